Background: an optimization exercise with open tools, aiming at a short achievable clock period and few clock cycles. Do not read the settings as production practice.
Where RTL was checked, it was by simulation tests only, not by an equivalence proof against the original.
The runs stand in the order in which they began. Some may have run side by side, so a run need not build on the results above it, and the first need not be the original design.
The series may have gaps, and a smaller design here may also do less where the tests do not look.
Function not checked in run 2: the RTL went through the layout flow alone.
Power and IR drop assume default switching activity.

### design/flow/run.sh
#!/bin/bash
# synth_recipe.tcl (not shown) runs the flow's synth.tcl, then flattens the netlist and writes it again
# the make line also repeats each setting of config.mk as NAME=value (left out here)
make -C /OpenROAD-flow-scripts/flow DESIGN_CONFIG=/design/flow/config.mk WORK_HOME=/design/flow/orfs CLKGATE_MAP_FILE= SYNTH_SCRIPT=/design/flow/synth_recipe.tcl finish
### design/flow/config.mk
export PLATFORM = sky130hd
export DESIGN_NAME = t21_node
export DESIGN_NICKNAME = t21_node
export VERILOG_FILES = /design/flow/design.v
export SDC_FILE = /design/flow/constraint.sdc
export NUM_CORES = 4
export LEC_CHECK = 0
export CAP_MARGIN = 20
export CORE_MARGIN = 2
export CORE_UTILIZATION = 40
export SLEW_MARGIN = 20
### design/flow/constraint.sdc
create_clock -name core_clock -period 11.0 [get_ports {clk}]
set_input_delay 2.2000 -clock core_clock [delete_from_list [all_inputs] [get_ports {clk}]]
set_output_delay 2.2000 -clock core_clock [all_outputs]
set_load 0.01 [all_outputs]
### design/flow/design.v
localparam OP_NOP = 4'd0;
localparam OP_MOV = 4'd1;
localparam OP_SWP = 4'd2;
localparam OP_SAV = 4'd3;
localparam OP_ADD = 4'd4;
localparam OP_SUB = 4'd5;
localparam OP_NEG = 4'd6;
localparam OP_JMP = 4'd7;
localparam OP_JEZ = 4'd8;
localparam OP_JNZ = 4'd9;
localparam OP_JGZ = 4'd10;
localparam OP_JLZ = 4'd11;
localparam OP_JRO = 4'd12;
localparam TARGET_NIL = 3'd0;
localparam TARGET_ACC = 3'd1;
localparam TARGET_UP = 3'd2;
localparam TARGET_DOWN = 3'd3;
localparam TARGET_LEFT = 3'd4;
localparam TARGET_RIGHT = 3'd5;
localparam TARGET_ANY = 3'd6;
localparam TARGET_LAST = 3'd7;
localparam IN_MUX_SEL_CONST = 2'd0;
localparam IN_MUX_SEL_ACC = 2'd1;
localparam IN_MUX_SEL_DIR = 2'd2;
localparam OUT_MUX_SEL_IN = 1'd0;
localparam OUT_MUX_SEL_ALU = 1'd1;
localparam INSTR_ALU_ADD = 2'b00;
localparam INSTR_ALU_SUB = 2'b01;
localparam INSTR_ALU_NEG = 2'b10;
localparam INSTR_REG_READ = 2'b00;
localparam INSTR_REG_WRITE = 2'b01;
localparam INSTR_REG_SWP = 2'b10;
localparam INSTR_REG_SAV = 2'b11;
`timescale 1ns / 1ps
module alu(
        input [1:0] instr,
        input signed [10:0] acc,
        input signed [10:0] src,
        output signed [10:0] out
    );
     localparam OP_NOP = 4'd0;
localparam OP_MOV = 4'd1;
localparam OP_SWP = 4'd2;
localparam OP_SAV = 4'd3;
localparam OP_ADD = 4'd4;
localparam OP_SUB = 4'd5;
localparam OP_NEG = 4'd6;
localparam OP_JMP = 4'd7;
localparam OP_JEZ = 4'd8;
localparam OP_JNZ = 4'd9;
localparam OP_JGZ = 4'd10;
localparam OP_JLZ = 4'd11;
localparam OP_JRO = 4'd12;
localparam TARGET_NIL = 3'd0;
localparam TARGET_ACC = 3'd1;
localparam TARGET_UP = 3'd2;
localparam TARGET_DOWN = 3'd3;
localparam TARGET_LEFT = 3'd4;
localparam TARGET_RIGHT = 3'd5;
localparam TARGET_ANY = 3'd6;
localparam TARGET_LAST = 3'd7;
localparam IN_MUX_SEL_CONST = 2'd0;
localparam IN_MUX_SEL_ACC = 2'd1;
localparam IN_MUX_SEL_DIR = 2'd2;
localparam OUT_MUX_SEL_IN = 1'd0;
localparam OUT_MUX_SEL_ALU = 1'd1;
localparam INSTR_ALU_ADD = 2'b00;
localparam INSTR_ALU_SUB = 2'b01;
localparam INSTR_ALU_NEG = 2'b10;
localparam INSTR_REG_READ = 2'b00;
localparam INSTR_REG_WRITE = 2'b01;
localparam INSTR_REG_SWP = 2'b10;
localparam INSTR_REG_SAV = 2'b11;
    function [10:0] saturate;
        input signed [11:0] in;
        localparam MIN_VAL = -11'sd999;
        localparam MAX_VAL = 11'sd999;
        begin
            saturate = (in < MIN_VAL) ? MIN_VAL :
                       (in > MAX_VAL) ? MAX_VAL :
                       in;  
        end
    endfunction
    wire signed [10:0] neg_out;
    wire signed [11:0] add_tmp;
    wire signed [11:0] sub_tmp;
    wire signed [10:0] add_out;
    wire signed [10:0] sub_out;
    assign neg_out = -acc;
    assign add_tmp = acc + src;
    assign sub_tmp =  acc - src;
    assign add_out = saturate(add_tmp);
    assign sub_out = saturate(sub_tmp);
     assign out = (instr == INSTR_ALU_ADD) ? add_out :
          (instr == INSTR_ALU_SUB) ? sub_out :
          neg_out;
endmodule
`timescale 1ns / 1ps
module op_decode(
        input [20:0] op_code,
        output [2:0] src,
        output signed [10:0] const_val,
        output [2:0] dst,
        output [3:0] pc_instr,
        output [1:0] alu_instr,
        output [1:0] registers_instr,
        output [1:0] in_mux_sel,
        output out_mux_sel
    );
     localparam OP_NOP = 4'd0;
localparam OP_MOV = 4'd1;
localparam OP_SWP = 4'd2;
localparam OP_SAV = 4'd3;
localparam OP_ADD = 4'd4;
localparam OP_SUB = 4'd5;
localparam OP_NEG = 4'd6;
localparam OP_JMP = 4'd7;
localparam OP_JEZ = 4'd8;
localparam OP_JNZ = 4'd9;
localparam OP_JGZ = 4'd10;
localparam OP_JLZ = 4'd11;
localparam OP_JRO = 4'd12;
localparam TARGET_NIL = 3'd0;
localparam TARGET_ACC = 3'd1;
localparam TARGET_UP = 3'd2;
localparam TARGET_DOWN = 3'd3;
localparam TARGET_LEFT = 3'd4;
localparam TARGET_RIGHT = 3'd5;
localparam TARGET_ANY = 3'd6;
localparam TARGET_LAST = 3'd7;
localparam IN_MUX_SEL_CONST = 2'd0;
localparam IN_MUX_SEL_ACC = 2'd1;
localparam IN_MUX_SEL_DIR = 2'd2;
localparam OUT_MUX_SEL_IN = 1'd0;
localparam OUT_MUX_SEL_ALU = 1'd1;
localparam INSTR_ALU_ADD = 2'b00;
localparam INSTR_ALU_SUB = 2'b01;
localparam INSTR_ALU_NEG = 2'b10;
localparam INSTR_REG_READ = 2'b00;
localparam INSTR_REG_WRITE = 2'b01;
localparam INSTR_REG_SWP = 2'b10;
localparam INSTR_REG_SAV = 2'b11;
    wire [3:0] op;
    assign op = op_code[20:17];
    assign src = op_code[16:14];
    assign const_val = op_code[13:3];
    assign dst = op_code[2:0];
    assign pc_instr = op;
    assign alu_instr = (op == OP_ADD) ? INSTR_ALU_ADD :
                       (op == OP_SUB) ? INSTR_ALU_SUB :
                       (op == OP_NEG) ? INSTR_ALU_NEG :
                       2'b11;
    assign registers_instr = ((op == OP_MOV && dst == TARGET_ACC)
                              || op == OP_ADD
                              || op == OP_SUB
                              || op == OP_NEG) ? INSTR_REG_WRITE :
                             (op == OP_SWP) ? INSTR_REG_SWP :
                             (op == OP_SAV) ? INSTR_REG_SAV :
                             INSTR_REG_READ;
    assign in_mux_sel = (src == TARGET_NIL) ? IN_MUX_SEL_CONST :
                        (src == TARGET_ACC) ? IN_MUX_SEL_ACC :
                        IN_MUX_SEL_DIR;
    assign out_mux_sel = (op == OP_MOV) ? OUT_MUX_SEL_IN : OUT_MUX_SEL_ALU;
endmodule
`timescale 1ns / 1ps
module registers(
        input clk,
        input clk_en,
        input reset,
        input [1:0] instr,
        input signed [10:0] val_in,
        output reg signed [10:0] acc
    );
     localparam OP_NOP = 4'd0;
localparam OP_MOV = 4'd1;
localparam OP_SWP = 4'd2;
localparam OP_SAV = 4'd3;
localparam OP_ADD = 4'd4;
localparam OP_SUB = 4'd5;
localparam OP_NEG = 4'd6;
localparam OP_JMP = 4'd7;
localparam OP_JEZ = 4'd8;
localparam OP_JNZ = 4'd9;
localparam OP_JGZ = 4'd10;
localparam OP_JLZ = 4'd11;
localparam OP_JRO = 4'd12;
localparam TARGET_NIL = 3'd0;
localparam TARGET_ACC = 3'd1;
localparam TARGET_UP = 3'd2;
localparam TARGET_DOWN = 3'd3;
localparam TARGET_LEFT = 3'd4;
localparam TARGET_RIGHT = 3'd5;
localparam TARGET_ANY = 3'd6;
localparam TARGET_LAST = 3'd7;
localparam IN_MUX_SEL_CONST = 2'd0;
localparam IN_MUX_SEL_ACC = 2'd1;
localparam IN_MUX_SEL_DIR = 2'd2;
localparam OUT_MUX_SEL_IN = 1'd0;
localparam OUT_MUX_SEL_ALU = 1'd1;
localparam INSTR_ALU_ADD = 2'b00;
localparam INSTR_ALU_SUB = 2'b01;
localparam INSTR_ALU_NEG = 2'b10;
localparam INSTR_REG_READ = 2'b00;
localparam INSTR_REG_WRITE = 2'b01;
localparam INSTR_REG_SWP = 2'b10;
localparam INSTR_REG_SAV = 2'b11;
    reg signed [10:0] bak;
    always @ (posedge clk)
    begin
        if (reset)
        begin
            acc <= 0;
            bak <= 0;
        end
        else if(clk_en)
        begin
            if (instr == INSTR_REG_SWP || instr == INSTR_REG_SAV)
            begin
                bak <= acc;
                if (instr == INSTR_REG_SWP)
                begin
                    acc <= bak;
                end
            end
            else if (instr == INSTR_REG_WRITE)
            begin
                acc <= val_in;
            end
        end
    end
endmodule
`timescale 1ns / 1ps
module instr_ram(
        input clk,
        input clk_en,
        input reset,
        input [3:0] instr,
        input signed [10:0] acc,
        input signed [10:0] jmp_off,
        input write_en,
        input [4:0] write_addr,
        input [20:0] write_data,
        output [20:0] opcode
    );
     localparam OP_NOP = 4'd0;
localparam OP_MOV = 4'd1;
localparam OP_SWP = 4'd2;
localparam OP_SAV = 4'd3;
localparam OP_ADD = 4'd4;
localparam OP_SUB = 4'd5;
localparam OP_NEG = 4'd6;
localparam OP_JMP = 4'd7;
localparam OP_JEZ = 4'd8;
localparam OP_JNZ = 4'd9;
localparam OP_JGZ = 4'd10;
localparam OP_JLZ = 4'd11;
localparam OP_JRO = 4'd12;
localparam TARGET_NIL = 3'd0;
localparam TARGET_ACC = 3'd1;
localparam TARGET_UP = 3'd2;
localparam TARGET_DOWN = 3'd3;
localparam TARGET_LEFT = 3'd4;
localparam TARGET_RIGHT = 3'd5;
localparam TARGET_ANY = 3'd6;
localparam TARGET_LAST = 3'd7;
localparam IN_MUX_SEL_CONST = 2'd0;
localparam IN_MUX_SEL_ACC = 2'd1;
localparam IN_MUX_SEL_DIR = 2'd2;
localparam OUT_MUX_SEL_IN = 1'd0;
localparam OUT_MUX_SEL_ALU = 1'd1;
localparam INSTR_ALU_ADD = 2'b00;
localparam INSTR_ALU_SUB = 2'b01;
localparam INSTR_ALU_NEG = 2'b10;
localparam INSTR_REG_READ = 2'b00;
localparam INSTR_REG_WRITE = 2'b01;
localparam INSTR_REG_SWP = 2'b10;
localparam INSTR_REG_SAV = 2'b11;
    reg [20:0] ram[31:0];
    reg [5:0] num_entries;
    reg [4:0] pc;
    wire jmp_en;
    wire signed [11:0] pc_jmp;
    wire signed [5:0] pc_ext;
    assign jmp_en = (instr == OP_JMP) ||
                    (instr == OP_JRO) ||
                    (instr == OP_JEZ && acc == 0) ||
                    (instr == OP_JNZ && acc != 0) ||
                    (instr == OP_JGZ && acc > 0) ||
                    (instr == OP_JLZ && acc < 0);
    assign pc_ext = {1'b0, pc};
    assign pc_jmp = pc_ext + jmp_off;
    assign opcode = ram[pc];
    always @ (posedge clk)
    begin
        if (reset)
        begin
            pc <= 0;
        end
        else if(clk_en)
        begin
            if (jmp_en)
            begin
                if (pc_jmp < 0)
                begin
                    pc <= 0;
                end
                else if (pc_jmp >= num_entries)
                begin
                    pc <= num_entries - 1;
                end
                else
                begin
                    pc <= pc_jmp;
                end
            end
            else
            begin
                if (pc == num_entries - 1)
                begin
                    pc <= 0;
                end
                else
                begin
                    pc <= pc + 1;
                end
            end
        end
        if (write_en)
        begin
            ram[write_addr] <= write_data;
            num_entries <= {1'b0, write_addr} + 6'd1;
        end
    end
endmodule
`timescale 1ns / 1ps
module dir_manager(
        input clk,
        input reset,
        input [2:0] src,
        input [2:0] dst,
        input signed [10:0] left_in_data,
        input left_in_valid,
        output left_in_ready,
        input signed [10:0] right_in_data,
        input right_in_valid,
        output right_in_ready,
        input signed [10:0] up_in_data,
        input up_in_valid,
        output up_in_ready,
        input signed [10:0] down_in_data,
        input down_in_valid,
        output down_in_ready,
        output signed [10:0] left_out_data,
        output left_out_valid,
        input left_out_ready,
        output signed [10:0] right_out_data,
        output right_out_valid,
        input right_out_ready,
        output signed [10:0] up_out_data,
        output up_out_valid,
        input up_out_ready,
        output signed [10:0] down_out_data,
        output down_out_valid,
        input down_out_ready,
        output clk_en,
        output signed [10:0] dir_src_data,
        input signed [10:0] dir_dst_data
    );
     localparam OP_NOP = 4'd0;
localparam OP_MOV = 4'd1;
localparam OP_SWP = 4'd2;
localparam OP_SAV = 4'd3;
localparam OP_ADD = 4'd4;
localparam OP_SUB = 4'd5;
localparam OP_NEG = 4'd6;
localparam OP_JMP = 4'd7;
localparam OP_JEZ = 4'd8;
localparam OP_JNZ = 4'd9;
localparam OP_JGZ = 4'd10;
localparam OP_JLZ = 4'd11;
localparam OP_JRO = 4'd12;
localparam TARGET_NIL = 3'd0;
localparam TARGET_ACC = 3'd1;
localparam TARGET_UP = 3'd2;
localparam TARGET_DOWN = 3'd3;
localparam TARGET_LEFT = 3'd4;
localparam TARGET_RIGHT = 3'd5;
localparam TARGET_ANY = 3'd6;
localparam TARGET_LAST = 3'd7;
localparam IN_MUX_SEL_CONST = 2'd0;
localparam IN_MUX_SEL_ACC = 2'd1;
localparam IN_MUX_SEL_DIR = 2'd2;
localparam OUT_MUX_SEL_IN = 1'd0;
localparam OUT_MUX_SEL_ALU = 1'd1;
localparam INSTR_ALU_ADD = 2'b00;
localparam INSTR_ALU_SUB = 2'b01;
localparam INSTR_ALU_NEG = 2'b10;
localparam INSTR_REG_READ = 2'b00;
localparam INSTR_REG_WRITE = 2'b01;
localparam INSTR_REG_SWP = 2'b10;
localparam INSTR_REG_SAV = 2'b11;
    localparam STATE_SRC = 1'd0;
    localparam STATE_DST = 1'd1;
    function is_dir_target;
    input [2:0] target;
    begin
        is_dir_target = target >= TARGET_UP;
    end
    endfunction
    reg state;
    wire perform_in;
    wire perform_out;
    reg signed [10:0] dir_src_data_reg;
    wire signed [10:0] dir_dst_data_internal;
    wire signed [10:0] dir_src_data_internal;
    wire [2:0] src_sel;
    wire src_waiting;
    wire stall_read;
    wire dst_available;
    assign clk_en = (!stall_read && state == STATE_SRC && !perform_out) || (state == STATE_DST && dst_available);
    assign perform_in = is_dir_target(src);
    assign src_waiting = state == STATE_SRC && perform_in;
    assign left_in_ready = src_waiting && src == TARGET_LEFT;
    assign right_in_ready = src_waiting && src == TARGET_RIGHT;
    assign up_in_ready = src_waiting && src == TARGET_UP;
    assign down_in_ready = src_waiting && src == TARGET_DOWN;
    assign src_sel = (src == TARGET_LEFT && left_in_valid) ? 3'b100 :
                     (src == TARGET_RIGHT && right_in_valid) ? 3'b101 :
                     (src == TARGET_UP && up_in_valid) ? 3'b110 :
                     (src == TARGET_DOWN && down_in_valid) ? 3'b111 :
                     3'b0;
    assign dir_src_data_internal = (src_sel[1:0] == 2'b00) ? left_in_data :
                                   (src_sel[1:0] == 2'b01) ? right_in_data :
                                   (src_sel[1:0] == 2'b10) ? up_in_data :
                                   down_in_data;
    assign stall_read = src_waiting && !src_sel[2];
    assign dir_src_data = (state == STATE_SRC) ? dir_src_data_internal : dir_src_data_reg;
    assign dir_dst_data_internal = (!perform_in) ? dir_dst_data : dir_src_data_reg;
    assign perform_out = is_dir_target(dst);
    assign left_out_data = dir_dst_data_internal;
    assign left_out_valid = state == STATE_DST && dst == TARGET_LEFT;
    assign right_out_data = dir_dst_data_internal;
    assign right_out_valid = state == STATE_DST && dst == TARGET_RIGHT;
    assign up_out_data = dir_dst_data_internal;
    assign up_out_valid = state == STATE_DST && dst == TARGET_UP;
    assign down_out_data = dir_dst_data_internal;
    assign down_out_valid = state == STATE_DST && dst == TARGET_DOWN;
    assign dst_available = (dst == TARGET_LEFT && left_out_ready) ||
                           (dst == TARGET_RIGHT && right_out_ready) ||
                           (dst == TARGET_UP && up_out_ready) ||
                           (dst == TARGET_DOWN && down_out_ready);
    always @ (posedge clk)
    begin
        if (reset)
        begin
            state <= STATE_SRC;
            dir_src_data_reg <= 'd0;
        end
        else
        begin
            if (state == STATE_SRC && perform_out && !stall_read)
            begin
                state <= STATE_DST;
                dir_src_data_reg <= dir_src_data_internal;
            end
            else if (state == STATE_DST && dst_available)
            begin
                state <= STATE_SRC;
            end
        end
    end
endmodule
`timescale 1ns / 1ps
module t21_node(
        input clk,
        input reset,
        input signed [10:0] left_in_data,
        input left_in_valid,
        output signed left_in_ready,
        input signed [10:0] right_in_data,
        input right_in_valid,
        output signed right_in_ready,
        input signed [10:0] up_in_data,
        input up_in_valid,
        output signed up_in_ready,
        input signed [10:0] down_in_data,
        input down_in_valid,
        output signed down_in_ready,
        output signed [10:0] left_out_data,
        output left_out_valid,
        input signed left_out_ready,
        output signed [10:0] right_out_data,
        output right_out_valid,
        input signed right_out_ready,
        output signed [10:0] up_out_data,
        output up_out_valid,
        input signed up_out_ready,
        output signed [10:0] down_out_data,
        output down_out_valid,
        input signed down_out_ready,
        input write_en,
        input [4:0] write_addr,
        input [20:0] write_data
    );
     localparam OP_NOP = 4'd0;
localparam OP_MOV = 4'd1;
localparam OP_SWP = 4'd2;
localparam OP_SAV = 4'd3;
localparam OP_ADD = 4'd4;
localparam OP_SUB = 4'd5;
localparam OP_NEG = 4'd6;
localparam OP_JMP = 4'd7;
localparam OP_JEZ = 4'd8;
localparam OP_JNZ = 4'd9;
localparam OP_JGZ = 4'd10;
localparam OP_JLZ = 4'd11;
localparam OP_JRO = 4'd12;
localparam TARGET_NIL = 3'd0;
localparam TARGET_ACC = 3'd1;
localparam TARGET_UP = 3'd2;
localparam TARGET_DOWN = 3'd3;
localparam TARGET_LEFT = 3'd4;
localparam TARGET_RIGHT = 3'd5;
localparam TARGET_ANY = 3'd6;
localparam TARGET_LAST = 3'd7;
localparam IN_MUX_SEL_CONST = 2'd0;
localparam IN_MUX_SEL_ACC = 2'd1;
localparam IN_MUX_SEL_DIR = 2'd2;
localparam OUT_MUX_SEL_IN = 1'd0;
localparam OUT_MUX_SEL_ALU = 1'd1;
localparam INSTR_ALU_ADD = 2'b00;
localparam INSTR_ALU_SUB = 2'b01;
localparam INSTR_ALU_NEG = 2'b10;
localparam INSTR_REG_READ = 2'b00;
localparam INSTR_REG_WRITE = 2'b01;
localparam INSTR_REG_SWP = 2'b10;
localparam INSTR_REG_SAV = 2'b11;
    wire clk_en;
    wire [20:0] op_code;
    wire [3:0] pc_instr;
    wire [2:0] src, dst;
    wire [1:0] alu_instr;
    wire [1:0] registers_instr;
    wire [1:0] in_mux_sel;
    wire out_mux_sel;
    wire signed [10:0] const_val;
    wire signed [10:0] acc_reg, alu_output;
    wire signed [10:0] src_input;
    wire signed [10:0] dst_output;
    wire signed [10:0] dir_output;
    dir_manager dir_manager_0(
        clk, reset,
        src, dst,
        left_in_data, left_in_valid, left_in_ready,
        right_in_data, right_in_valid, right_in_ready,
        up_in_data, up_in_valid, up_in_ready,
        down_in_data, down_in_valid, down_in_ready,
        left_out_data, left_out_valid, left_out_ready,
        right_out_data, right_out_valid, right_out_ready,
        up_out_data, up_out_valid, up_out_ready,
        down_out_data, down_out_valid, down_out_ready,
        clk_en,
        dir_output, dst_output
    );
    op_decode op_decode_0(op_code, src, const_val, dst, pc_instr, alu_instr, registers_instr, in_mux_sel, out_mux_sel);
    alu alu_0(alu_instr, acc_reg, src_input, alu_output);
    instr_ram instr_ram_0(clk, clk_en, reset, pc_instr, acc_reg, src_input, write_en, write_addr, write_data, op_code);
    registers registers_0(clk, clk_en, reset, registers_instr, dst_output, acc_reg);
    assign src_input = (in_mux_sel == IN_MUX_SEL_CONST) ? const_val :
                        (in_mux_sel == IN_MUX_SEL_ACC) ? acc_reg :
                        dir_output;
    assign dst_output = (out_mux_sel == OUT_MUX_SEL_IN) ? src_input :
                        alu_output;
endmodule
==> results of run 1 <==
tightest hold or removal path, stage by stage, from the launching register on:
cell and delay [ns]:
dfxtp_1 0.33, a21oi_1 0.06, nor2_1 0.07
per-layer routing:
| layer | GRT usage | vias to the layer above |
|---|---|---|
| li1 | - | 7651 |
| met1 | 0.286 | 9347 |
| met2 | 0.364 | 659 |
| met3 | 0.0321 | 118 |
| met4 | 0.0722 | 2 |
| met5 | 0 | - |
cells by family after synthesis:
family	count (synthesis)	synth area share
flops	722	0.673
simple gates	323	0.0489
mux	268	0.165
fa+ha+maj	49	0.0201
compound gates	257	0.0558
xor+xnor	38	0.0105
buf+inv	166	0.0260
what timing repair did:
item / in CTS / in global routing
buffers inserted: 0 / 7
gates resized for setup: 1 / 7
endpoints found under the hold margin: 0 / 0
pin swaps: 0 / 1
setup endpoints to repair: 4 / 40
cells in the final DEF, fill, tap and decap left out, types with 12 or more instances in the layout:
master / instances
a211oi_1: 15
nor2_1: 105
xnor2_1: 27
buf_12: 13
clkinv_2: 19
a31oi_1: 15
nand2_1: 58
inv_1: 40
clkbuf_16: 79
mux4_2: 196
o21ai_0: 46
mux2i_1: 57
nand3_1: 21
dfxtp_1: 40
o211ai_1: 12
ha_1: 45
edfxtp_1: 678
nor3_1: 17
buf_4: 63
clkdlybuf4s50_1: 132
a21oi_1: 61
nand2b_1: 18
nor2_4: 32
layout make-up:
type,count,share of cell area
Clock buffer,91,0.0548
Antenna cell,1,0.0000674
Inverter,43,0.00438
Multi-Input combinational cell,935,0.263
Timing Repair Buffer,210,0.0569
Clock inverter,41,0.0128
Tap cell,1040,0.0351
Sequential cell,722,0.573
per-stage QoR:
stage / std cells / total power [mW] / hold WS (ns) / area [µm²] / setup WS (ns)
5_1_grt: 3082 / 11.5 / 0.511 / 37100 / 0.0106
6_report: 3083 / 11.0 / 0.486 / 37100 / 0.498
3_5_place_dp: 2942 / 8.37 / 0.479 / 34500 / 0.159
4_1_cts: 3074 / 11.0 / 0.489 / 37000 / 0.0556
2_1_floorplan: 1823 / 6.62 / 0.448 / 31600 / 1.04
3_3_place_gp: 2932 / 8.41 / 0.466 / 34200 / 0.188
power by group through the flow:
stage	combinational [mW]	sequential, mW	clock, mW
2_1_floorplan	3.44	3.19	0
3_3_place_gp	5.09	3.32	0
3_5_place_dp	5.05	3.32	0
4_1_cts	5.09	3.26	2.64
5_1_grt	5.54	3.26	2.73
6_report	5.14	3.25	2.60
how the worst max path moves through the flow:
| stage | startpoint | end | slack, ns | cells after the start |
|---|---|---|---|---|
| finish | right_in_valid | up_out_data[1] | 0.50 | 28 |
| global route | flip-flop | down_out_data[3] | 0.01 | 26 |
| CTS | flip-flop | up_out_data[1] | 0.06 | 28 |
| detailed placement | up_in_valid | up_out_data[1] | 0.16 | 25 |
| global placement | right_in_valid | down_out_data[4] | 0.19 | 24 |
| floorplan | flip-flop | left_out_data[3] | 1.04 | 29 |
==> impl_metrics.csv, run 1 <==
group,metric,value,unit
status,status,"finished clean",
pwr,clkPwrFrac,0.236,
cts,cts_buffer_depth,3,
global_routing,grt-ovfl-total,0,
cts,cts_made_buffers,75,
cells_and_area,regMostFlops,"instr_ram_0.ram",
sta,skew,0.0260,ns
routing,dr_wl_met2,43500,µm
worst_hold_path,hold_end,"registers_0.bak[1]",
cells_and_area,fillers,6492,
sta,period_share,0.955,
synth,yosys-top-cells-count,"678 x edfxtp_1, 196 x mux4_2, 137 x nor2_1",
cts,clk_latency,0.61,ns
cells_and_area,largest_register_ffs,672,
critical_path,cp_common_cell,"a21oi_1",
critical_path,critPathBufInv,5,
routing,vias,17800,
sta,final.setup.tns,0,ns
synth,ys.warnings.count,4,
critical_path,worstSetupPathType,"in2out",
synth,synth.distinct_cells,84,
pwr,p_int,6.86,mW
sta,worstMarginPinSlew,1.17,ns
floorplanning,placeableCoreArea,77700,µm²
global_routing,antenna_found_initial,2,
synth,yosysTopAreaCell,"edfxtp_1",
synth,synth-seq-cells,722,
critical_path,arrival,8.30,ns
cells_and_area,post-route-util,0.477,
floorplanning,chipWidth,285,µm
sta,hold_viol,0,
synth,synth-edff-count,678,
floorplanning,die-area,81100,µm²
cts,clock-sinks,722,
critical_path,max_stage_delay,0.53,ns
critical_path,critPathTopFamily,"compound AO/OA/AOI/OAI gates",
critical_path,crit_path_top_delay_cell,"clkdlybuf4s50_1",
sta,layout_min_cycle_time,10.50,ns
cells_and_area,seqCellArea,21300,µm²
critical_path,reg2reg_to,"registers_0.acc[1]",
critical_path,cp-start-kind,"primary input",
cells_and_area,area_growth,17.6,%
critical_path,worst-path-max-fanout,9,
worst_hold_path,hold_path_depth,2,
synth,synth.avg_cell_area,17.3,µm²
synth,synth_area,31600,µm²
critical_path,rr_worst_depth,25,
floorplanning,initial_core_util,0.406,
critical_path,critical_path_required,8.80,ns
synth,yosysSeqAreaShare,0.673,
routing,wl_per_cell,28.4,µm
cts,cts_tree,"yes",
synth,synth_top_area_share,0.645,
routing,met3WireLength,5260,µm
routing,drt_wl_total,87700,µm
sta,max_freq,95.2,MHz
pwr,seqPwrFrac,0.296,
routing,drc,0,
synth,yosys-top-cells-area,"edfxtp_1 65%, mux4_2 14%, dfxtp_1 2.8%, mux2i_1 1.8%, ha_1 1.8%",
global_routing,grtUsageTotal,0.215,
sta,relSlewSlack,0.218,
pwr,leakage,12.0,nW
routing,postRouteAntennaNets,0,
routing,top_layer,"met5",
routing,drt_iter0_drc,1694,
cts,ctsRootBufferMaster,"clkbuf_16",
synth,ys.flop_type,"edfxtp_1",
cells_and_area,multiInputGateArea,9770,µm²
routing,vias_per_cell,5.77,
synth,syn_inst,1823,
synth,async_flop_share,0,
sta,slew_viol_final,0,
global_routing,grt_pass1_vias,18100,
synth,synth.most_common_cell,"edfxtp_1",
cts,ctsHtreeMaxLevel,3,
global_routing,grt_start_max_net_pins,90,
routing,drt-pass1-iter-count,5,
cts,cts-hold-fix-buffers,0,
placement,place_congestion,0.877,
critical_path,r2r_slack,3.65,ns
synth,synth_fp_nets,1952,
placement,dp_hpwl,53700,µm
cts,clk_pin_slew,0.06,ns
cells_and_area,fin_nets,2116,
floorplanning,ios,133,
sta,setup_viol,0,
floorplanning,num_rows,102,
routing,wl_met1,36300,µm
pwr,vdd_drop_max,0.000152,V
pwr,power.switching,4.12,mW
pwr,switching_share,0.375,
flow_run,max_cap_viol_count,0,
floorplanning,die_h,285,µm
placement,io_buffer_count,132,
sta,rsz0062_at_grt,"false",
pwr,combinationalPowerShare,0.468,
critical_path,worstSetupEndpointType,"primary output",
global_routing,grt_pass1_wl,127000,µm
cells_and_area,drive_gt1_frac,0.227,
worst_hold_path,hold_path_class,"reg2reg",
worst_hold_path,min-delay-start,"registers_0.bak[1]",
pwr,p_per_area,296,nW/µm²
Testbench counts, summed over its fixed seeds: cycles 46,013.
==> run 2: changes to the inputs <==
==> design/flow/design.v (replaced) <==
localparam OP_NOP = 4'd0;
localparam OP_MOV = 4'd1;
localparam OP_SWP = 4'd2;
localparam OP_SAV = 4'd3;
localparam OP_ADD = 4'd4;
localparam OP_SUB = 4'd5;
localparam OP_NEG = 4'd6;
localparam OP_JMP = 4'd7;
localparam OP_JEZ = 4'd8;
localparam OP_JNZ = 4'd9;
localparam OP_JGZ = 4'd10;
localparam OP_JLZ = 4'd11;
localparam OP_JRO = 4'd12;
localparam TARGET_NIL = 3'd0;
localparam TARGET_ACC = 3'd1;
localparam TARGET_UP = 3'd2;
localparam TARGET_DOWN = 3'd3;
localparam TARGET_LEFT = 3'd4;
localparam TARGET_RIGHT = 3'd5;
localparam TARGET_ANY = 3'd6;
localparam TARGET_LAST = 3'd7;
localparam IN_MUX_SEL_CONST = 2'd0;
localparam IN_MUX_SEL_ACC = 2'd1;
localparam IN_MUX_SEL_DIR = 2'd2;
localparam OUT_MUX_SEL_IN = 1'd0;
localparam OUT_MUX_SEL_ALU = 1'd1;
localparam INSTR_ALU_ADD = 2'b00;
localparam INSTR_ALU_SUB = 2'b01;
localparam INSTR_ALU_NEG = 2'b10;
localparam INSTR_REG_READ = 2'b00;
localparam INSTR_REG_WRITE = 2'b01;
localparam INSTR_REG_SWP = 2'b10;
localparam INSTR_REG_SAV = 2'b11;
`timescale 1ns / 1ps
module t21_node(
        input clk,
        input reset,
        input signed [10:0] left_in_data,
        input left_in_valid,
        output signed left_in_ready,
        input signed [10:0] right_in_data,
        input right_in_valid,
        output signed right_in_ready,
        input signed [10:0] up_in_data,
        input up_in_valid,
        output signed up_in_ready,
        input signed [10:0] down_in_data,
        input down_in_valid,
        output signed down_in_ready,
        output signed [10:0] left_out_data,
        output left_out_valid,
        input signed left_out_ready,
        output signed [10:0] right_out_data,
        output right_out_valid,
        input signed right_out_ready,
        output signed [10:0] up_out_data,
        output up_out_valid,
        input signed up_out_ready,
        output signed [10:0] down_out_data,
        output down_out_valid,
        input signed down_out_ready,
        input write_en,
        input [4:0] write_addr,
        input [20:0] write_data
    );
     localparam OP_NOP = 4'd0;
localparam OP_MOV = 4'd1;
localparam OP_SWP = 4'd2;
localparam OP_SAV = 4'd3;
localparam OP_ADD = 4'd4;
localparam OP_SUB = 4'd5;
localparam OP_NEG = 4'd6;
localparam OP_JMP = 4'd7;
localparam OP_JEZ = 4'd8;
localparam OP_JNZ = 4'd9;
localparam OP_JGZ = 4'd10;
localparam OP_JLZ = 4'd11;
localparam OP_JRO = 4'd12;
localparam TARGET_NIL = 3'd0;
localparam TARGET_ACC = 3'd1;
localparam TARGET_UP = 3'd2;
localparam TARGET_DOWN = 3'd3;
localparam TARGET_LEFT = 3'd4;
localparam TARGET_RIGHT = 3'd5;
localparam TARGET_ANY = 3'd6;
localparam TARGET_LAST = 3'd7;
localparam IN_MUX_SEL_CONST = 2'd0;
localparam IN_MUX_SEL_ACC = 2'd1;
localparam IN_MUX_SEL_DIR = 2'd2;
localparam OUT_MUX_SEL_IN = 1'd0;
localparam OUT_MUX_SEL_ALU = 1'd1;
localparam INSTR_ALU_ADD = 2'b00;
localparam INSTR_ALU_SUB = 2'b01;
localparam INSTR_ALU_NEG = 2'b10;
localparam INSTR_REG_READ = 2'b00;
localparam INSTR_REG_WRITE = 2'b01;
localparam INSTR_REG_SWP = 2'b10;
localparam INSTR_REG_SAV = 2'b11;
    function is_port;
        input [2:0] t;
        is_port = (t[2:1] == 2'b01) || (t[2:1] == 2'b10);
    endfunction
    function is_hang;
        input [2:0] t;
        is_hang = (t[2:1] == 2'b11);
    endfunction
    function [3:0] port_oh;
        input [2:0] t;
        port_oh = {t == TARGET_RIGHT, t == TARGET_LEFT, t == TARGET_DOWN, t == TARGET_UP};
    endfunction
    function is_jmp;
        input [3:0] o;
        is_jmp = (o >= OP_JMP) && (o <= OP_JRO);
    endfunction
    function [10:0] sat;
        input signed [11:0] x;
        sat = (x > 12'sd999) ? 11'sd999 : (x < -12'sd999) ? -11'sd999 : x[10:0];
    endfunction
    function cond;
        input [3:0] o;
        input zf;
        input nf;
        cond = (o == OP_JMP) || (o == OP_JRO) ||
               (o == OP_JEZ && zf) || (o == OP_JNZ && !zf) ||
               (o == OP_JGZ && !zf && !nf) || (o == OP_JLZ && nf);
    endfunction
    reg [20:0] ram_i [0:31];
    reg [2:0]  ram_n [0:31];
    reg [4:0]  ram_t [0:31];
    reg [4:0]  nm1;             
    wire signed [11:0] wsum = $signed({7'd0, write_addr}) + $signed({write_data[13], write_data[13:3]});
    wire [4:0] wtraw = wsum[11] ? 5'd0 : (|wsum[10:5]) ? 5'd31 : wsum[4:0];
    always @(posedge clk) begin
        if (write_en) begin
            ram_i[write_addr] <= write_data;
            ram_t[write_addr] <= wtraw;
            nm1 <= write_addr;
        end
    end
    integer k;
    always @(posedge clk) begin
        for (k = 0; k < 32; k = k + 1) begin
            if (write_en && write_addr == k)
                ram_n[k] <= (write_addr == 5'd0) ? write_data[16:14] : ram_i[0][16:14];
            else if (write_en && write_addr == k + 1)
                ram_n[k] <= write_data[16:14];
        end
    end
    function [4:0] seqa;
        input [4:0] a;
        input [4:0] last;
        seqa = (a == last) ? 5'd0 : a + 5'd1;
    endfunction
    function [4:0] clampt;
        input [4:0] t;
        input [4:0] last;
        clampt = (t > last) ? last : t;
    endfunction
    reg [4:0]  pc;
    reg [20:0] cur;
    reg [2:0]  cur_n;
    reg [4:0]  cur_c;
    reg [20:0] ns, nt;
    reg [2:0]  ns_n, nt_n;
    reg [4:0]  ns_c, nt_c;      
    reg [4:0]  ns_pc, nt_pc;
    reg [4:0]  ns_sq, nt_sq;    
    reg        nt_v;
    reg        rf;
    reg signed [10:0] acc, bak;
    reg [10:0] sv;
    reg [4:0]  jt, jt_sq;       
    reg        opr;
    reg        pre;
    reg [3:0]  rdy;
    reg [3:0]  ov;
    reg [10:0] od;
    reg        wd;
    assign up_in_ready = rdy[0];
    assign down_in_ready = rdy[1];
    assign left_in_ready = rdy[2];
    assign right_in_ready = rdy[3];
    assign up_out_valid = ov[0];
    assign down_out_valid = ov[1];
    assign left_out_valid = ov[2];
    assign right_out_valid = ov[3];
    assign up_out_data = od;
    assign down_out_data = od;
    assign left_out_data = od;
    assign right_out_data = od;
    wire [3:0] in_v = {right_in_valid, left_in_valid, down_in_valid, up_in_valid};
    wire [3:0] out_r = {right_out_ready, left_out_ready, down_out_ready, up_out_ready};
    wire rd_fire = |(rdy & in_v);
    wire [10:0] rd_data = ({11{rdy[0]}} & up_in_data) | ({11{rdy[1]}} & down_in_data) |
                          ({11{rdy[2]}} & left_in_data) | ({11{rdy[3]}} & right_in_data);
    wire wr_fire = |(ov & out_r);
    wire [3:0]  op  = cur[20:17];
    wire [2:0]  src = cur[16:14];
    wire [10:0] cc  = cur[13:3];
    wire [2:0]  dst = cur[2:0];
    wire src_p = is_port(src);
    wire src_h = is_hang(src);
    wire dst_p = is_port(dst);
    wire dst_h = is_hang(dst);
    wire signed [10:0] S = (src == TARGET_NIL) ? cc : (src == TARGET_ACC) ? acc : sv;
    wire z = (acc == 11'd0);
    wire ng = acc[10];
    wire taken = cond(op, z, ng);
    wire jmp = is_jmp(op);
    wire cjump = jmp && taken && (src == TARGET_NIL);
    wire djump = jmp && taken && (src != TARGET_NIL);
    wire signed [11:0] asum = acc + S;
    wire signed [11:0] adif = acc - S;
    wire [10:0] add_s = sat(asum);
    wire [10:0] sub_s = sat(adif);
    wire [10:0] neg_a = -acc;
    wire [10:0] wval = src_p ? sv :
                       (op == OP_MOV) ? S :
                       (op == OP_ADD) ? add_s :
                       (op == OP_SUB) ? sub_s : neg_a;
    reg signed [10:0] acc_x, bak_x;
    always @* begin
        acc_x = acc;
        bak_x = bak;
        case (op)
            OP_MOV: if (dst == TARGET_ACC) acc_x = S;
            OP_SWP: begin acc_x = bak; bak_x = acc; end
            OP_SAV: bak_x = acc;
            OP_ADD: acc_x = add_s;
            OP_SUB: acc_x = sub_s;
            OP_NEG: acc_x = neg_a;
            default: ;
        endcase
    end
    reg zx, nx_;
    always @* begin
        zx = z;
        nx_ = ng;
        case (op)
            OP_MOV: if (dst == TARGET_ACC) begin zx = (S == 11'd0); nx_ = S[10]; end
            OP_SWP: begin zx = (bak == 11'd0); nx_ = bak[10]; end
            OP_ADD: begin zx = (asum == 12'd0); nx_ = asum[11]; end
            OP_SUB: begin zx = (adif == 12'd0); nx_ = adif[11]; end
            OP_NEG: begin zx = z; nx_ = neg_a[10]; end
            default: ;
        endcase
    end
    wire signed [11:0] jsum = $signed({7'd0, pc}) + $signed({S[10], S});
    wire jlo = jsum[11];
    wire jhi = (|jsum[10:5]) || (jsum[4:0] >= nm1);
    wire [4:0] jtgt = jlo ? 5'd0 : jhi ? nm1 : jsum[4:0];
    wire [4:0] jtgt_sq = jlo ? ((nm1 == 5'd0) ? 5'd0 : 5'd1) : jhi ? 5'd0 : jsum[4:0] + 5'd1;
    wire hang = src_h || (opr && dst_h);
    wire base_ok = !rf && opr && !hang;
    wire need_w = base_ok && dst_p && !(|ov) && !wd;
    wire fill = base_ok && cjump && !nt_v;
    wire exec = base_ok && !(cjump && !nt_v) && (!dst_p || wd || ((|ov) && wr_fire));
    wire pre_ok_cur = !jmp && !dst_p && !dst_h && is_port(cur_n);
    wire tk = cjump;
    wire [20:0] nx    = tk ? nt : ns;
    wire [4:0]  nx_pc = tk ? nt_pc : ns_pc;
    wire [2:0]  nx_n  = tk ? nt_n : ns_n;
    wire [4:0]  nx_c  = tk ? nt_c : ns_c;
    wire [4:0]  nx_sq = tk ? nt_sq : ns_sq;
    wire [20:0] f_ss_i = ram_i[ns_sq];
    wire [2:0]  f_ss_n = ram_n[ns_sq];
    wire [4:0]  f_ss_c = clampt(ram_t[ns_sq], nm1);
    wire [20:0] f_ts_i = ram_i[nt_sq];
    wire [2:0]  f_ts_n = ram_n[nt_sq];
    wire [4:0]  f_ts_c = clampt(ram_t[nt_sq], nm1);
    wire [20:0] f_sc_i = ram_i[ns_c];
    wire [2:0]  f_sc_n = ram_n[ns_c];
    wire [4:0]  f_sc_c = clampt(ram_t[ns_c], nm1);
    wire [20:0] f_tc_i = ram_i[nt_c];
    wire [2:0]  f_tc_n = ram_n[nt_c];
    wire [4:0]  f_tc_c = clampt(ram_t[nt_c], nm1);
    wire [20:0] f_j_i  = ram_i[jt];
    wire [2:0]  f_j_n  = ram_n[jt];
    wire [4:0]  f_j_c  = clampt(ram_t[jt], nm1);
    wire [20:0] f_jq_i = ram_i[jt_sq];
    wire [2:0]  f_jq_n = ram_n[jt_sq];
    wire [4:0]  f_jq_c = clampt(ram_t[jt_sq], nm1);
    wire fdj = exec && djump && src_p;
    wire rl = rf || fdj;
    wire [20:0] ld    = rl ? f_j_i : nx;
    wire [4:0]  ld_pc = rl ? jt : nx_pc;
    wire [2:0]  ld_n  = rl ? f_j_n : nx_n;
    wire [2:0]  ld_s  = tk ? f_tc_i[16:14] : f_sc_i[16:14];
    wire [4:0]  ld_c  = rl ? f_j_c : nx_c;
    wire [3:0]  ld_op = ld[20:17];
    wire [2:0]  ld_src = ld[16:14];
    wire [2:0]  ld_dst = ld[2:0];
    wire pre_hit = pre && rd_fire;
    wire ld_opr = !is_port(ld_src) || pre_hit;
    wire ld_tk = cond(ld_op, zx, nx_);
    wire ld_cj = is_jmp(ld_op) && ld_src == TARGET_NIL && !rl;
    wire [2:0] ld_pn = (ld_cj && ld_tk) ? ld_s : ld_n;
    wire ld_pre_ok = ld_opr && !is_hang(ld_src) && (!is_jmp(ld_op) || ld_cj) && !is_port(ld_dst) &&
                     !is_hang(ld_dst) && is_port(ld_pn);
    wire ld_wfast = ld_opr && is_port(ld_dst) && !is_hang(ld_src) &&
                    (is_port(ld_src) || ld_op == OP_MOV);
    wire [10:0] ld_w = is_port(ld_src) ? rd_data :
                       (ld_src == TARGET_NIL) ? ld[13:3] : (rf ? acc : acc_x);
    wire [4:0] jpc = pre ? nx_pc : pc;
    wire signed [11:0] rsum = $signed({7'd0, jpc}) + $signed({rd_data[10], rd_data});
    wire rlo = rsum[11];
    wire rhi = (|rsum[10:5]) || (rsum[4:0] >= nm1);
    wire [4:0] jt_rd = rlo ? 5'd0 : rhi ? nm1 : rsum[4:0];
    wire [4:0] jt_rd_sq = rlo ? ((nm1 == 5'd0) ? 5'd0 : 5'd1) : rhi ? 5'd0 : rsum[4:0] + 5'd1;
    wire [4:0] wlast = write_en ? write_addr : nm1;
    always @(posedge clk) begin
        if (reset) begin
            jt <= 5'd0;
            jt_sq <= (wlast == 5'd0) ? 5'd0 : 5'd1;
            rf <= 1'b1;
            nt_v <= 1'b0;
            acc <= 11'd0;
            bak <= 11'd0;
            opr <= 1'b0;
            pre <= 1'b0;
            rdy <= 4'd0;
            ov <= 4'd0;
            wd <= 1'b0;
        end else if (rf || exec) begin
            wd <= 1'b0;
            if (exec) begin
                acc <= acc_x;
                bak <= bak_x;
            end
            if (exec && djump && !src_p) begin
                jt <= jtgt;
                jt_sq <= jtgt_sq;
                rf <= 1'b1;
                rdy <= 4'd0;
                ov <= 4'd0;
                pre <= 1'b0;
            end else begin
                rf <= 1'b0;
                pc <= ld_pc;
                cur <= ld;
                cur_n <= ld_n;
                cur_c <= ld_c;
                if (rl) begin
                    ns <= f_jq_i;
                    ns_n <= f_jq_n;
                    ns_c <= f_jq_c;
                    ns_pc <= jt_sq;
                    ns_sq <= seqa(jt_sq, nm1);
                end else if (tk) begin
                    ns <= f_ts_i;
                    ns_n <= f_ts_n;
                    ns_c <= f_ts_c;
                    ns_pc <= nt_sq;
                    ns_sq <= seqa(nt_sq, nm1);
                    nt <= f_tc_i;
                    nt_n <= f_tc_n;
                    nt_c <= f_tc_c;
                    nt_pc <= nt_c;
                    nt_sq <= seqa(nt_c, nm1);
                end else begin
                    ns <= f_ss_i;
                    ns_n <= f_ss_n;
                    ns_c <= f_ss_c;
                    ns_pc <= ns_sq;
                    ns_sq <= seqa(ns_sq, nm1);
                    nt <= f_sc_i;
                    nt_n <= f_sc_n;
                    nt_c <= f_sc_c;
                    nt_pc <= ns_c;
                    nt_sq <= seqa(ns_c, nm1);
                end
                nt_v <= !rl;
                if (rl) jt <= f_j_c;
                opr <= ld_opr;
                if (pre_hit) begin
                    sv <= rd_data;
                    jt <= jt_rd;
                    jt_sq <= jt_rd_sq;
                end
                pre <= ld_pre_ok;
                rdy <= (!ld_opr) ? port_oh(ld_src) : ld_pre_ok ? port_oh(ld_pn) : 4'd0;
                ov <= ld_wfast ? port_oh(ld_dst) : 4'd0;
                if (ld_wfast) od <= ld_w;
            end
        end else begin
            if (fill) begin
                nt <= f_j_i;
                nt_n <= f_j_n;
                nt_c <= f_j_c;
                nt_pc <= jt;
                nt_sq <= seqa(jt, nm1);
                nt_v <= 1'b1;
                if ((|ov) && wr_fire) begin
                    ov <= 4'd0;
                    wd <= 1'b1;
                end
            end
            if (!opr && rd_fire) begin
                opr <= 1'b1;
                sv <= rd_data;
                jt <= jt_rd;
                jt_sq <= jt_rd_sq;
                pre <= pre_ok_cur;
                rdy <= pre_ok_cur ? port_oh(cur_n) : 4'd0;
                if (dst_p) begin
                    ov <= port_oh(dst);
                    od <= rd_data;
                end
            end
            if (need_w) begin
                ov <= port_oh(dst);
                od <= wval;
            end
        end
    end
endmodule
==> design/flow/flow/run.sh (new file) <==
#!/bin/bash
set -uo pipefail
bash standard.sh SETUP_SLACK_MARGIN=7.5 finish > layout.log 2>&1
==> design/flow/standard.sh (new file) <==
#!/bin/bash
# synth_recipe.tcl (not shown) runs the flow's synth.tcl, then flattens the netlist and writes it again
# the make line also repeats each setting of config.mk as NAME=value (left out here)
make -C /OpenROAD-flow-scripts/flow DESIGN_CONFIG=/design/flow/config.mk WORK_HOME=/design/flow/orfs CLKGATE_MAP_FILE= SYNTH_SCRIPT=/design/flow/synth_recipe.tcl "${@:-finish}"
removed: design/flow/run.sh
==> run 2 against run 1 <==
Net effect: still clean; count of clock-buffer cells in the layout increased by 67; register-to-register slack improved by 2.6 ns; synthesized area increased to 2.8 times the previous value; global-route usage up 13 points; maximum frequency rose by 120%; sequential share of layout area is 27 points lower; worst hold slack improved by 0.0051 ns; combinational power grew 98%; flip-flop and latch count is 410 higher; critical path type is now reg2reg; critical endpoint is now od[6]; largest cell class is now multi-input combinational cells; highest routed layer unchanged.
==> impl_metrics.csv, run 2 <==
group,metric,value,unit
pwr,seqPwrFrac,0.260,
global_routing,antenna_found_initial,18,
cells_and_area,area_growth,23.4,%
status,status,"finished clean",
cts,ctsRootBufferMaster,"clkbuf_16",
pwr,switching_share,0.379,
synth,synth.distinct_cells,86,
floorplanning,chipWidth,477,µm
pwr,p_per_area,182,nW/µm²
floorplanning,ios,133,
critical_path,max_stage_delay,0.53,ns
routing,drt_wl_total,404000,µm
routing,vias,73800,
cells_and_area,seqCellArea,33400,µm²
sta,slew_viol_final,0,
global_routing,grtUsageTotal,0.344,
cts,cts_buffer_depth,3,
worst_hold_path,hold_path_class,"reg2reg",
critical_path,arrival,5.30,ns
placement,placed_area,95000,µm²
pwr,leakage,36.5,nW
synth,synth-edff-count,1062,
sta,rsz0062_at_grt,"true",
synth,synth.avg_cell_area,14.4,µm²
pwr,clkPwrFrac,0.233,
critical_path,crit_chain,"buf_6 -> nor2_4 -> buf_12 -> mux2i_4 -> inv_4 -> ha_4 -> o21bai_4 -> nand3b_1 -> a311oi_4 -> buf_4 -> buf_6 -> or4_4 -> buf_6 -> nand3_4 -> buf_4 -> o41ai_4 -> nand3_1 -> o21ai_4 -> o21ai_1 -> a211o_1 -> a21oi_1 -> or3_1",
critical_path,crit_path_top_delay_cell,"edfxtp_1",
sta,relSlewSlack,0.158,
cells_and_area,fillers,18300,
synth,yosys-top-cells-area,"mux4_2 39%, edfxtp_1 36%, mux2i_1 2.8%, clkbuf_1 1.8%, nand2_1 1.7%",
cells_and_area,most-common-layout-cells,"1564 x mux4_2, 1062 x edfxtp_1, 368 x buf_4",
cts,cts_tree,"yes",
cells_and_area,drive_gt1_frac,0.488,
sta,period_share,0.431,
flow_run,max_cap_viol_count,0,
sta,worstMarginPinSlew,1.26,ns
cts,ctsHtreeMaxLevel,4,
cells_and_area,top_regs,"ram_i (672), ram_t (160), ram_n (96)",
global_routing,grt_pass1_vias,70000,
placement,place_congestion,0.995,
synth,yosysTopAreaCell,"mux4_2",
routing,drt_iter0_drc,13400,
synth,synth_top_area_share,0.393,
sta,setup_viol,0,
cells_and_area,final_common_cell,"mux4_2",
sta,layout_min_cycle_time,4.74,ns
routing,drt-pass1-iter-count,13,
sta,skew,0.0348,ns
synth,ys.flop_type,"edfxtp_1",
cells_and_area,regMostFlops,"ram_i",
global_routing,grt_start_max_net_pins,93,
cells_and_area,design_area,111000,µm²
critical_path,rr_worst_depth,22,
routing,drc,0,
pwr,vdd_drop_max,0.000204,V
floorplanning,num_rows,173,
cells_and_area,fin_nets,6761,
critical_path,worstSetupEndpointType,"flip-flop",
cts,clock-sinks,1132,
global_routing,grt_pass1_wl,554000,µm
routing,postRouteAntennaNets,0,
synth,synth.most_common_cell,"mux4_2",
cells_and_area,final_cell_count_no_fill,9642,
sta,max_freq,211,MHz
global_routing,grt-ovfl-total,0,
cts,cts-hold-fix-buffers,0,
routing,vias_per_cell,7.65,
synth,synth_fp_nets,6419,
critical_path,worst-path-max-fanout,7,
critical_path,critPathTopFamily,"simple AND/OR/NAND/NOR gates",
critical_path,worstSetupPathType,"reg2reg",
synth,synth-seq-cells,1132,
synth,yosysSeqAreaShare,0.371,
sta,final.setup.tns,0,ns
critical_path,cp_common_cell,"buf_6",
synth,async_flop_share,0,
synth,synth_area,89600,µm²
synth,ys.warnings.count,2,
placement,dpl.cell_count,8840,
critical_path,critPathBufInv,7,
placement,io_buffer_count,132,
cts,clk_pin_slew,0.06,ns
placement,dp_hpwl,213000,µm
cells_and_area,multiInputGateArea,57300,µm²
cells_and_area,largest_register_ffs,672,
pwr,p_int,12.5,mW
synth,syn_inst,6212,
floorplanning,placeableCoreArea,223000,µm²
pwr,power.switching,7.64,mW
sta,hold_viol,0,
floorplanning,initial_core_util,0.403,
worst_hold_path,hold_path_depth,2,
cts,cts_made_buffers,135,
pwr,combinationalPowerShare,0.507,
critical_path,cp-start-kind,"flip-flop",
floorplanning,die_h,477,µm
routing,wl_per_cell,41.9,µm
synth,yosys-top-cells-count,"1564 x mux4_2, 1062 x edfxtp_1, 421 x clkbuf_1",
floorplanning,die-area,228000,µm²
cts,clk_latency,0.84,ns
critical_path,critical_path_required,11.56,ns
critical_path,crit_cells,22,
sta,holdWs,0.491,ns
## run 2: cell count changes after synthesis, moves of 76 or more
cell,change
o21ai_0,+212
nand2_1,+347
edfxtp_1,+384
a21oi_1,+168
mux2i_1,+192
ha_1,+76
a22oi_1,+80
nand3_1,+140
buf_1,+131
nor2_1,+135
clkbuf_1,+373
mux4_2,+1368
## run 2: path summary, 6_finish.rpt
kind	startpoint	to	slack, ns
max reg2reg	cur[15]	od[6]	6.26
min	wd	wd	0.49
min reg2reg	wd	wd	0.49
max	cur[15]	od[6]	6.26
## run 2: cells by family (layout without fill, tap and decap cells)
group | after synthesis | count (layout) | synth area share
mux | 1892 | 1892 | 0.431
flops | 1132 | 1132 | 0.371
simple gates | 1170 | 1176 | 0.0606
xor+xnor | 82 | 82 | 0.00801
compound gates | 1036 | 1053 | 0.0758
other cells | 0 | 11 | 0
fa+ha+maj | 127 | 127 | 0.0181
buf+inv | 773 | 1194 | 0.0350
## run 2: per-stage QoR
step	util	setup slack, ns	total power, mW
floorplan	-	5.95	10.9
global placement	0.427	4.67	13.2
detailed placement	0.427	4.65	13.2
CTS	0.485	6.43	19.3
global route	0.497	6.17	20.6
finish	0.497	6.26	20.2
## run 2: area by class of cell
type / count / area share
Clock inverter: 81 / 0.00853
Sequential cell: 1132 / 0.302
Antenna cell: 11 / 0.000249
Timing Repair inverter: 2 / 0.000158
Tap cell: 2975 / 0.0337
Multi-Input combinational cell: 4330 / 0.518
Timing Repair Buffer: 841 / 0.0999
Inverter: 112 / 0.00498
Clock buffer: 158 / 0.0320
## run 2: power groups by stage
| stage | clock, mW | sequential, mW | combinational, mW |
|---|---|---|---|
| finish | 4.69 | 5.25 | 10.2 |
| global route | 4.87 | 5.25 | 10.5 |
| CTS | 4.71 | 5.24 | 9.33 |
| detailed placement | 0 | 5.48 | 7.70 |
| global placement | 0 | 5.48 | 7.67 |
| floorplan | 0 | 5.10 | 5.75 |
## run 2: worst register-to-register path, cell delays in order (launching register included)
cell and delay, ns:
edfxtp_1 0.53, buf_6 0.19, nor2_4 0.13, buf_12 0.15
mux2i_4 0.29, inv_4 0.07, ha_4 0.31, o21bai_4 0.08
nand3b_1 0.20, a311oi_4 0.13, buf_4 0.18, buf_6 0.11
or4_4 0.42, buf_6 0.14, nand3_4 0.09, buf_4 0.13
o41ai_4 0.08, nand3_1 0.28, o21ai_4 0.13, o21ai_1 0.14
a211o_1 0.26, a21oi_1 0.09, or3_1 0.36
## run 2: what timing repair did
action                                  4_1_cts  5_1_grt
buffers inserted                            322      124
gates cloned                                 94       11
endpoints found under the setup margin     1528      624
resized for setup                           974      289
pin swaps                                   137      124
## run 2: per-layer routing
metal  vias to the layer above  routed length (µm)  track usage
li1                      27300                   -            -
met1                     37200              131000        0.417
met2                      7338              174000        0.499
met3                      1923               65500        0.146
met4                        24               34600        0.234
met5                         -                 267            0
==> run 3: changes to the inputs <==
--- a/design/flow/design.v
+++ b/design/flow/design.v
@@ -130,3 +130,3 @@
     reg [4:0]  nm1;             
-    wire signed [11:0] wsum = $signed({7'd0, write_addr}) + $signed({write_data[13], write_data[13:3]});
+    wire signed [11:0] wsum = {7'd0, write_addr} + {write_data[13], write_data[13:3]};
     wire [4:0] wtraw = wsum[11] ? 5'd0 : (|wsum[10:5]) ? 5'd31 : wsum[4:0];
@@ -161,3 +161,2 @@
     reg [2:0]  cur_n;
-    reg [4:0]  cur_c;
     reg [20:0] ns, nt;
@@ -170,3 +169,3 @@
     reg signed [10:0] acc, bak;
-    reg [10:0] sv;
+    reg [10:0] sv;              
     reg [4:0]  jt, jt_sq;       
@@ -174,5 +173,6 @@
     reg        pre;
+    reg [4:0]  prp;             
     reg [3:0]  rdy;
     reg [3:0]  ov;
-    reg [10:0] od;
+    reg [10:0] od_u, od_d, od_l, od_r;    
     reg        wd;
@@ -186,6 +186,6 @@
     assign right_out_valid = ov[3];
-    assign up_out_data = od;
-    assign down_out_data = od;
-    assign left_out_data = od;
-    assign right_out_data = od;
+    assign up_out_data = od_u;
+    assign down_out_data = od_d;
+    assign left_out_data = od_l;
+    assign right_out_data = od_r;
     wire [3:0] in_v = {right_in_valid, left_in_valid, down_in_valid, up_in_valid};
@@ -204,5 +204,4 @@
     wire dst_h = is_hang(dst);
-    wire signed [10:0] S = (src == TARGET_NIL) ? cc : (src == TARGET_ACC) ? acc : sv;
-    wire z = (acc == 11'd0);
-    wire ng = acc[10];
+    wire signed [10:0] S = sv;
+    reg z, ng;    
     wire taken = cond(op, z, ng);
@@ -247,3 +246,3 @@
     end
-    wire signed [11:0] jsum = $signed({7'd0, pc}) + $signed({S[10], S});
+    wire signed [11:0] jsum = {7'd0, pc} + {S[10], S};
     wire jlo = jsum[11];
@@ -282,3 +281,3 @@
     wire [4:0]  f_jq_c = clampt(ram_t[jt_sq], nm1);
-    wire fdj = exec && djump && src_p;
+    wire fdj = base_ok && djump && src_p && !dst_p;
     wire rl = rf || fdj;
@@ -303,8 +302,18 @@
                        (ld_src == TARGET_NIL) ? ld[13:3] : (rf ? acc : acc_x);
-    wire [4:0] jpc = pre ? nx_pc : pc;
-    wire signed [11:0] rsum = $signed({7'd0, jpc}) + $signed({rd_data[10], rd_data});
-    wire rlo = rsum[11];
-    wire rhi = (|rsum[10:5]) || (rsum[4:0] >= nm1);
-    wire [4:0] jt_rd = rlo ? 5'd0 : rhi ? nm1 : rsum[4:0];
-    wire [4:0] jt_rd_sq = rlo ? ((nm1 == 5'd0) ? 5'd0 : 5'd1) : rhi ? 5'd0 : rsum[4:0] + 5'd1;
+    wire [10:0] ld_sv = (ld_src == TARGET_NIL) ? ld[13:3] :
+                        (ld_src == TARGET_ACC) ? (rf ? acc : acc_x) : rd_data;
+    wire [4:0] jpc = pre ? prp : pc;
+    wire [6:0] jpc0 = {2'b00, jpc};
+    wire [6:0] jpc1 = {2'b00, jpc} + 7'd1;
+    wire [6:0] jpcm = {2'b00, jpc} - {2'b00, nm1};
+    wire [6:0] rd7 = {rd_data[5], rd_data[5:0]};
+    wire big_pos = !rd_data[10] && (|rd_data[9:5]);
+    wire big_neg = rd_data[10] && !(&rd_data[9:5]);
+    wire [6:0] rs0 = jpc0 + rd7;
+    wire [6:0] rs1 = jpc1 + rd7;
+    wire [6:0] rsm = jpcm + rd7;
+    wire rlo = big_neg || (!big_pos && rs0[6]);
+    wire rhi = !rlo && (big_pos || !rsm[6]);
+    wire [4:0] jt_rd = rlo ? 5'd0 : rhi ? nm1 : rs0[4:0];
+    wire [4:0] jt_rd_sq = rlo ? ((nm1 == 5'd0) ? 5'd0 : 5'd1) : rhi ? 5'd0 : rs1[4:0];
     wire [4:0] wlast = write_en ? write_addr : nm1;
@@ -318,2 +327,4 @@
             bak <= 11'd0;
+            z <= 1'b1;
+            ng <= 1'b0;
             opr <= 1'b0;
@@ -328,4 +339,6 @@
                 bak <= bak_x;
+                z <= zx;
+                ng <= nx_;
             end
-            if (exec && djump && !src_p) begin
+            if (exec && djump && !fdj) begin
                 jt <= jtgt;
@@ -341,3 +354,2 @@
                 cur_n <= ld_n;
-                cur_c <= ld_c;
                 if (rl) begin
@@ -374,4 +386,4 @@
                 opr <= ld_opr;
+                sv <= ld_sv;
                 if (pre_hit) begin
-                    sv <= rd_data;
                     jt <= jt_rd;
@@ -380,5 +392,9 @@
                 pre <= ld_pre_ok;
+                prp <= (ld_cj && ld_tk) ? (tk ? nt_c : ns_c) : (rl ? jt_sq : (tk ? nt_sq : ns_sq));
                 rdy <= (!ld_opr) ? port_oh(ld_src) : ld_pre_ok ? port_oh(ld_pn) : 4'd0;
                 ov <= ld_wfast ? port_oh(ld_dst) : 4'd0;
-                if (ld_wfast) od <= ld_w;
+                if (ld_wfast && ld_dst == TARGET_UP) od_u <= ld_w;
+                if (ld_wfast && ld_dst == TARGET_DOWN) od_d <= ld_w;
+                if (ld_wfast && ld_dst == TARGET_LEFT) od_l <= ld_w;
+                if (ld_wfast && ld_dst == TARGET_RIGHT) od_r <= ld_w;
             end
@@ -403,2 +419,3 @@
                 pre <= pre_ok_cur;
+                prp <= ns_pc;
                 rdy <= pre_ok_cur ? port_oh(cur_n) : 4'd0;
@@ -406,3 +423,6 @@
                     ov <= port_oh(dst);
-                    od <= rd_data;
+                    if (dst == TARGET_UP) od_u <= rd_data;
+                    if (dst == TARGET_DOWN) od_d <= rd_data;
+                    if (dst == TARGET_LEFT) od_l <= rd_data;
+                    if (dst == TARGET_RIGHT) od_r <= rd_data;
                 end
@@ -411,3 +431,6 @@
                 ov <= port_oh(dst);
-                od <= wval;
+                if (dst == TARGET_UP) od_u <= wval;
+                if (dst == TARGET_DOWN) od_d <= wval;
+                if (dst == TARGET_LEFT) od_l <= wval;
+                if (dst == TARGET_RIGHT) od_r <= wval;
             end
--- a/design/flow/config.mk
+++ b/design/flow/config.mk
@@ -9,3 +9,4 @@
 export CORE_MARGIN = 2
-export CORE_UTILIZATION = 40
+export CORE_UTILIZATION = 30
+export PLACE_DENSITY = 0.45
 export SLEW_MARGIN = 20
==> run 3 against run 2 <==
Net effect: still clean; cell count is 16% higher; worst setup slack better by 0.32 ns; first-iteration DRC count is 8.6% lower; die area increased by 36%; count of clock-buffer cells in the layout increased by 27; largest power group unchanged; highest routed layer unchanged.
==> impl_metrics.csv, run 3 <==
group,metric,value,unit
cells_and_area,fillers,27900,
floorplanning,chipWidth,556,µm
critical_path,crit_chain,"inv_2 -> ha_4 -> inv_2 -> a221o_1 -> o21ai_4 -> nor3_4 -> or4_4 -> or4_4 -> a21o_1 -> a32oi_2 -> a31oi_4 -> buf_12 -> buf_6 -> or4_4 -> a211oi_2",
global_routing,grt_pass1_vias,72800,
routing,wl_per_cell,42.1,µm
global_routing,grt_start_max_net_pins,65,
cts,cts-hold-fix-buffers,0,
placement,io_buffer_count,132,
critical_path,max_stage_delay,0.57,ns
floorplanning,num_rows,202,
pwr,power,23.6,mW
synth,ys.warnings.count,2,
critical_path,cp-start-kind,"flip-flop",
cts,clock-sinks,1161,
synth,yosysTopAreaCell,"mux4_2",
floorplanning,placeableCoreArea,303000,µm²
routing,top_layer,"met5",
floorplanning,die-area,309000,µm²
synth,syn_inst,6516,
sta,layout_min_cycle_time,4.41,ns
sta,setup_viol,0,
status,status,"finished clean",
placement,dp_hpwl,248000,µm
worst_hold_path,hold_path_class,"reg2reg",
synth,yosys-top-cells-area,"mux4_2 38%, edfxtp_1 36%, mux2i_1 2.7%, nand2_1 1.8%, clkbuf_1 1.8%",
routing,drc,0,
pwr,leakage,38.6,nW
synth,ys.flop_type,"edfxtp_1",
synth,synth-edff-count,1089,
routing,drt-pass1-iter-count,7,
cts,clk_latency,0.86,ns
synth,yosys-top-cells-count,"1535 x mux4_2, 1089 x edfxtp_1, 450 x nand2_1",
cts,cts_tree,"yes",
sta,final.setup.tns,0,ns
cells_and_area,regMostFlops,"ram_i",
cts,ctsRootBufferMaster,"clkbuf_16",
sta,relSlewSlack,0.148,
pwr,vdd_drop_max,0.000201,V
sta,rsz0062_at_grt,"true",
critical_path,crit_path_top_delay_cell,"or4_4",
synth,synth.avg_cell_area,14.0,µm²
cells_and_area,drive_gt1_frac,0.474,
floorplanning,ios,133,
synth,synth.distinct_cells,95,
synth,synth_area,91500,µm²
pwr,p_per_area,202,nW/µm²
synth,synth.most_common_cell,"mux4_2",
placement,dpl.cell_count,10200,
floorplanning,initial_core_util,0.302,
routing,vias,76600,
routing,met3WireLength,59000,µm
cells_and_area,fin_nets,7285,
cts,cts_buffer_depth,3,
critical_path,worst-path-max-fanout,7,
routing,drt_iter0_drc,12300,
routing,vias_per_cell,6.85,
synth,async_flop_share,0,
routing,dr_wl_met2,206000,µm
floorplanning,die_h,556,µm
routing,wl_met1,171000,µm
sta,worstMarginPinSlew,1.28,ns
cells_and_area,area_growth,27.9,%
cells_and_area,top_regs,"ram_i (672), ram_t (160), ram_n (96)",
global_routing,grtUsageTotal,0.297,
routing,drt_wl_total,471000,µm
synth,yosysSeqAreaShare,0.373,
synth,synth_top_area_share,0.378,
cells_and_area,final_common_cell,"mux4_2",
sta,skew,0.0397,ns
sta,slew_viol_final,0,
cells_and_area,final_cell_count_no_fill,11200,
critical_path,r2r_slack,6.59,ns
routing,postRouteAntennaNets,0,
critical_path,critical_path_required,11.76,ns
critical_path,arrival,5.17,ns
global_routing,grt_pass1_wl,634000,µm
global_routing,antenna_found_initial,20,
cts,clk_pin_slew,0.06,ns
cells_and_area,largest_register_ffs,672,
synth,synth-seq-cells,1161,
sta,max_freq,227,MHz
critical_path,worstSetupPathType,"reg2reg",
synth,synth_fp_nets,6729,
sta,period_share,0.401,
cts,cts_made_buffers,151,
global_routing,grt-ovfl-total,0,
placement,place_congestion,0.912,
critical_path,cp_common_cell,"or4_4",
flow_run,max_cap_viol_count,0,
sta,hold_viol,0,
cells_and_area,most-common-layout-cells,"1535 x mux4_2, 1089 x edfxtp_1, 437 x buf_4",
critical_path,worstSetupEndpointType,"flip-flop",
cts,ctsHtreeMaxLevel,4,
==> run 3: cell count changes after synthesis, sizes merged, moves of 15 or more <==
cell,previous run,this run
nand2,405,450
a222oi,24,43
o21ai,265,296
a21oi,231,271
o211ai,24,41
edfxtp,1062,1089
nor2b,42,59
buf,240,208
nor2,272,345
mux4,1565,1535
a221oi,45,60
==> run 3: critical path: cells and delay by family, from the launching register on <==
family | cells | cell delay [ns]
adder cells (fa/ha/maj) | 1 | 0.35
AND/OR/NAND/NOR | 4 | 1.65
buffers and inverters | 4 | 0.40
AO/OA/AOI/OAI | 6 | 1.37
flip-flops | 1 | 0.53
==> run 3: cell type report <==
class | instances | area, µm² | share of cell area
sequential | 1161 | 34300 | 0.293
inverter | 121 | 591 | 0.00505
antenna | 7 | 17.5 | 0.000150
clock buffer | 185 | 4030 | 0.0345
tap | 3978 | 4980 | 0.0425
timing repair buffer | 1013 | 13500 | 0.115
clock inverter | 97 | 993 | 0.00849
timing repair inverter | 6 | 156 | 0.00134
multi-input combinational | 4618 | 58400 | 0.499
==> run 3: kinds of logic after synthesis <==
| group | share of synthesized area |
|---|---|
| AO/OA/AOI/OAI | 0.0873 |
| XOR/XNOR | 0.00785 |
| adder cells (fa/ha/maj) | 0.0187 |
| buffers and inverters | 0.0318 |
| flip-flops | 0.373 |
| multiplexers | 0.414 |
| AND/OR/NAND/NOR | 0.0675 |
==> run 3: path summary, 6_finish.rpt <==
path / cells after the start / start / endpoint
min: 1 / wd / wd
min reg2reg: 1 / wd / wd
max: 15 / sv[4] / rdy[2]
max reg2reg: 15 / sv[4] / rdy[2]
==> run 3: report_power, final <==
group | internal, mW | switching [mW] | total (mW) | leakage [nW]
registers | 5.15 | 0.407 | 5.56 | 10.5
clock network | 2.96 | 2.19 | 5.14 | 2.45
logic | 6.07 | 6.87 | 12.9 | 25.6
==> run 3: metal layers <==
layer / GRT usage / vias to the layer above
met5: 0.000469 / -
met4: 0.179 / 12
met3: 0.0852 / 1403
met2: 0.443 / 6376
met1: 0.380 / 39800
li1: - / 29000
==> run 3: timing repair <==
item / CTS / global route
endpoints found under the setup margin: 1570 / 763
gates resized for setup: 1060 / 264
cloned: 111 / 9
setup buffers: 444 / 121
pin swaps: 182 / 114
==> run 3: metrics by stage <==
| step | cell area (µm²) | setup slack [ns] | hold slack (ns) | util |
|---|---|---|---|---|
| global placement | 98700 | 3.05 | 0.452 | 0.326 |
| finish | 117000 | 6.59 | 0.484 | 0.386 |
| detailed placement | 98800 | 4.73 | 0.463 | 0.326 |
| CTS | 115000 | 6.64 | 0.477 | 0.378 |
| floorplan | 93700 | 6.38 | 0.441 | - |
| global route | 117000 | 6.53 | 0.519 | 0.386 |
Testbench counts for the RTL of run 3, summed over its fixed seeds: cycles 42,633.
==> run 4: changes to the inputs <==
--- a/design/flow/design.v
+++ b/design/flow/design.v
@@ -175,2 +175,3 @@
     reg [3:0]  rdy;
+    reg [3:0]  rsel;            
     reg [3:0]  ov;
@@ -193,4 +194,4 @@
     wire rd_fire = |(rdy & in_v);
-    wire [10:0] rd_data = ({11{rdy[0]}} & up_in_data) | ({11{rdy[1]}} & down_in_data) |
-                          ({11{rdy[2]}} & left_in_data) | ({11{rdy[3]}} & right_in_data);
+    wire [10:0] rd_data = ({11{rsel[0]}} & up_in_data) | ({11{rsel[1]}} & down_in_data) |
+                          ({11{rsel[2]}} & left_in_data) | ({11{rsel[3]}} & right_in_data);
     wire wr_fire = |(ov & out_r);
@@ -233,2 +234,5 @@
     end
+    wire [11:0] za = {acc[10], acc};
+    wire [11:0] zb = {S[10], S};
+    wire add_z = ((za ^ zb) == {za[10:0] | zb[10:0], 1'b0});
     reg zx, nx_;
@@ -240,4 +244,4 @@
             OP_SWP: begin zx = (bak == 11'd0); nx_ = bak[10]; end
-            OP_ADD: begin zx = (asum == 12'd0); nx_ = asum[11]; end
-            OP_SUB: begin zx = (adif == 12'd0); nx_ = adif[11]; end
+            OP_ADD: begin zx = add_z; nx_ = asum[11]; end
+            OP_SUB: begin zx = (acc == S); nx_ = adif[11]; end
             OP_NEG: begin zx = z; nx_ = neg_a[10]; end
@@ -300,2 +304,3 @@
                     (is_port(ld_src) || ld_op == OP_MOV);
+    wire [3:0] rdy_ld = (!ld_opr) ? port_oh(ld_src) : ld_pre_ok ? port_oh(ld_pn) : 4'd0;
     wire [10:0] ld_w = is_port(ld_src) ? rd_data :
@@ -393,8 +398,9 @@
                 prp <= (ld_cj && ld_tk) ? (tk ? nt_c : ns_c) : (rl ? jt_sq : (tk ? nt_sq : ns_sq));
-                rdy <= (!ld_opr) ? port_oh(ld_src) : ld_pre_ok ? port_oh(ld_pn) : 4'd0;
+                rdy <= rdy_ld;
+                if (|rdy_ld) rsel <= rdy_ld;
                 ov <= ld_wfast ? port_oh(ld_dst) : 4'd0;
-                if (ld_wfast && ld_dst == TARGET_UP) od_u <= ld_w;
-                if (ld_wfast && ld_dst == TARGET_DOWN) od_d <= ld_w;
-                if (ld_wfast && ld_dst == TARGET_LEFT) od_l <= ld_w;
-                if (ld_wfast && ld_dst == TARGET_RIGHT) od_r <= ld_w;
+                if (ld_dst == TARGET_UP) od_u <= ld_w;
+                if (ld_dst == TARGET_DOWN) od_d <= ld_w;
+                if (ld_dst == TARGET_LEFT) od_l <= ld_w;
+                if (ld_dst == TARGET_RIGHT) od_r <= ld_w;
             end
@@ -421,2 +427,3 @@
                 rdy <= pre_ok_cur ? port_oh(cur_n) : 4'd0;
+                if (pre_ok_cur) rsel <= port_oh(cur_n);
                 if (dst_p) begin
==> run 4 against run 3 <==
Net effect: still clean; worst setup slack better by 0.026 ns; critical path depth is 2 higher; synthesized cell count grew 1.1%; worst hold slack worse by 0.0074 ns.
==> impl_metrics.csv, run 4 <==
group,metric,value,unit
global_routing,grt_pass1_wl,632000,µm
floorplanning,placeableCoreArea,306000,µm²
synth,yosysTopAreaCell,"mux4_2",
routing,drt_iter0_drc,12000,
routing,drt_wl_total,467000,µm
cts,cts_made_buffers,157,
placement,dpl.cell_count,10400,
cells_and_area,drive_gt1_frac,0.485,
cells_and_area,top_regs,"ram_i (672), ram_t (160), ram_n (96)",
flow_run,max_cap_viol_count,0,
synth,synth-edff-count,1093,
critical_path,arrival,5.12,ns
synth,synth-simple-area-share,0.0637,
synth,synth_compound_area_frac,0.0922,
critical_path,crit_chain,"buf_12 -> buf_12 -> buf_16 -> mux4_2 -> mux4_2 -> mux2i_4 -> ha_2 -> nor2b_1 -> o21a_1 -> o21ai_1 -> nand2b_1 -> a21oi_2 -> a31oi_2 -> mux2_4 -> a222oi_1 -> a21oi_2 -> mux2_2",
synth,synth.avg_cell_area,14.0,µm²
critical_path,worst-path-max-fanout,5,
pwr,p_per_area,175,nW/µm²
cts,ctsHtreeMaxLevel,4,
synth,ys.flop_type,"edfxtp_1",
synth,synth_area,92100,µm²
synth,ys.warnings.count,2,
floorplanning,chipWidth,558,µm
synth,muxShareOfSynthArea,0.409,
cells_and_area,fin_nets,7403,
synth,synth.distinct_cells,97,
sta,hold_viol,0,
status,status,"finished clean",
placement,dp_hpwl,253000,µm
sta,final.setup.tns,0,ns
sta,setup_viol,0,
routing,postRouteAntennaNets,0,
global_routing,grt_start_max_net_pins,88,
critical_path,max_stage_delay,0.53,ns
critical_path,cp-start-kind,"flip-flop",
critical_path,worstSetupPathType,"reg2reg",
critical_path,worstSetupEndpointType,"flip-flop",
sta,period_share,0.399,
sta,rsz0062_at_grt,"true",
global_routing,grt_pass1_vias,73600,
critical_path,critical_path_required,11.73,ns
cells_and_area,area_growth,27.9,%
sta,relSlewSlack,0.178,
global_routing,grtUsageTotal,0.293,
floorplanning,die_h,558,µm
routing,vias,76400,
routing,vias_per_cell,6.70,
sta,layout_min_cycle_time,4.39,ns
cells_and_area,regMostFlops,"ram_i",
sta,skew,0.0876,ns
sta,holdWs,0.476,ns
cells_and_area,most-common-layout-cells,"1525 x mux4_2, 1093 x edfxtp_1, 525 x buf_4",
placement,io_buffer_count,132,
global_routing,grt-ovfl-total,0,
floorplanning,initial_core_util,0.301,
global_routing,antenna_found_initial,15,
floorplanning,num_rows,203,
critical_path,r2r_slack,6.61,ns
synth,synth_fp_nets,6812,
cts,clock-sinks,1165,
cells_and_area,final_common_cell,"mux4_2",
pwr,vdd_drop_max,0.000140,V
cts,cts_buffer_depth,4,
floorplanning,ios,133,
synth,yosysSeqAreaShare,0.372,
synth,yosys-top-cells-count,"1525 x mux4_2, 1093 x edfxtp_1, 417 x clkbuf_1",
sta,slew_viol_final,0,
synth,synth-adder-area-share,0.0201,
synth,synthXorXnorAreaFrac,0.00941,
cts,clk_latency,0.89,ns
synth,yosys-top-cells-area,"mux4_2 37%, edfxtp_1 36%, mux2i_1 2.5%, ha_1 1.8%, clkbuf_1 1.7%",
cts,cts_tree,"yes",
critical_path,crit_path_top_delay_cell,"mux4_2",
synth,synth_top_area_share,0.373,
cells_and_area,post-route-util,0.385,
synth,synth-seq-cells,1165,
cts,clk_pin_slew,0.06,ns
floorplanning,die-area,311000,µm²
routing,drc,0,
routing,drt-pass1-iter-count,9,
synth,synth_top_family_by_area,"multiplexers",
pwr,leakage,38.7,nW
synth,synth.most_common_cell,"mux4_2",
cells_and_area,largest_register_ffs,672,
cells_and_area,final_cell_count_no_fill,11400,
routing,wl_per_cell,41.0,µm
synth,async_flop_share,0,
cts,ctsRootBufferMaster,"clkbuf_16",
sta,worstMarginPinSlew,1.22,ns
cts,cts-hold-fix-buffers,0,
worst_hold_path,hold_path_class,"reg2reg",
synth,syn_inst,6588,
sta,max_freq,228,MHz
placement,place_congestion,0.933,
-- run 4: changes by cell type in the layout (fill, tap and decap cells not counted), moves of 15 or more --
cell / change
buf_4: +88
nand2_1: -51
nor2_1: +30
a21oi_1: +29
buf_12: -28
nand3_1: -24
mux2i_1: -20
o21ai_1: +19
o21ai_2: +18
buf_6: -16
nand2_2: +15
o21ai_0: +15
-- run 4: report_power, final --
part | internal, mW | switching, mW | total, mW
Sequential | 5.11 | 0.324 | 5.43
Combinational | 4.84 | 5.29 | 10.1
Clock | 2.91 | 2.17 | 5.08
Total | 12.9 | 7.79 | 20.6
-- run 4: through the flow --
| stage | area, µm² | setup WS, ns | power (mW) |
|---|---|---|---|
| after detailed placement | 99200 | 4.85 | 13.2 |
| final | 118000 | 6.61 | 20.6 |
| after global routing | 118000 | 6.56 | 21.2 |
| after global placement | 99100 | 4.72 | 13.2 |
| after floorplan | 94300 | 6.34 | 10.8 |
| after CTS | 115000 | 6.76 | 20.0 |
-- run 4: cell families after synthesis --
kind of cell,count (synthesis)
muxes,1845
AOI/OAI and AO/OA,1297
and+or+nand+nor,1259
DFF,1165
buffers and inverters,779
adders and majority gates,144
xor gates and xnor gates,99
-- run 4: area by class of cell --
cell class / instances / area, µm²
diodes: 9 / 22.5
clock buffers: 199 / 4200
clock inverters: 76 / 667
fillers: 28300 / 188000
inverters: 133 / 642
multi-input cells: 4670 / 59400
flip-flops and latches: 1165 / 34400
well taps: 4100 / 5130
repair buffers: 1051 / 13300
repair inverters: 1 / 11.3
-- run 4: metal layers --
metal  vias up  part of all wire  track usage
li1      29200                 -            -
met1     39900              0.36        0.373
met2      5902              0.45        0.446
met3      1366              0.12       0.0844
met4         6             0.070        0.168
met5         -          0.000094            0
-- run 4: what timing repair did --
action | CTS | global route
gates cloned | 109 | 9
gates resized for setup | 1167 | 244
setup buffers | 458 | 156
endpoints found under the setup margin | 1585 | 651
pin swaps | 182 | 155
-- run 4: path summary, 6_finish.rpt --
check,depth (start not counted),endpoint,startpoint
max,17,flip-flop,flip-flop
min,2,wd,wd
max reg2reg,17,flip-flop,flip-flop
min reg2reg,2,wd,wd
-- run 4: critical path, delay by kind of cell (launching register included) --
family | cells | cell delay (ns)
adders and majority gates | 1 | 0.24
muxes | 5 | 1.94
AOI/OAI and AO/OA | 6 | 1.16
DFF | 1 | 0.39
and+or+nand+nor | 2 | 0.13
buffers and inverters | 3 | 0.38
Testbench counts for the RTL of run 4, summed over its fixed seeds: cycles 42,633.
==> run 5: changes to the inputs <==
--- a/design/flow/design.v
+++ b/design/flow/design.v
@@ -112,3 +112,4 @@
         input [3:0] o;
-        is_jmp = (o >= OP_JMP) && (o <= OP_JRO);
+        is_jmp = (!o[3] && o[2] && o[1] && o[0]) || (o[3] && !o[2]) ||
+                 (o[3] && o[2] && !o[1] && !o[0]);
     endfunction
@@ -130,4 +131,8 @@
     reg [4:0]  nm1;             
-    wire signed [11:0] wsum = {7'd0, write_addr} + {write_data[13], write_data[13:3]};
-    wire [4:0] wtraw = wsum[11] ? 5'd0 : (|wsum[10:5]) ? 5'd31 : wsum[4:0];
+    wire [10:0] wc = write_data[13:3];
+    wire wbig_pos = !wc[10] && (|wc[9:5]);
+    wire wbig_neg = wc[10] && !(&wc[9:5]);
+    wire [6:0] wsum7 = {2'b00, write_addr} + {wc[5], wc[5:0]};
+    wire [4:0] wtraw = wbig_neg ? 5'd0 : wbig_pos ? 5'd31 :
+                       wsum7[6] ? 5'd0 : wsum7[5] ? 5'd31 : wsum7[4:0];
     always @(posedge clk) begin
@@ -148,2 +153,63 @@
     end
+    reg [4:0]  tcl  [0:31];
+    reg        skp  [0:31];
+    reg [31:0] lastr;
+    wire [4:0] wtcl = !wc[10] ? write_addr : (wbig_neg || wsum7[6]) ? 5'd0 : wsum7[4:0];
+    wire wskp = (write_data[20:17] == OP_JMP || write_data[20:17] == OP_JRO) &&
+                write_data[16:14] == TARGET_NIL && !is_port(write_data[2:0]) && !is_hang(write_data[2:0]);
+    always @(posedge clk) begin
+        if (write_en) begin
+            lastr <= 32'd1 << write_addr;
+            for (k = 0; k < 32; k = k + 1) begin
+                if (write_addr == k) begin
+                    tcl[k] <= wtcl;
+                    skp[k] <= wskp;
+                end else begin
+                    tcl[k] <= (ram_t[k] > write_addr) ? write_addr : ram_t[k];
+                end
+            end
+        end
+    end
+    genvar g;
+    wire [3:0] e0o = ram_i[0][20:17];
+    wire [2:0] e0s = ram_i[0][16:14];
+    wire [2:0] e0d = ram_i[0][2:0];
+    wire e0pre = !is_port(e0s) && !is_hang(e0s) && !is_jmp(e0o) && !is_port(e0d) &&
+                 !is_hang(e0d) && is_port(ram_n[0]);
+    wire [3:0] e0rdy = is_port(e0s) ? port_oh(e0s) : e0pre ? port_oh(ram_n[0]) : 4'd0;
+    wire [3:0] e0sel = is_port(e0s) ? port_oh(e0s) : port_oh(ram_n[0]);
+    wire [3:0] e0ov = (!is_port(e0s) && !is_hang(e0s) && e0o == OP_MOV) ? port_oh(e0d) : 4'd0;
+    wire [4:0] eseq [0:31];
+    wire [2:0] en [0:31];
+    generate
+        for (g = 0; g < 32; g = g + 1) begin : g_skip
+            if (g == 31) begin : g_last
+                assign eseq[g] = skp[0] ? tcl[0] : 5'd0;
+                assign en[g] = skp[0] ? TARGET_NIL : ram_n[g];
+            end else begin : g_mid
+                wire sk = lastr[g] ? skp[0] : skp[g + 1];
+                assign eseq[g] = lastr[g] ? (skp[0] ? tcl[0] : 5'd0) : (skp[g + 1] ? tcl[g + 1] : g + 1);
+                assign en[g] = sk ? TARGET_NIL : ram_n[g];
+            end
+        end
+    endgenerate
+    function [13:0] decf;
+        input [20:0] w;
+        begin
+            decf[0] = is_port(w[16:14]);
+            decf[1] = is_hang(w[16:14]);
+            decf[2] = is_port(w[2:0]);
+            decf[3] = is_hang(w[2:0]);
+            decf[4] = is_jmp(w[20:17]);
+            decf[5] = w[16:14] == TARGET_NIL;
+            decf[6] = w[20:17] == OP_JMP || w[20:17] == OP_JRO;
+            decf[7] = w[20:17] == OP_JEZ;
+            decf[8] = w[20:17] == OP_JNZ;
+            decf[9] = w[20:17] == OP_JGZ;
+            decf[10] = w[20:17] == OP_JLZ;
+            decf[11] = w[20:17] == OP_MOV;
+            decf[12] = w[20:17] == OP_JRO;
+            decf[13] = w[2:0] == TARGET_ACC;
+        end
+    endfunction
     function [4:0] seqa;
@@ -172,3 +238,6 @@
     reg        opr;
-    reg        pre;
+    reg        pre_r;           
+    reg [3:0]  rdyx;            
+    reg [4:0]  prpx;            
+    wire       pre = pre_r || (|rdyx);
     reg [4:0]  prp;             
@@ -179,6 +248,6 @@
     reg        wd;
-    assign up_in_ready = rdy[0];
-    assign down_in_ready = rdy[1];
-    assign left_in_ready = rdy[2];
-    assign right_in_ready = rdy[3];
+    assign up_in_ready = rdy[0] | rdyx[0];
+    assign down_in_ready = rdy[1] | rdyx[1];
+    assign left_in_ready = rdy[2] | rdyx[2];
+    assign right_in_ready = rdy[3] | rdyx[3];
     assign up_out_valid = ov[0];
@@ -193,5 +262,7 @@
     wire [3:0] out_r = {right_out_ready, left_out_ready, down_out_ready, up_out_ready};
-    wire rd_fire = |(rdy & in_v);
-    wire [10:0] rd_data = ({11{rsel[0]}} & up_in_data) | ({11{rsel[1]}} & down_in_data) |
-                          ({11{rsel[2]}} & left_in_data) | ({11{rsel[3]}} & right_in_data);
+    wire [3:0] rda = rdy | rdyx;
+    wire [3:0] rds = rsel | rdyx;
+    wire rd_fire = |(rda & in_v);
+    wire [10:0] rd_data = ({11{rds[0]}} & up_in_data) | ({11{rds[1]}} & down_in_data) |
+                          ({11{rds[2]}} & left_in_data) | ({11{rds[3]}} & right_in_data);
     wire wr_fire = |(ov & out_r);
@@ -201,12 +272,13 @@
     wire [2:0]  dst = cur[2:0];
-    wire src_p = is_port(src);
-    wire src_h = is_hang(src);
-    wire dst_p = is_port(dst);
-    wire dst_h = is_hang(dst);
+    reg [13:0] cf;
+    wire src_p = cf[0];
+    wire src_h = cf[1];
+    wire dst_p = cf[2];
+    wire dst_h = cf[3];
     wire signed [10:0] S = sv;
     reg z, ng;    
-    wire taken = cond(op, z, ng);
-    wire jmp = is_jmp(op);
-    wire cjump = jmp && taken && (src == TARGET_NIL);
-    wire djump = jmp && taken && (src != TARGET_NIL);
+    wire taken = cf[6] || (cf[7] && z) || (cf[8] && !z) || (cf[9] && !z && !ng) || (cf[10] && ng);
+    wire jmp = cf[4];
+    wire cjump = jmp && taken && cf[5];
+    wire djump = jmp && taken && !cf[5];
     wire signed [11:0] asum = acc + S;
@@ -260,2 +332,7 @@
     wire exec = base_ok && !(cjump && !nt_v) && (!dst_p || wd || ((|ov) && wr_fire));
+    wire rx_ok = !rf && !opr && src_p && cf[11] && !dst_p && !dst_h;
+    wire rexec = rx_ok && rd_fire;
+    wire [10:0] acc_f = rexec ? ((dst == TARGET_ACC) ? rd_data : acc) : acc_x;
+    wire zf = rexec ? ((dst == TARGET_ACC) ? (rd_data == 11'd0) : z) : zx;
+    wire nf = rexec ? ((dst == TARGET_ACC) ? rd_data[10] : ng) : nx_;
     wire pre_ok_cur = !jmp && !dst_p && !dst_h && is_port(cur_n);
@@ -268,19 +345,20 @@
     wire [20:0] f_ss_i = ram_i[ns_sq];
-    wire [2:0]  f_ss_n = ram_n[ns_sq];
-    wire [4:0]  f_ss_c = clampt(ram_t[ns_sq], nm1);
+    wire [2:0]  f_ss_n = en[ns_sq];
+    wire [4:0]  f_ss_c = tcl[ns_sq];
     wire [20:0] f_ts_i = ram_i[nt_sq];
-    wire [2:0]  f_ts_n = ram_n[nt_sq];
-    wire [4:0]  f_ts_c = clampt(ram_t[nt_sq], nm1);
+    wire [2:0]  f_ts_n = en[nt_sq];
+    wire [4:0]  f_ts_c = tcl[nt_sq];
     wire [20:0] f_sc_i = ram_i[ns_c];
-    wire [2:0]  f_sc_n = ram_n[ns_c];
-    wire [4:0]  f_sc_c = clampt(ram_t[ns_c], nm1);
+    wire [2:0]  f_sc_n = en[ns_c];
+    wire [4:0]  f_sc_c = tcl[ns_c];
     wire [20:0] f_tc_i = ram_i[nt_c];
-    wire [2:0]  f_tc_n = ram_n[nt_c];
-    wire [4:0]  f_tc_c = clampt(ram_t[nt_c], nm1);
+    wire [2:0]  f_tc_n = en[nt_c];
+    wire [4:0]  f_tc_c = tcl[nt_c];
     wire [20:0] f_j_i  = ram_i[jt];
     wire [2:0]  f_j_n  = ram_n[jt];
-    wire [4:0]  f_j_c  = clampt(ram_t[jt], nm1);
+    wire [4:0]  f_j_c  = tcl[jt];
     wire [20:0] f_jq_i = ram_i[jt_sq];
-    wire [2:0]  f_jq_n = ram_n[jt_sq];
-    wire [4:0]  f_jq_c = clampt(ram_t[jt_sq], nm1);
+    wire [2:0]  f_jq_n = en[jt_sq];
+    wire [2:0]  f_j_en = en[jt];
+    wire [4:0]  f_jq_c = tcl[jt_sq];
     wire fdj = base_ok && djump && src_p && !dst_p;
@@ -298,5 +376,6 @@
     wire ld_tk = cond(ld_op, zx, nx_);
+    wire ld_ccj = ld_op == OP_JEZ || ld_op == OP_JNZ || ld_op == OP_JGZ || ld_op == OP_JLZ;
     wire ld_cj = is_jmp(ld_op) && ld_src == TARGET_NIL && !rl;
     wire [2:0] ld_pn = (ld_cj && ld_tk) ? ld_s : ld_n;
-    wire ld_pre_ok = ld_opr && !is_hang(ld_src) && (!is_jmp(ld_op) || ld_cj) && !is_port(ld_dst) &&
+    wire ld_pre_ok = ld_opr && !is_hang(ld_src) && (!is_jmp(ld_op) || (ld_cj && !(rexec && dst == TARGET_ACC && ld_ccj))) && !is_port(ld_dst) &&
                      !is_hang(ld_dst) && is_port(ld_pn);
@@ -304,8 +383,9 @@
                     (is_port(ld_src) || ld_op == OP_MOV);
-    wire [3:0] rdy_ld = (!ld_opr) ? port_oh(ld_src) : ld_pre_ok ? port_oh(ld_pn) : 4'd0;
+    wire [3:0] rdy_ld =
+                        (!ld_opr) ? port_oh(ld_src) : ld_pre_ok ? port_oh(ld_pn) : 4'd0;
     wire [10:0] ld_w = is_port(ld_src) ? rd_data :
-                       (ld_src == TARGET_NIL) ? ld[13:3] : (rf ? acc : acc_x);
+                       (ld_src == TARGET_NIL) ? ld[13:3] : (rf ? acc : acc_f);
     wire [10:0] ld_sv = (ld_src == TARGET_NIL) ? ld[13:3] :
-                        (ld_src == TARGET_ACC) ? (rf ? acc : acc_x) : rd_data;
-    wire [4:0] jpc = pre ? prp : pc;
+                        (ld_src == TARGET_ACC) ? (rf ? acc : acc_f) : rd_data;
+    wire [4:0] jpc = (|rdyx) ? prpx : pre_r ? prp : pc;
     wire [6:0] jpc0 = {2'b00, jpc};
@@ -323,8 +403,15 @@
     wire [4:0] jt_rd_sq = rlo ? ((nm1 == 5'd0) ? 5'd0 : 5'd1) : rhi ? 5'd0 : rs1[4:0];
+    wire [3:0] xrd0 = port_oh(ram_i[0][16:14]);
+    wire [3:0] xrdl = port_oh(ram_i[nm1][16:14]);
+    wire [3:0] xr = rlo ? xrd0 : rhi ? xrdl : 4'd0;
+    wire [4:0] xpc = rlo ? 5'd0 : nm1;
+    wire ld_jro = ld_op == OP_JRO && is_port(ld_src) && !is_port(ld_dst) && !is_hang(ld_dst);
+    wire cur_jro = cf[12] && src_p && !dst_p && !dst_h;
     wire [4:0] wlast = write_en ? write_addr : nm1;
+    wire rs_direct = wlast >= 5'd2 && !(is_jmp(ram_i[0][20:17]) && ram_i[0][16:14] == TARGET_NIL);
+    wire [2:0] e0_src = ram_i[0][16:14];
+    wire [10:0] e0_w = (e0_src == TARGET_NIL) ? ram_i[0][13:3] : 11'd0;
     always @(posedge clk) begin
+        rdyx <= 4'd0;
         if (reset) begin
-            jt <= 5'd0;
-            jt_sq <= (wlast == 5'd0) ? 5'd0 : 5'd1;
-            rf <= 1'b1;
             nt_v <= 1'b0;
@@ -334,14 +421,41 @@
             ng <= 1'b0;
-            opr <= 1'b0;
-            pre <= 1'b0;
-            rdy <= 4'd0;
-            ov <= 4'd0;
             wd <= 1'b0;
-        end else if (rf || exec) begin
+            if (rs_direct) begin
+                rf <= 1'b0;
+                pc <= 5'd0;
+                cur <= ram_i[0];
+                cf <= decf(ram_i[0]);
+                cur_n <= ram_n[0];
+                ns <= ram_i[1];
+                ns_n <= (write_en && write_addr == 5'd2) ? write_data[16:14] : ram_n[1];
+                ns_c <= (ram_t[1] > wlast) ? wlast : ram_t[1];
+                ns_pc <= 5'd1;
+                ns_sq <= 5'd2;
+                opr <= !is_port(e0_src);
+                sv <= (e0_src == TARGET_NIL) ? ram_i[0][13:3] : 11'd0;
+                pre_r <= e0pre;
+                prp <= 5'd1;
+                rdy <= e0rdy;
+                rsel <= e0sel;
+                ov <= e0ov;
+                if (ram_i[0][2:0] == TARGET_UP) od_u <= e0_w;
+                if (ram_i[0][2:0] == TARGET_DOWN) od_d <= e0_w;
+                if (ram_i[0][2:0] == TARGET_LEFT) od_l <= e0_w;
+                if (ram_i[0][2:0] == TARGET_RIGHT) od_r <= e0_w;
+            end else begin
+                jt <= 5'd0;
+                jt_sq <= (wlast == 5'd0) ? 5'd0 : 5'd1;
+                rf <= 1'b1;
+                opr <= 1'b0;
+                pre_r <= 1'b0;
+                rdy <= 4'd0;
+                ov <= 4'd0;
+            end
+        end else if (rf || exec || rexec) begin
             wd <= 1'b0;
-            if (exec) begin
-                acc <= acc_x;
+            if (exec || rexec) begin
+                acc <= acc_f;
                 bak <= bak_x;
-                z <= zx;
-                ng <= nx_;
+                z <= zf;
+                ng <= nf;
             end
@@ -353,3 +467,3 @@
                 ov <= 4'd0;
-                pre <= 1'b0;
+                pre_r <= 1'b0;
             end else begin
@@ -358,2 +472,3 @@
                 cur <= ld;
+                cf <= decf(ld);
                 cur_n <= ld_n;
@@ -364,3 +479,3 @@
                     ns_pc <= jt_sq;
-                    ns_sq <= seqa(jt_sq, nm1);
+                    ns_sq <= eseq[jt_sq];
                 end else if (tk) begin
@@ -370,3 +485,3 @@
                     ns_pc <= nt_sq;
-                    ns_sq <= seqa(nt_sq, nm1);
+                    ns_sq <= eseq[nt_sq];
                     nt <= f_tc_i;
@@ -375,3 +490,3 @@
                     nt_pc <= nt_c;
-                    nt_sq <= seqa(nt_c, nm1);
+                    nt_sq <= eseq[nt_c];
                 end else begin
@@ -381,3 +496,3 @@
                     ns_pc <= ns_sq;
-                    ns_sq <= seqa(ns_sq, nm1);
+                    ns_sq <= eseq[ns_sq];
                     nt <= f_sc_i;
@@ -386,3 +501,3 @@
                     nt_pc <= ns_c;
-                    nt_sq <= seqa(ns_c, nm1);
+                    nt_sq <= eseq[ns_c];
                 end
@@ -396,6 +511,14 @@
                 end
-                pre <= ld_pre_ok;
-                prp <= (ld_cj && ld_tk) ? (tk ? nt_c : ns_c) : (rl ? jt_sq : (tk ? nt_sq : ns_sq));
-                rdy <= rdy_ld;
-                if (|rdy_ld) rsel <= rdy_ld;
+                if (pre_hit && ld_jro) begin
+                    pre_r <= 1'b0;
+                    rdy <= 4'd0;
+                    rsel <= 4'd0;
+                    rdyx <= xr;
+                    prpx <= xpc;
+                end else begin
+                    pre_r <= ld_pre_ok;
+                    prp <= (ld_cj && ld_tk) ? (tk ? nt_c : ns_c) : (rl ? jt_sq : (tk ? nt_sq : ns_sq));
+                    rdy <= rdy_ld;
+                    rsel <= ld_opr ? port_oh(ld_pn) : port_oh(ld_src);
+                end
                 ov <= ld_wfast ? port_oh(ld_dst) : 4'd0;
@@ -409,6 +532,6 @@
                 nt <= f_j_i;
-                nt_n <= f_j_n;
+                nt_n <= f_j_en;
                 nt_c <= f_j_c;
                 nt_pc <= jt;
-                nt_sq <= seqa(jt, nm1);
+                nt_sq <= eseq[jt];
                 nt_v <= 1'b1;
@@ -424,6 +547,14 @@
                 jt_sq <= jt_rd_sq;
-                pre <= pre_ok_cur;
-                prp <= ns_pc;
-                rdy <= pre_ok_cur ? port_oh(cur_n) : 4'd0;
-                if (pre_ok_cur) rsel <= port_oh(cur_n);
+                if (cur_jro) begin
+                    pre_r <= 1'b0;
+                    rdy <= 4'd0;
+                    rsel <= 4'd0;
+                    rdyx <= xr;
+                    prpx <= xpc;
+                end else begin
+                    pre_r <= pre_ok_cur;
+                    prp <= ns_pc;
+                    rdy <= pre_ok_cur ? port_oh(cur_n) : 4'd0;
+                    rsel <= port_oh(cur_n);
+                end
                 if (dst_p) begin
--- a/design/flow/config.mk
+++ b/design/flow/config.mk
@@ -9,4 +9,4 @@
 export CORE_MARGIN = 2
-export CORE_UTILIZATION = 30
-export PLACE_DENSITY = 0.45
+export CORE_UTILIZATION = 25
+export PLACE_DENSITY = 0.4
 export SLEW_MARGIN = 20
==> run 5 against run 4 <==
Net effect: register-to-register slack improved by 0.11 ns; sequential power increased by about 30%; synthesized area increased by 23%; clock power up 22%; count of clock-buffer cells in the layout rose by 31; utilization decreased by 4.5 points; synthesized cell count rose by 47%; first-iteration DRC count rose by 77%; critical path type unchanged; worst setup slack better by 0.11 ns; combinational power grew 66%; largest power group unchanged; non-clock buffer count up 711.
==> impl_metrics.csv, run 5 <==
group,metric,value,unit
status,status,"finished clean",
synth,synthXorXnorAreaFrac,0.00372,
global_routing,grtUsageTotal,0.396,
critical_path,critical_path_required,11.70,ns
sta,hold_viol,0,
synth,muxShareOfSynthArea,0.287,
routing,wl_per_cell,56.0,µm
synth,synth_top_family_by_area,"multiplexers",
sta,setup_viol,0,
routing,drc,0,
global_routing,met1_usage,0.503,
cells_and_area,largest_register_ffs,672,
critical_path,max_stage_delay,0.54,ns
global_routing,grt_pass1_wl,1190000,µm
synth,ys.warnings.count,4,
routing,postRouteAntennaNets,0,
floorplanning,die-area,457000,µm²
synth,synth.most_common_cell,"edfxtp_1",
cells_and_area,top_regs,"ram_i (672), ram_t (160), tcl (160)",
critical_path,arrival,4.98,ns
cts,cts_tree,"yes",
synth,synth.distinct_cells,98,
pwr,leakage,52.8,nW
cts,cts_made_buffers,187,
global_routing,grt_use_met2,0.550,
worst_hold_path,min-delay-start,"wd",
critical_path,rr_worst_depth,13,
synth,synth_compound_area_frac,0.175,
sta,slew_viol_final,0,
synth,synth_top_area_share,0.356,
sta,worstMarginPinSlew,1.27,ns
sta,relSlewSlack,0.157,
global_routing,grt_start_max_net_pins,105,
floorplanning,num_rows,246,
global_routing,met3_usage,0.166,
cts,cts_buffer_depth,4,
critical_path,worstSetupEndpointType,"flip-flop",
flow_run,max_cap_viol_count,0,
global_routing,grt-ovfl-total,0,
synth,synth-seq-cells,1412,
worst_hold_path,hold_end,"wd",
worst_hold_path,hold_path_depth,2,
cells_and_area,fin_nets,11000,
cells_and_area,post-route-util,0.340,
sta,final.setup.tns,0,ns
cts,clk_pin_slew,0.06,ns
critical_path,worstSetupPathType,"reg2reg",
routing,drt-pass1-iter-count,9,
synth,synth.avg_cell_area,11.7,µm²
synth,async_flop_share,0,
sta,layout_min_cycle_time,4.28,ns
cts,clock-sinks,1412,
global_routing,grt.busiest_layer,"met2",
synth,syn_inst,9657,
critical_path,worst-path-max-fanout,4,
cells_and_area,regMostFlops,"ram_i",
critical_path,critPathTopFamily,"compound AO/OA/AOI/OAI gates",
routing,drt_wl_total,949000,µm
cells_and_area,most-common-layout-cells,"1340 x edfxtp_1, 1246 x mux4_2, 1051 x buf_4",
sta,skew,0.120,ns
synth,yosysTopAreaCell,"edfxtp_1",
routing,vias_per_cell,6.97,
placement,dp_hpwl,620000,µm
synth,synth_area,113000,µm²
placement,placed_area,127000,µm²
cells_and_area,design_area,153000,µm²
synth,synth_fp_nets,9982,
synth,synth-simple-area-share,0.101,
critical_path,r2r_slack,6.72,ns
pwr,p_per_area,197,nW/µm²
synth,ys.flop_type,"edfxtp_1",
floorplanning,ios,133,
floorplanning,placeableCoreArea,449000,µm²
floorplanning,chipWidth,676,µm
cts,clk_latency,0.97,ns
synth,synth-adder-area-share,0.0277,
global_routing,grt_pass1_vias,108000,
critical_path,cp_common_cell,"a211oi_4",
cts,cts-hold-fix-buffers,0,
critical_path,reg2reg_from,"sv[0]",
sta,max_freq,234,MHz
pwr,vdd_drop_max,0.000150,V
cells_and_area,final_common_cell,"edfxtp_1",
critical_path,crit_path_top_delay_cell,"edfxtp_1",
floorplanning,die_h,676,µm
sta,period_share,0.389,
cells_and_area,area_growth,35.2,%
cts,ctsHtreeMaxLevel,4,
routing,drt_iter0_drc,21300,
cts,ctsRootBufferMaster,"clkbuf_16",
critical_path,critPathBufInv,0,
synth,yosys-top-cells-area,"edfxtp_1 36%, mux4_2 25%, a221oi_1 3.6%, mux2i_1 3.3%, a22o_1 2.9%",
cells_and_area,drive_gt1_frac,0.438,
critical_path,reg2reg_to,"od_l[6]",
global_routing,antenna_found_initial,138,
worst_hold_path,hold_path_class,"reg2reg",
sta,rsz0062_at_grt,"true",
critical_path,cp-start-kind,"flip-flop",
synth,yosys-top-cells-count,"1340 x edfxtp_1, 1244 x mux4_2, 780 x nand2_1",
routing,vias,118000,
synth,yosysSeqAreaShare,0.369,
floorplanning,initial_core_util,0.251,
placement,place_congestion,1.08,
synth,synth-edff-count,1340,
critical_path,crit_chain,"ha_4 -> fa_2 -> a211oi_4 -> o21bai_1 -> a2111o_1 -> o211ai_1 -> or3_4 -> a211oi_4 -> o21bai_4 -> or2_4 -> or4_4 -> a31o_4 -> a21o_1",
placement,io_buffer_count,132,
run 5: worst min-delay path: stages, from the launching register on:
cell and delay (ns):
dfxtp_1 0.33, nor2_1 0.05, nor2_1 0.08
run 5: layout make-up:
cell class	instances	area [µm²]
fill	44100	297000
multi-input combinational	7154	76000
sequential	1412	41800
timing repair buffer	1762	20000
tap	5952	7450
clock buffer	230	4940
inverter	194	1020
clock inverter	104	996
antenna	122	305
timing repair inverter	11	183
run 5: through the flow:
stage	total power [mW]	hold WS, ns	setup slack [ns]	instances
CTS	28.9	0.491	6.77	16600
global placement	20.2	0.469	4.22	15600
floorplan	14.5	0.456	6.30	9657
finish	30.1	0.498	6.72	16900
detailed placement	20.2	0.477	4.17	15600
global route	30.5	0.522	6.64	16800
run 5: what timing repair did:
item | 4_1_cts | 5_1_grt
endpoints found under the setup margin | 1941 | 1241
setup buffers | 549 | 226
hold endpoints to repair | 0 | 0
cloned | 84 | 35
gates resized for setup | 1967 | 619
pin swaps | 313 | 228
run 5: worst max-delay path by stage:
stage / from / to / slack (ns) / cells after the start
2_1_floorplan: right_in_data[1] / flip-flop / 6.30 / 12
3_3_place_gp: up_out_ready / flip-flop / 4.22 / 11
3_5_place_dp: up_out_ready / flip-flop / 4.17 / 11
4_1_cts: sv[0] / od_u[6] / 6.77 / 13
5_1_grt: sv[0] / od_d[6] / 6.64 / 13
6_report: sv[0] / od_l[6] / 6.72 / 13
run 5: kinds of logic (layout without fill, tap and decap cells):
group,count (synthesis),in the layout
AOI/OAI and AO/OA,2784,2785
muxes,1670,1670
buffers and inverters,1098,2301
other,0,122
DFF,1412,1412
and+or+nand+nor,2399,2405
xor gates and xnor gates,48,48
adders and majority gates,246,246
run 5: power breakdown:
group	internal (mW)	leakage [nW]	total, mW	switching [mW]
Combinational	6.77	36.9	16.8	10.1
Clock	3.52	2.88	6.20	2.68
Sequential	6.34	13.1	7.06	0.720
Total	16.6	52.8	30.1	13.5
run 5: metal layers:
layer,vias to the layer above,part of all wire,wire length [µm]
li1,42500,-,-
met3,2883,0.13,123000
met4,36,0.079,74700
met1,62000,0.39,368000
met2,10700,0.40,382000
met5,-,0.00061,574
Testbench counts for the RTL of run 5, summed over its fixed seeds: cycles 39,493.

what the ideal ports hide:
In the flow no input, the clock included, has a driving cell. The finished layouts below were timed again as built, in two steps.
Step 1 assumes that a clkbuf_16 drives the clock port and a buf_2 every other input.
Step 2 moves the port delays by t, midway between the first and last clock arrival at a register: inputs arrive t later, outputs are due t later. That takes back most of the time a late clock gives input paths.
Slacks: no drivers / after step 1 / after step 2; pairs: no drivers / after step 1.
run	shift t [ns]	setup slack, ns	worst hold slack (ns)	latest minus earliest clock arrival (ns)	cell pins on the clock port's net
run 1	0.671	0.498 / 0.473 / 0.473	0.486 / 0.486 / 0.486	0.033 / 0.033	1
run 2	0.909	6.263 / 6.263 / 5.557	0.491 / 0.491 / 0.491	0.045 / 0.045	1
run 3	0.952	6.588 / 6.588 / 5.840	0.484 / 0.484 / 0.484	0.047 / 0.047	1
run 4	0.959	6.614 / 6.614 / 5.927	0.476 / 0.476 / 0.476	0.088 / 0.088	1
run 5	1.028	6.723 / 6.723 / 5.884	0.498 / 0.498 / 0.498	0.133 / 0.132	1
After both steps setup and hold are still met in every run listed. For run 5, which loses most, drivers alone change the setup slack by 0.000 ns; drivers and shift together by -0.839 ns.
